Background: an optimization exercise with open tools, aiming at small area. Do not read the settings as production practice.
In this exercise RTL edits were held to simulation tests only and were not proved equivalent to the original.
The runs stand in the order in which they began. Some may have run side by side, so a run need not build on the results above it, and the first need not be the original design.
Not every run is shown, and edits may drop behaviour that the tests do not exercise.

--- design/flow/design.v ---
module add3 (input logic [3:0] a,
	     output logic [3:0] y);
  assign y = (a<4'd5) ? a : a+4'd3;
endmodule  
`timescale 1ns / 1ps
module avg_4( 
input logic [7:0] count1, count2, count3, count4,
output logic [7:0] pulseavg
    );
    logic [9:0] sum;
    assign sum = count1 + count2 + count3 + count4;
    assign pulseavg = sum >> 2;
endmodule
module binary_to_bcd( input [7:0] b, output [3:0] hundreds, tens, ones );
   logic [3:0] a1, a2, a3, a4, a5, a6, a7;
   logic [3:0] y1, y2, y3, y4, y5, y6, y7;
   add3 U_ADD3_1 (.a(a1), .y(y1));
   add3 U_ADD3_2 (.a(a2), .y(y2));
   add3 U_ADD3_3 (.a(a3), .y(y3));
   add3 U_ADD3_4 (.a(a4), .y(y4));
   add3 U_ADD3_5 (.a(a5), .y(y5));
   add3 U_ADD3_6 (.a(a6), .y(y6));
   add3 U_ADD3_7 (.a(a7), .y(y7));
   assign a1 = {1'b0, b[7:5]};
   assign a2 = {y1[2:0], b[4]};
   assign a3 = {y2[2:0], b[3]};
   assign a4 = {y3[2:0], b[2]};
   assign a5 = {y4[2:0], b[1]};
   assign a6 = {1'b0,y1[3],y2[3],y3[3]};
   assign a7 = {y6[2:0],y4[3]};
   assign ones = {y5[2:0],b[0]};
   assign tens = {y7[2:0],y5[3]};
   assign hundreds = {2'b0,y6[3],y7[3]};
endmodule  
module counter_bcd(input logic clk, rst, enb,
	       output logic [3:0] q,
	       output logic 	  carry);
assign carry = (q == 4'd9) && enb;
  always_ff @( posedge clk )
    begin
       if (rst || carry) q <= 0;
       else if (enb) q <= q + 1;
    end
endmodule  
module debounce(input logic clk, pb, output logic pb_debounced);
   parameter CLKFREQ = 1000;     
   parameter DEBOUNCE_MS = 10;   
   parameter CTRBITS = $clog2(DEBOUNCE_MS*CLKFREQ/1000);
   logic pb_q1, pb_q2, pb_edge, carry;
   logic [CTRBITS:0] count;   
   assign carry = count[CTRBITS];
   always_ff @(posedge clk)
     begin
	pb_q1 <= pb;
	pb_q2 <= pb_q1;
	if (carry) pb_debounced <= pb_q2;
     end
   assign pb_edge = pb_q1 ^ pb_q2;   
   always_ff @(posedge clk)
     if (pb_edge) count <= '0;
     else if (!carry) count <= count + 1;
endmodule  
module pd_counter (input logic clk, rst, enb, clr,
		     output logic [7:0] q);
   always_ff @(posedge clk)
     if (rst || clr) q <= 0;
     else if (enb && (q != 8'b11111111)) q <= q + 1;
endmodule  
module pd_to_bpm(
    input logic [7:0] pd,
    output logic [7:0] bpm
);
    always_comb begin
        int i;
        bpm = 0;   
        for (i=0; i<=255; i++) begin
            if (i == pd) begin
                if (i <= 23) bpm = 255;
                else bpm = int'( 6000.0/i );
            end
        end
    end
endmodule
module pulse_fsm(
    input logic clk,
    input logic rst,
    input logic [11:0] din,
    output logic pulse
    );
    parameter THRESH_HI = 12'd2100;
    parameter THRESH_LO = 12'd2000;
    logic din_gt_hi, din_gt_lo;
    assign din_gt_hi = (din > THRESH_HI);
    assign din_gt_lo = (din > THRESH_LO);
    typedef enum logic { LO, HI } states_t;
    states_t ps, ns;
    always_ff @(posedge clk)
        if (rst) ps <= LO;
        else ps <= ns;
    always_comb begin
       ns = LO;
       pulse = 0;
       case (ps)
            LO: begin
                pulse = 0;
                if (din_gt_hi) ns = HI;
                else ns = LO;
            end
            HI: begin
                pulse = 1;
                if (din_gt_lo) ns = HI;
                else ns = LO;
            end
        endcase
    end
endmodule
module reg_enb #(parameter W=8) (input logic clk, rst, enb,
		 input logic [W-1:0] d,
		 output logic [W-1:0] q);
   always_ff @(posedge clk)
     if (rst) q <= 0;
     else if (enb) q <= d;
endmodule  
module sevenseg_hex (input logic [3:0] a,
		 output logic [6:0] segs_n );
   logic [6:0] 			    segs;   
   always_comb
     unique case (a) 
       4'h0 : segs = 7'b111_1110; 
       4'h1 : segs = 7'b011_0000; 
       4'h2 : segs = 7'b110_1101; 
       4'h3 : segs = 7'b111_1001; 
       4'h4 : segs = 7'b011_0011; 
       4'h5 : segs = 7'b101_1011; 
       4'h6 : segs = 7'b101_1111; 
       4'h7 : segs = 7'b111_0000; 
       4'h8 : segs = 7'b111_1111; 
       4'h9 : segs = 7'b111_0011;
       4'ha : segs = 7'b111_0111;
       4'hb : segs = 7'b001_1111;
       4'hc : segs = 7'b000_1101;
       4'hd : segs = 7'b011_1101;
       4'he : segs = 7'b100_1111;
       4'hf : segs = 7'b100_0111;
   endcase  
   assign segs_n = ~segs;   
endmodule  
module sevenseg_control( input logic clk, rst,
			    input logic [3:0]  d7, d6, d5, d4, d3, d2, d1, d0,
			    input logic [7:0] blank, dpmask,
			    output logic [7:0] anode_n,
			    output logic [6:0] segs_n,
			    output logic dp_n );
   logic [2:0] 			       count;
   logic [3:0] 			       dsel;
   always_ff @(posedge clk)
     if (rst) count <= 0;
     else count <= count + 1;
     assign dp_n = !((dpmask[count]==1'b1) && (blank[count]==1'b0));
   always_comb
      begin
        anode_n = '1;   
	    for (int i=0; i<=7; i=i+1)
	       if ((count == i) && (blank[i] == 1'b0)) anode_n[i] = 1'b0;
	       else anode_n[i] = 1'b1;
       end
   always_comb
     case (count) 
       3'd0: dsel = d0;
       3'd1: dsel = d1;
       3'd2: dsel = d2;
       3'd3: dsel = d3;
       3'd4: dsel = d4;
       3'd5: dsel = d5;
       3'd6: dsel = d6;
       3'd7: dsel = d7;
       default: dsel = '0;
     endcase  
   sevenseg_hex U_SEVENSEG(.a(dsel), .segs_n);
endmodule  
module single_pulser(input logic clk, din, output logic d_pulse);
   logic dq1, dq2;
   always_ff @(posedge clk)
     begin
	   dq1 <= din;
	   dq2 <= dq1;
     end
   assign d_pulse = dq1 & ~dq2;
endmodule  
`timescale 1ns / 1ps
module thermometer_decode(
    input logic [3:0] d,
    output logic [15:0] y
    );
    always_comb
        case (d)
            4'd0: y = 16'b0000000000000001;
            4'd1: y = 16'b0000000000000011;
            4'd2: y = 16'b0000000000000111;
            4'd3: y = 16'b0000000000000111;
            4'd4: y = 16'b0000000000011111;
            4'd5: y = 16'b0000000000111111;
            4'd6: y = 16'b0000000001111111;
            4'd7: y = 16'b0000000011111111;
            4'd8: y = 16'b0000000111111111;
            4'd9: y = 16'b0000001111111111;
            4'd10: y = 16'b0000011111111111;
            4'd11: y = 16'b0000111111111111;
            4'd12: y = 16'b0001111111111111;
            4'd13: y = 16'b0011111111111111;
            4'd14: y = 16'b0111111111111111;
            4'd15: y = 16'b1111111111111111;
        endcase
endmodule
module pulse_monitor (
    input logic clk, rst, pulse_in,
	output logic [3:0] d2, d1, d0,
	output logic pulse_led
);
   logic [7:0] count, count1, count2, count3, count4;
   logic [7:0] bpm;                                                     
   logic [7:0] pulseavg;
   logic pulse_db, pulse_sp, cy;                                         
   assign  pulse_led = pulse_in;                                             
   logic [3:0] q_nc;   
   debounce U_PDB(.clk,.pb(pulse_in), .pb_debounced(pulse_db));
   single_pulser U_PULSE (.clk,.din(pulse_db), .d_pulse(pulse_sp));      
   pd_counter U_COUNT (.clk,.rst,.clr(pulse_sp), .enb(cy), .q(count));    
   reg_enb U_REG1 (.clk, .rst, .enb(pulse_sp), .d(count), .q(count1));
   reg_enb U_REG2 (.clk, .rst, .enb(pulse_sp), .d(count1), .q(count2));
   reg_enb U_REG3 (.clk, .rst, .enb(pulse_sp), .d(count2), .q(count3));
   reg_enb U_REG4 (.clk, .rst, .enb(pulse_sp), .d(count3), .q(count4));
   counter_bcd U_BCDCOUNTER(.clk, .rst, .enb(1'b1), .q(q_nc), .carry(cy));
   avg_4 U_AVERAGE(.count1, .count2, .count3,.count4, .pulseavg);          
   pd_to_bpm U_PD_TO_BPM (.pd(pulseavg), .bpm(bpm));
   binary_to_bcd U_B2B (.b(bpm), .hundreds(d2), .tens(d1), .ones(d0));
endmodule
module health_monitor(
    input  logic        clk,
    input  logic        rst,
    input  logic [11:0] adc_data,    
    output logic [15:0] led,         
    output logic        pulse,       
    output logic [6:0]  segs_n,
    output logic [7:0]  anode_n,
    output logic        dp_n
    );
    logic [3:0] pd2, pd1, pd0;       
    logic       pulse_in;            
    thermometer_decode U_THERM(.d(adc_data[11:8]), .y(led));
    pulse_fsm U_PFSM(.clk, .rst(1'b0), .din(adc_data), .pulse(pulse_in));
    pulse_monitor U_PULSEMONITOR(.pulse_in, .d0(pd0), .d1(pd1), .d2(pd2),
                                 .clk, .rst, .pulse_led(pulse));
    logic [7:0] blank, dpmask;
    assign blank = 8'b11111000;
    assign dpmask = 8'b00000000;
    sevenseg_control U_SSC(
        .clk, .rst, .blank, .dpmask,
        .d7(4'd0), .d6(4'd0), .d5(4'd0), .d4(4'd0), .d3(4'd0),
        .d2(pd2), .d1(pd1), .d0(pd0),
        .anode_n, .segs_n, .dp_n
        );
endmodule
--- design/flow/run.sh ---
#!/bin/bash
# synth_recipe.tcl (not shown) runs the flow's synth.tcl, then flattens the netlist and writes it again
# the make line also repeats each setting of config.mk as NAME=value (left out here)
make -C /OpenROAD-flow-scripts/flow DESIGN_CONFIG=/design/flow/config.mk WORK_HOME=/design/flow/orfs CLKGATE_MAP_FILE= SYNTH_SCRIPT=/design/flow/synth_recipe.tcl finish
--- design/flow/config.mk ---
export PLATFORM = sky130hd
export DESIGN_NAME = health_monitor
export DESIGN_NICKNAME = health_monitor
export VERILOG_FILES = /design/flow/design.v
export SDC_FILE = /design/flow/constraint.sdc
export NUM_CORES = 4
export LEC_CHECK = 0
export CAP_MARGIN = 20
export CORE_MARGIN = 2
export CORE_UTILIZATION = 40
export SLEW_MARGIN = 20
--- design/flow/constraint.sdc ---
create_clock -name core_clock -period 20.0 [get_ports {clk}]
set_input_delay 4.0000 -clock core_clock [delete_from_list [all_inputs] [get_ports {clk}]]
set_output_delay 4.0000 -clock core_clock [all_outputs]
set_load 0.01 [all_outputs]
==> results of run 1 <==
registers in the layout, summed over array words and instances (netlist names):
| register | cells |
|---|---|
| U_PULSEMONITOR.U_REG2.q | 8 |
| U_PULSEMONITOR.U_PDB.pb_q1 | 1 |
| U_PFSM.ps | 1 |
| U_PULSEMONITOR.U_REG1.q | 8 |
| U_PULSEMONITOR.U_PDB.pb_q2 | 1 |
| U_PULSEMONITOR.U_COUNT.q | 8 |
| U_PULSEMONITOR.U_PDB.pb_debounced | 1 |
| U_PULSEMONITOR.U_REG4.q | 8 |
| U_PULSEMONITOR.U_BCDCOUNTER.q | 4 |
| U_PULSEMONITOR.U_REG3.q | 8 |
| U_PULSEMONITOR.U_PULSE.dq1 | 1 |
| U_PULSEMONITOR.U_PULSE.dq2 | 1 |
| U_SSC.count | 3 |
| U_PULSEMONITOR.U_PDB.count | 5 |
synth_stat cells, types with 12 or more instances:
cell	n
o21ai_0	48
or3_1	12
inv_1	55
nand2_1	125
a21oi_1	73
a211oi_1	13
dfxtp_1	57
clkbuf_1	43
nor2_1	83
o211ai_1	15
ha_1	37
xor2_1	12
nand3_1	25
nor3_1	20
a21o_1	14
metrics by stage:
step                hold WS, ns  setup WS, ns
floorplan                 0.323          5.80
finish                    0.346          3.23
global route              0.363          2.43
CTS                       0.352          3.34
detailed placement        0.332          3.72
global placement          0.326          3.89
kinds of logic after synthesis:
logic type | count (synthesis)
other | 1
AO/OA/AOI/OAI | 305
adder cells (fa/ha/maj) | 46
flip-flops | 58
AND/OR/NAND/NOR | 349
buffers and inverters | 121
XOR/XNOR | 24
multiplexers | 16
layout make-up:
cell class	instances	area (um2)	share of cell area (%)
Timing Repair Buffer	51	480	6.51
Sequential cell	58	1170	15.9
Inverter	56	210	2.85
Clock inverter	4	50.0	0.678
Multi-Input combinational cell	747	4940	67.0
Tap cell	216	270	3.66
Clock buffer	12	256	3.48
cell usage in the layout (no fill, tap or decap), types with 12 or more instances in the layout:
cell type / instances
nor2_1: 83
dfxtp_1: 57
ha_1: 37
nand3_1: 25
o21ai_0: 48
a211oi_1: 13
inv_1: 55
a21oi_1: 73
o211ai_1: 15
nand2_1: 125
nor3_1: 20
or3_1: 12
buf_4: 12
a21o_1: 14
clkdlybuf4s50_1: 39
worst min-delay path by stage:
stage,from,depth (start not counted),endpoint
floorplan,U_PULSEMONITOR.U_PDB.pb_debounced,0,U_PULSEMONITOR.U_PULSE.dq1
global placement,U_PULSEMONITOR.U_PDB.pb_debounced,0,U_PULSEMONITOR.U_PULSE.dq1
detailed placement,U_PULSEMONITOR.U_PDB.pb_debounced,0,U_PULSEMONITOR.U_PULSE.dq1
CTS,U_PULSEMONITOR.U_PDB.pb_debounced,0,U_PULSEMONITOR.U_PULSE.dq1
global route,U_PULSEMONITOR.U_PDB.pb_debounced,0,U_PULSEMONITOR.U_PULSE.dq1
finish,U_PULSEMONITOR.U_PDB.pb_debounced,0,U_PULSEMONITOR.U_PULSE.dq1
per-layer routing:
metal / track usage, % / vias up
li1: - / 3368
met2: 33.0 / 343
met4: 9.14 / 0
met3: 2.92 / 68
met1: 29.0 / 3128
met5: 0 / -
worst max-delay path: cells and delay by family, from the launching register on:
| family | cells | cell delay, ns |
|---|---|---|
| muxes | 1 | 0.14 |
| adders and majority gates | 9 | 3.04 |
| and+or+nand+nor | 12 | 2.87 |
| AOI/OAI and AO/OA | 19 | 4.61 |
| buffers and inverters | 6 | 0.94 |
| xor gates and xnor gates | 3 | 0.47 |
| DFF | 1 | 0.35 |
==> metrics.cfg, run 1 <==
[outcome]
outcome=timing/DRC/antenna clean

[clock_tree]
cts_buffer_depth=2
cts_tree=built
postCtsHoldBufs=0
cts-resized-gates=0
cts_made_buffers=9
clk_latency_ns=0.32
path_clk_slew_ns=0.05
cts_max_level=3
root_buffer=clkbuf_16
clkSinkCount=58
cts_setup_buffers=0

[synthesis]
synth_compound_area_share_pct=32.9
synth_top_area_cell=dfxtp_1
synth_ff_type=dfxtp_1
yosys_warnings=242
synth_top_family_by_area=compound AO/OA/AOI/OAI gates
postSynthAreaPerCell_um2=7.16
synth_seq_cells=58
synthAdderAreaFrac_pct=9.76
synthCells=920
synth-seq-area-share_pct=17.8
yosys.area_share.simple_pct=25.7
muxShareOfSynthArea_pct=2.72
synth_xor_area_share_pct=3.31
synth.distinct_cells=93
synth-async-reset-ratio_pct=0
synth_area_um2=6590
synth_top_area_share_pct=17.3
synth-edff-count=1
synth_area_leaders=dfxtp_1, nand2_1, ha_1

[drt]
highest_layer=met4
drc_errors=0
first_pass_iters=5
wl_met3_mm=1.60
postRouteWirelength_mm=19.1
wl_met2_mm=8.30
wl_per_cell_um=16.7
drt_iter0_markers=909
wl_met1_mm=8.44
avgViaCountPerCell=6.04
vias=6907
final_antenna_net_count=0

[floorplan]
rows=46
die-area_um2=17500
initial_utilization_pct=41.2
core_um2=16000
num_io_pins=47
die-height_um=132
die_w_um=132

[timing]
worst_clock_skew_ns=0.00622
min_period_over_period_pct=83.8
rsz0062_at_grt=no
period_needed_ns=16.77
setup_viol=0
fmax_mhz=59.6
slew_viol_final=0
tightest_slew_ns=1.03
relSlewSlack_pct=31.0
fin_tns_setup_ns=0
hold_violations=0

[worst_setup_path]
critical_path_arrival_ns=12.77
cp-end-kind=primary output
crit_path_end=segs_n[3]
r2r_start=U_PULSEMONITOR.U_BCDCOUNTER.q[0]
ff2ff_setup_slack_ns=18.16
worstPathRequired_ns=16.00
r2r_end=U_PULSEMONITOR.U_COUNT.q[7]
cp-startpoint=U_PULSEMONITOR.U_REG2.q[0]
critPathKind=reg -> out
crit_path_top_delay_cell=a211oi_1
startpoint_type=register
path_max_fanout=13
path_common_cell=ha_1
cp_slowest_stage_delay_ns=0.78
reg2reg_depth=7

[placed_design]
place_area_um2=7070
dpl.cell_count=1128
place.gp.congestion=1.00
dp_hpwl_mm=13.5
port_buffers=39

[global_routing]
grt_overflow=0
antenna_found_initial=0
grt_pass1_wl_mm=31.4
grt_max_degree=40
grt_pass1_vias=6336
grtUsageTotal_pct=21.1

[flow_run]
cap_violations=0

[finish]
fin_area_um2=7380
n_antenna_cell=0
drive_gt1_share_pct=8.62
nFillCells=1679
syn2layout_area_growth_pct=12.1
final_util_pct=46.1
final_nets=983
final_cells=1144

[min_path]
worstHoldPathType=reg -> reg

Power of run 1 is not shown: the default activity estimate is doubtful for this run.
==> run 2, diff against run 1 <==
==> design/flow/design.v (replaced) <==
module avg_4(
    input  logic [7:0] count1, count2, count3, count4,
    output logic [7:0] pulseavg
    );
    logic [7:0] x1, k1;              
    logic [8:0] u, v, w, x2, k2;     
    logic [9:0] p, g, cc, sum;
    always_comb begin
        x1 = count1 ^ count2 ^ count3;
        k1 = (count1 & count2) | (count1 & count3) | (count2 & count3);
        u = {1'b0, x1};
        v = {1'b0, count4};
        w = {k1, 1'b0};
        x2 = u ^ v ^ w;
        k2 = (u & v) | (u & w) | (v & w);
        p = {1'b0, x2};
        g = {k2, 1'b0};
        cc[0] = 1'b0;
        for (int i = 0; i < 9; i++)
            cc[i+1] = (p[i] & g[i]) | (p[i] & cc[i]) | (g[i] & cc[i]);
        sum = p ^ g ^ cc;
    end
    assign pulseavg = sum[9:2];
endmodule
module counter_bcd(input logic clk, rst, count0,
                   output logic carry);
   logic [2:0] s;
   always_ff @(posedge clk)
     if (rst) s <= '0;
     else s <= {s[1], s[0], ~(s[2] | s[1])};
   assign carry = count0 & s[2] & ~s[1];
endmodule
module debounce(input logic clk, pb, output logic pb_debounced);
   logic       pb_q1, pb_q2;
   logic [4:0] count;           
   always_ff @(posedge clk) begin
      pb_q1 <= pb;
      pb_q2 <= pb_q1;
      if (count[4]) pb_debounced <= pb_q2;
      if (pb_q1 ^ pb_q2) count <= '0;
      else if (!count[4]) count <= count + 5'd1;
   end
endmodule
module pd_counter (input logic clk, clr, enb,
                   output logic [7:0] q);
   always_ff @(posedge clk)
     if (clr) q <= '0;
     else if (enb && (q != 8'hff)) q <= q + 8'd1;
endmodule
module pd_to_bpm(input logic [7:0] a, output logic [9:0] y);
  logic n19, n20, n21, n22, n23, n24, n25, n26, n27, n28;
  logic n29, n30, n32, n33, n34, n35, n36, n37, n39, n40;
  logic n41, n42, n43, n44, n45, n46, n47, n48, n49, n50;
  logic n51, n52, n53, n54, n55, n56, n58, n59, n61, n62;
  logic n63, n64, n65, n66, n67, n68, n69, n70, n71, n72;
  logic n73, n74, n75, n76, n77, n78, n79, n80, n81, n82;
  logic n83, n84, n85, n86, n87, n88, n89, n90, n91, n92;
  logic n93, n94, n95, n96, n97, n98, n99, n100, n101, n102;
  logic n103, n104, n105, n106, n107, n108, n109, n111, n112, n114;
  logic n115, n116, n117, n118, n119, n120, n121, n122, n123, n124;
  logic n125, n126, n127, n128, n129, n130, n131, n132, n133, n134;
  logic n135, n136, n137, n138, n139, n140, n141, n142, n143, n144;
  logic n145, n146, n147, n148, n149, n150, n151, n152, n153, n154;
  logic n155, n156, n157, n158, n159, n160, n161, n162, n163, n164;
  logic n165, n166, n167, n168, n169, n170, n171, n172, n173, n174;
  logic n175, n176, n177, n178, n179, n180, n181, n182, n183, n184;
  logic n186, n187, n188, n189, n190, n191, n192, n193, n194, n195;
  logic n196, n197, n198, n199, n200, n201, n202, n203, n204, n205;
  logic n206, n207, n208, n209, n210, n211, n212, n213, n214, n215;
  logic n216, n217, n218, n219, n220, n221, n222, n223, n225, n227;
  logic n228, n229, n230, n231, n232, n233, n234, n235, n236, n237;
  logic n238, n239, n240, n241, n242, n243, n244, n245, n246, n247;
  logic n248, n249, n250, n251, n252, n253, n254, n255, n256, n257;
  logic n258, n259, n260, n261, n262, n263, n264, n265, n266, n267;
  logic n268, n269, n270, n271, n272, n273, n274, n275, n276, n277;
  logic n278, n279, n280, n281, n282, n283, n284, n285;
  assign n19 = ~a[3] & ~a[2];
  assign n20 = a[4] & n19;
  assign n21 = a[4] & a[3];
  assign n22 = a[0] & n21;
  assign n23 = ~n20 & ~n22;
  assign n24 = a[3] & ~a[2];
  assign n25 = ~a[1] & ~n24;
  assign n26 = ~n23 & ~n25;
  assign n27 = ~a[5] & ~n26;
  assign n28 = ~a[5] & ~a[2];
  assign n29 = ~n27 & ~n28;
  assign n30 = ~a[7] & ~a[6];
  assign y[9] = ~n29 & n30;
  assign n32 = ~a[1] & ~a[0];
  assign n33 = a[3] & a[2];
  assign n34 = a[4] & n33;
  assign n35 = ~n32 & n34;
  assign n36 = a[5] & n35;
  assign n37 = n30 & ~n36;
  assign y[8] = n29 & n37;
  assign n39 = n29 & n35;
  assign n40 = ~a[4] & ~n33;
  assign n41 = ~n39 & ~n40;
  assign n42 = ~a[2] & ~a[1];
  assign n43 = ~a[4] & ~a[3];
  assign n44 = ~n42 & ~n43;
  assign n45 = ~a[6] & ~a[5];
  assign n46 = ~a[6] & ~n42;
  assign n47 = ~n45 & ~n46;
  assign n48 = ~n44 & ~n47;
  assign n49 = ~a[6] & n40;
  assign n50 = a[3] & n49;
  assign n51 = a[6] & a[5];
  assign n52 = a[6] & ~n40;
  assign n53 = ~n51 & ~n52;
  assign n54 = ~n50 & n53;
  assign n55 = ~n48 & n54;
  assign n56 = ~a[7] & n55;
  assign y[7] = ~n41 & n56;
  assign n58 = ~n21 & n45;
  assign n59 = ~a[7] & ~n55;
  assign y[6] = n58 | n59;
  assign n61 = a[5] & ~a[4];
  assign n62 = a[6] & n19;
  assign n63 = ~a[6] & a[2];
  assign n64 = ~a[3] & a[1];
  assign n65 = n63 & ~n64;
  assign n66 = ~n62 & ~n65;
  assign n67 = a[2] & a[0];
  assign n68 = ~a[3] & ~n67;
  assign n69 = ~a[2] & a[1];
  assign n70 = a[2] & ~a[1];
  assign n71 = ~n69 & ~n70;
  assign n72 = n68 & ~n71;
  assign n73 = n66 & ~n72;
  assign n74 = n61 & ~n73;
  assign n75 = ~a[7] & a[6];
  assign n76 = a[5] & n75;
  assign n77 = n21 & ~n42;
  assign n78 = n76 & ~n77;
  assign n79 = ~n74 & n78;
  assign n80 = a[1] & a[0];
  assign n81 = ~a[5] & a[3];
  assign n82 = n80 & ~n81;
  assign n83 = a[2] & ~n43;
  assign n84 = ~n82 & n83;
  assign n85 = a[6] & ~n19;
  assign n86 = ~a[5] & ~n85;
  assign n87 = ~n84 & ~n86;
  assign n88 = ~a[7] & ~n34;
  assign n89 = ~n22 & n88;
  assign n90 = ~n87 & n89;
  assign n91 = ~n79 & ~n90;
  assign n92 = a[5] & a[4];
  assign n93 = a[3] & ~a[0];
  assign n94 = ~a[1] & ~n93;
  assign n95 = ~n92 & ~n94;
  assign n96 = ~a[2] & n80;
  assign n97 = ~n95 & ~n96;
  assign n98 = a[3] & a[1];
  assign n99 = n30 & ~n98;
  assign n100 = ~n97 & n99;
  assign n101 = n91 & ~n100;
  assign n102 = a[5] & n20;
  assign n103 = n101 & n102;
  assign n104 = n21 & n69;
  assign n105 = ~n52 & ~n104;
  assign n106 = ~a[5] & ~n105;
  assign n107 = a[7] & ~n58;
  assign n108 = ~n74 & ~n107;
  assign n109 = ~n106 & n108;
  assign y[5] = n103 | ~n109;
  assign n111 = ~n39 & ~n107;
  assign n112 = n53 & ~n111;
  assign y[4] = ~n101 | n112;
  assign n114 = ~n19 & n32;
  assign n115 = ~n83 & n114;
  assign n116 = ~a[3] & n32;
  assign n117 = ~a[4] & ~n116;
  assign n118 = a[3] & ~a[1];
  assign n119 = a[2] & ~n118;
  assign n120 = n117 & ~n119;
  assign n121 = ~a[3] & ~n42;
  assign n122 = a[4] & n121;
  assign n123 = n75 & ~n122;
  assign n124 = ~n120 & n123;
  assign n125 = ~n29 & n124;
  assign n126 = n21 & ~n70;
  assign n127 = y[9] & ~n126;
  assign n128 = ~n125 & ~n127;
  assign n129 = ~n115 & ~n128;
  assign n130 = a[3] & ~n46;
  assign n131 = ~a[1] & n34;
  assign n132 = ~n32 & n88;
  assign n133 = ~n131 & ~n132;
  assign n134 = ~n130 & ~n133;
  assign n135 = a[7] & a[6];
  assign n136 = ~n30 & ~n135;
  assign n137 = ~n20 & n136;
  assign n138 = ~n117 & n137;
  assign n139 = ~n134 & ~n138;
  assign n140 = a[7] & ~n69;
  assign n141 = ~n80 & ~n140;
  assign n142 = n77 & ~n141;
  assign n143 = ~a[7] & ~a[0];
  assign n144 = ~a[4] & ~a[2];
  assign n145 = n143 & n144;
  assign n146 = a[5] & ~n145;
  assign n147 = ~n142 & ~n146;
  assign n148 = n139 & ~n147;
  assign n149 = ~a[1] & a[0];
  assign n150 = ~n21 & n149;
  assign n151 = ~n32 & ~n80;
  assign n152 = a[2] & ~n151;
  assign n153 = a[4] & ~n94;
  assign n154 = ~n152 & n153;
  assign n155 = ~n150 & ~n154;
  assign n156 = n51 & n98;
  assign n157 = n155 & n156;
  assign n158 = ~a[5] & ~n98;
  assign n159 = ~n152 & ~n158;
  assign n160 = n49 & ~n159;
  assign n161 = ~n157 & ~n160;
  assign n162 = ~n148 & n161;
  assign n163 = ~n129 & n162;
  assign n164 = a[5] & a[2];
  assign n165 = ~a[0] & ~n28;
  assign n166 = ~n164 & ~n165;
  assign n167 = y[7] & ~n166;
  assign n168 = ~a[5] & ~n21;
  assign n169 = a[7] & ~n92;
  assign n170 = ~n168 & n169;
  assign n171 = a[4] & ~n91;
  assign n172 = ~a[7] & n80;
  assign n173 = ~n21 & n172;
  assign n174 = ~a[6] & ~n173;
  assign n175 = ~n68 & n76;
  assign n176 = ~n34 & ~n40;
  assign n177 = ~n175 & ~n176;
  assign n178 = ~n174 & ~n177;
  assign n179 = a[2] & n61;
  assign n180 = n64 & n179;
  assign n181 = ~n178 & ~n180;
  assign n182 = ~n171 & ~n181;
  assign n183 = ~n170 & ~n182;
  assign n184 = ~n167 & n183;
  assign y[3] = n163 & ~n184;
  assign n186 = ~n42 & n76;
  assign n187 = ~n40 & n51;
  assign n188 = ~n186 & ~n187;
  assign n189 = ~n21 & ~n32;
  assign n190 = a[2] & n189;
  assign n191 = ~a[2] & ~n189;
  assign n192 = ~n190 & ~n191;
  assign n193 = ~y[5] & n192;
  assign n194 = ~n188 & ~n193;
  assign n195 = ~n119 & n142;
  assign n196 = ~a[4] & n70;
  assign n197 = ~n150 & ~n196;
  assign n198 = ~a[7] & ~n197;
  assign n199 = ~a[0] & n126;
  assign n200 = ~a[6] & ~n199;
  assign n201 = ~n19 & ~n33;
  assign n202 = n140 & n201;
  assign n203 = a[1] & n145;
  assign n204 = ~n202 & ~n203;
  assign n205 = n200 & n204;
  assign n206 = ~n198 & n205;
  assign n207 = ~n195 & n206;
  assign n208 = ~n194 & ~n207;
  assign n209 = ~n118 & ~n149;
  assign n210 = y[7] & ~n209;
  assign n211 = n27 & ~n210;
  assign n212 = n184 & n211;
  assign n213 = ~y[3] & ~n212;
  assign n214 = n208 & n213;
  assign n215 = a[3] & n213;
  assign n216 = a[7] & ~n32;
  assign n217 = a[5] & ~n216;
  assign n218 = ~a[7] & ~n149;
  assign n219 = a[4] & n216;
  assign n220 = ~n218 & ~n219;
  assign n221 = ~n217 & n220;
  assign n222 = ~n208 & n221;
  assign n223 = ~n215 & n222;
  assign y[1] = n214 | n223;
  assign n225 = n100 & y[1];
  assign y[2] = ~n163 | n225;
  assign n227 = ~a[3] & n42;
  assign n228 = n208 & ~n227;
  assign n229 = n177 & n221;
  assign n230 = ~n228 & n229;
  assign n231 = a[1] & ~n135;
  assign n232 = ~n143 & ~n231;
  assign n233 = ~n177 & n232;
  assign n234 = ~a[0] & n62;
  assign n235 = n19 & n172;
  assign n236 = ~n234 & ~n235;
  assign n237 = ~n233 & n236;
  assign n238 = ~n230 & n237;
  assign n239 = n61 & ~n238;
  assign n240 = n67 & n134;
  assign n241 = a[7] & a[0];
  assign n242 = ~a[4] & ~n93;
  assign n243 = ~n241 & n242;
  assign n244 = a[6] & ~n243;
  assign n245 = n155 & n244;
  assign n246 = a[7] & ~n64;
  assign n247 = ~n245 & ~n246;
  assign n248 = ~n240 & n247;
  assign n249 = ~a[5] & ~n248;
  assign n250 = ~n58 & ~n249;
  assign n251 = ~a[4] & ~a[1];
  assign n252 = n24 & ~n251;
  assign n253 = ~a[6] & ~n196;
  assign n254 = ~n252 & n253;
  assign n255 = a[6] & n201;
  assign n256 = ~n254 & ~n255;
  assign n257 = a[4] & ~a[0];
  assign n258 = ~n69 & ~n257;
  assign n259 = n68 & n258;
  assign n260 = a[7] & ~n259;
  assign n261 = ~n256 & n260;
  assign n262 = ~n213 & n261;
  assign n263 = ~n250 & ~n262;
  assign n264 = ~n66 & n121;
  assign n265 = ~a[7] & n24;
  assign n266 = ~n79 & ~n265;
  assign n267 = a[1] & ~n266;
  assign n268 = ~n264 & ~n267;
  assign n269 = ~a[0] & ~n268;
  assign n270 = n33 & ~n80;
  assign n271 = ~n139 & n270;
  assign n272 = ~n32 & ~n62;
  assign n273 = ~n136 & ~n272;
  assign n274 = ~a[3] & ~n149;
  assign n275 = n75 & ~n274;
  assign n276 = n118 & ~n241;
  assign n277 = ~n63 & ~n276;
  assign n278 = ~n275 & n277;
  assign n279 = ~n273 & n278;
  assign n280 = a[6] & n118;
  assign n281 = n92 & ~n280;
  assign n282 = ~n279 & n281;
  assign n283 = ~n271 & n282;
  assign n284 = ~n269 & ~n283;
  assign n285 = ~n263 & n284;
  assign y[0] = n239 | ~n285;
endmodule
module pulse_fsm(
    input  logic        clk,
    input  logic [11:0] din,
    output logic        pulse
    );
    logic din_gt_hi, din_gt_lo;
    assign din_gt_hi = (din > 12'd2100);
    assign din_gt_lo = (din > 12'd2000);
    always_ff @(posedge clk)
        if (pulse) pulse <= din_gt_lo;
        else pulse <= din_gt_hi;
endmodule
module reg_enb (input logic clk, enb,
                input  logic [7:0] d,
                output logic [7:0] c1, c2, c3, c4);
   always_ff @(posedge clk)
     if (enb) begin
        c1 <= d;
        c2 <= c1;
        c3 <= c2;
        c4 <= c3;
     end
endmodule
module sevenseg_hex (input logic [3:0] a,
                     output logic [6:0] segs_n );
   logic [6:0] segs;
   always_comb
     case (a)
       4'h0 : segs = 7'b111_1110;
       4'h1 : segs = 7'b011_0000;
       4'h2 : segs = 7'b110_1101;
       4'h3 : segs = 7'b111_1001;
       4'h4 : segs = 7'b011_0011;
       4'h5 : segs = 7'b101_1011;
       4'h6 : segs = 7'b101_1111;
       4'h7 : segs = 7'b111_0000;
       4'h8 : segs = 7'b111_1111;
       4'h9 : segs = 7'b111_0011;
       4'ha : segs = 7'b111_0111;
       4'hb : segs = 7'b001_1111;
       4'hc : segs = 7'b000_1101;
       4'hd : segs = 7'b011_1101;
       4'he : segs = 7'b100_1111;
       default : segs = 7'b100_0111;
     endcase
   assign segs_n = ~segs;
endmodule
module sevenseg_control( input logic clk, rst,
                         input  logic [9:0] bcd,    
                         output logic [2:0] count,
                         output logic [7:0] anode_n,
                         output logic [6:0] segs_n,
                         output logic dp_n );
   logic [3:0] dsel;
   always_ff @(posedge clk)
     if (rst) count <= '0;
     else count <= count + 3'd1;
   assign dp_n = 1'b1;
   assign anode_n = {5'b11111, count != 3'd2, count != 3'd1, count != 3'd0};
   always_comb
     case (count)
       3'd0: dsel = bcd[3:0];
       3'd1: dsel = bcd[7:4];
       3'd2: dsel = {2'b00, bcd[9:8]};
       default: dsel = 4'd0;
     endcase
   sevenseg_hex U_SEVENSEG(.a(dsel), .segs_n);
endmodule
module single_pulser(input logic clk, din, output logic d_pulse);
   logic dq1, dq2;
   always_ff @(posedge clk) begin
      dq1 <= din;
      dq2 <= dq1;
   end
   assign d_pulse = dq1 & ~dq2;
endmodule
module thermometer_decode(
    input  logic [3:0]  d,
    output logic [15:0] y
    );
    always_comb begin
        for (int i = 0; i < 16; i++)
            y[i] = (d >= i);
        y[3] = (d >= 4);
    end
endmodule
module pulse_monitor (
    input  logic       clk, rst, pulse_in, count0,
    output logic [9:0] bcd
);
   logic [7:0] count, count1, count2, count3, count4, pulseavg;
   logic       pulse_db, pulse_sp, cy, clr;
   debounce U_PDB(.clk, .pb(pulse_in), .pb_debounced(pulse_db));
   single_pulser U_PULSE (.clk, .din(pulse_db), .d_pulse(pulse_sp));
   counter_bcd U_PRESCALE(.clk, .rst, .count0, .carry(cy));
   assign clr = rst | pulse_sp;
   pd_counter U_COUNT (.clk, .clr, .enb(cy), .q(count));
   reg_enb U_HIST (.clk, .enb(clr), .d(count), .c1(count1), .c2(count2),
                   .c3(count3), .c4(count4));
   avg_4 U_AVERAGE(.count1, .count2, .count3, .count4, .pulseavg);
   pd_to_bpm U_PD_TO_BPM (.a(pulseavg), .y(bcd));
endmodule
module health_monitor(
    input  logic        clk,
    input  logic        rst,
    input  logic [11:0] adc_data,    
    output logic [15:0] led,         
    output logic        pulse,       
    output logic [6:0]  segs_n,
    output logic [7:0]  anode_n,
    output logic        dp_n
    );
    logic [9:0] bcd;                 
    logic [2:0] count;               
    logic       pre_a, pre_b;        
    thermometer_decode U_THERM(.d(adc_data[11:8]), .y(led));
    pulse_fsm U_PFSM(.clk, .din(adc_data), .pulse);
    pulse_monitor U_PULSEMONITOR(.clk, .rst, .pulse_in(pulse), .count0(count[0]),
                                 .bcd);
    sevenseg_control U_SSC(.clk, .rst, .bcd, .count, .anode_n, .segs_n, .dp_n);
endmodule
--- a/design/flow/config.mk
+++ b/design/flow/config.mk
@@ -5,7 +5,9 @@
 export SDC_FILE = /design/flow/constraint.sdc
 export NUM_CORES = 4
 export LEC_CHECK = 0
+export ABC_AREA = 1
 export CAP_MARGIN = 20
 export CORE_MARGIN = 2
 export CORE_UTILIZATION = 40
+export CTS_BUF_LIST = sky130_fd_sc_hd__clkbuf_4
 export SLEW_MARGIN = 20
==> metrics.cfg, run 2 <==
[clock_tree]
cts_setup_buffers=0  ; unchanged
cts-resized-gates=0  ; unchanged
path_clk_slew_ns=0.09  ; +0.04 ns
cts_buffer_depth=2  ; unchanged
root_buffer=clkbuf_4
postCtsHoldBufs=0  ; unchanged
cts_made_buffers=9  ; unchanged
cts_tree=built
clkSinkCount=57  ; -1.7%
cts_max_level=3  ; unchanged
clk_latency_ns=0.38  ; +0.06 ns

[timing]
fin_tns_setup_ns=0  ; unchanged
period_needed_ns=11.83  ; -4.93 ns
relSlewSlack_pct=55.7  ; +25 points
tightest_slew_ns=0.664  ; -0.362 ns
slew_viol_final=0  ; unchanged
worst_clock_skew_ns=0.00865  ; +0.00243 ns
rsz0062_at_grt=no
setup_viol=0  ; unchanged
min_period_over_period_pct=59.2  ; -25 points
fmax_mhz=84.5  ; +42%
hold_violations=0  ; unchanged

[drt]
drc_errors=0  ; unchanged
wl_per_cell_um=13.1  ; -21%
final_antenna_net_count=0  ; unchanged
postRouteWirelength_mm=9.55  ; -50%
vias=3606  ; -48%
first_pass_iters=7  ; +2
avgViaCountPerCell=4.95  ; -18%
drt_iter0_markers=201  ; -78%

[synthesis]
synth_seq_cells=57  ; -1.7%
synth_top_area_share_pct=22.8  ; +5.4 points
synth_top_area_cell=edfxtp_1
synth.distinct_cells=52  ; -44%
synth_area_um2=4350  ; -34%
synth_most_common_cell=inv_1
synth_common_cells=inv_1, nand2_1, nor2_1, edfxtp_1, nand3_1
synthCells=542  ; -41%
synth_area_leaders=edfxtp_1, dfxtp_1, fa_1
synth-seq-area-share_pct=33.8  ; +16 points
postSynthAreaPerCell_um2=8.03  ; +12%
synth-edff-count=33  ; +32
synth_ff_type=edfxtp_1
yosys_warnings=10  ; -96%
synth-async-reset-ratio_pct=0  ; unchanged

[worst_setup_path]
cpLargestDelayFamily=adder cells
path_max_fanout=13  ; unchanged
startpoint_type=register
critical_path_arrival_ns=7.83  ; -4.94 ns
worstPathRequired_ns=16.00  ; about the same
crit_path_top_delay_cell=fa_1
cp.buffers_inverters=9  ; +3
ff2ff_setup_slack_ns=18.03  ; -0.13 ns
cp_slowest_stage_delay_ns=0.83  ; +0.05 ns
cp.depth=39  ; -22%
cp-startpoint=U_PULSEMONITOR.U_HIST.c1[1]
path_common_cell=nand2_1
r2r_end=U_PULSEMONITOR.U_COUNT.q[4]
r2r_start=U_PULSEMONITOR.U_COUNT.q[0]
reg2reg_depth=8  ; +1
cp-end-kind=primary output
critPathKind=reg -> out
crit_path_end=segs_n[4]

[finish]
final_nets=644  ; -34%
layout_common_cells=inv_1, nand2_1, nor2_1
syn2layout_area_growth_pct=13.5
drive_gt1_share_pct=10.4  ; +1.8 points
final_common_cell=inv_1

[floorplan]
die-area_um2=11700  ; -33%
core_um2=10700  ; -33%
die_w_um=108  ; -18%
num_io_pins=47  ; unchanged
initial_utilization_pct=40.5  ; -0.65 points
die-height_um=108  ; -18%
rows=38  ; -17%

[global_routing]
grt_max_degree=27  ; -33%
grtUsageTotal_pct=17.0  ; -4.1 points
antenna_found_initial=1  ; +1
grt_pass1_wl_mm=15.6  ; -50%
grt_pass1_vias=3490  ; -45%
grt_overflow=0  ; unchanged

[placed_design]
port_buffers=39  ; unchanged
dp_hpwl_mm=7.58  ; -44%
place.gp.congestion=0.987  ; -1.3%

[min_path]
worstHoldPathType=reg -> reg

[outcome]
outcome=timing/DRC/antenna clean

[flow_run]
cap_violations=0  ; unchanged

run 2: kinds of logic (layout without fill, tap and decap cells):
kind of cell / count (synthesis) / in the layout / share of synthesized area [%]
simple gates: 230 / 230 / 24.6
buf+inv: 126 / 166 / 13.0
compound gates: 77 / 77 / 10.4
flops: 57 / 57 / 33.8
fa+ha+maj: 47 / 47 / 17.3
xor+xnor: 4 / 4 / 0.805
other cells: 1 / 8 / 0.0861
run 2: cell type report:
cell class	count	area [um2]
Clock buffer	12	90.1
Sequential cell	57	1470
Clock inverter	4	43.8
Timing Repair Buffer	40	398
Tap cell	140	175
Antenna cell	1	2.50
Multi-Input combinational cell	365	2340
Fill cell	1095	5800
Inverter	110	420
run 2: worst min path at each step:
stage	startpoint	to	slack [ns]	cells after the start
after CTS	U_PULSEMONITOR.U_PULSE.dq1	U_PULSEMONITOR.U_PULSE.dq2	0.36	0
after floorplan	U_PULSEMONITOR.U_PDB.pb_debounced	U_PULSEMONITOR.U_PULSE.dq1	0.32	0
after global placement	U_PULSEMONITOR.U_PULSE.dq1	U_PULSEMONITOR.U_PULSE.dq2	0.34	0
after global routing	U_PULSEMONITOR.U_PULSE.dq1	U_PULSEMONITOR.U_PULSE.dq2	0.36	0
after detailed placement	U_PULSEMONITOR.U_PULSE.dq1	U_PULSEMONITOR.U_PULSE.dq2	0.34	0
final	U_PULSEMONITOR.U_PULSE.dq1	U_PULSEMONITOR.U_PULSE.dq2	0.35	0
run 2: worst register-to-register path, stage by stage, from the launching register on:
cell and delay [ns]:
dfxtp_1 0.34, ha_1 0.21, inv_1 0.10, nor4_1 0.08, a31oi_1 0.35, inv_1 0.16
nor3_1 0.31, nand2_1 0.09, a221oi_1 0.24
run 2: metrics by stage:
stage,utilization [%],cell area [um2],cells,setup WS (ns),hold WS (ns)
final,46.0,4940,729,8.17,0.354
after CTS,46.0,4940,728,8.11,0.356
after global placement,44.7,4800,712,8.79,0.340
after detailed placement,44.7,4800,712,8.58,0.338
after floorplan,-,4380,548,9.96,0.323
after global routing,46.0,4940,729,7.60,0.358
run 2: metal layers:
metal	vias up	track usage (%)	share of wire, %
met2	153	29.8	49
li1	1801	-	-
met5	-	0	0
met4	0	9.89	4.3
met3	32	2.95	6.0
met1	1620	19.5	40
Power of run 2 is not shown: the default activity estimate is doubtful for this run.
==> run 3, diff against run 2 <==
==> design/flow/config.mk (replaced) <==
export PLATFORM = sky130hd
export DESIGN_NAME = health_monitor
export DESIGN_NICKNAME = health_monitor
export VERILOG_FILES = /design/flow/design.v
export SDC_FILE = /design/flow/constraint.sdc
export NUM_CORES = 4
export LEC_CHECK = 0
export CAP_MARGIN = 20
export CORE_MARGIN = 2
export CORE_UTILIZATION = 40
export SLEW_MARGIN = 20
==> metrics.cfg, run 3 <==
[synthesis]
synth_seq_cells=57  ; unchanged
synth-seq-area-share_pct=34.5  ; +0.71 points
synth_area_leaders=edfxtp_1, dfxtp_1, fa_1
synth-edff-count=33  ; unchanged
synth_top_area_cell=edfxtp_1
synth_area_um2=4260  ; -2.1%
synth_most_common_cell=inv_1
synth_ff_type=edfxtp_1
yosys_warnings=10  ; unchanged
synthCells=451  ; -17%
synth_top_area_share_pct=23.2  ; +0.48 points
synth-async-reset-ratio_pct=0  ; unchanged
postSynthAreaPerCell_um2=9.45  ; +18%
synth.distinct_cells=71  ; +37%
synth_common_cells=inv_1, edfxtp_1, nor2_1, o21ai_0, nand2_1

[worst_setup_path]
critPathKind=reg -> out
worstPathRequired_ns=16.00  ; about the same
ff2ff_setup_slack_ns=17.64  ; -0.39 ns
startpoint_type=register
cp-startpoint=U_PULSEMONITOR.U_HIST.c1[1]
cp_slowest_stage_delay_ns=1.02  ; +0.19 ns
r2r_end=U_PULSEMONITOR.U_COUNT.q[5]
critical_path_arrival_ns=8.50  ; +0.67 ns
cp-end-kind=primary output
path_common_cell=fa_1
crit_path_top_delay_cell=fa_1
crit_path_end=segs_n[3]
reg2reg_depth=7  ; -1
r2r_start=U_PULSEMONITOR.U_COUNT.q[0]
path_max_fanout=23  ; +10

[timing]
fin_tns_setup_ns=0  ; unchanged
tightest_slew_ns=0.972  ; +0.308 ns
slew_viol_final=0  ; unchanged
setup_viol=0  ; unchanged
rsz0062_at_grt=no
relSlewSlack_pct=35.2  ; -21 points
fmax_mhz=80.0  ; -5.3%
worst_clock_skew_ns=0.00650  ; -0.00215 ns
period_needed_ns=12.50  ; +0.669 ns
min_period_over_period_pct=62.5  ; +3.3 points
hold_violations=0  ; unchanged

[flow_run]
cap_violations=0  ; unchanged

[drt]
postRouteWirelength_mm=9.51  ; -0.45%
first_pass_iters=5  ; -2
avgViaCountPerCell=5.43  ; +9.7%
drc_errors=0  ; unchanged
final_antenna_net_count=0  ; unchanged
vias=3381  ; -6.2%
drt_iter0_markers=240  ; +19%
wl_per_cell_um=15.3  ; +16%

[finish]
layout_common_cells=inv_1, clkdlybuf4s50_1, edfxtp_1
final_nets=543  ; -16%
nFillCells=982  ; -10%
drive_gt1_share_pct=6.16  ; -4.2 points
syn2layout_area_growth_pct=15.2
final_cells=623  ; -15%
n_antenna_cell=0  ; -1
final_common_cell=inv_1

[global_routing]
grt_pass1_vias=3297  ; -5.5%
antenna_found_initial=0  ; -1
use_met1_pct=21.7  ; +2.2 points
grt.busiest_layer=met2
grtUsageMet2_pct=28.3  ; -1.5 points
grtUsageTotal_pct=17.2  ; +0.16 points
grt_pass1_wl_mm=15.7  ; +0.89%
grt_max_degree=41  ; +52%
grt_overflow=0  ; unchanged
grt.met3_usage_pct=3.04  ; +0.086 points

[min_path]
worstHoldPathType=reg -> reg
hold_path_depth=0  ; unchanged

[clock_tree]
cts_tree=built
postCtsHoldBufs=0  ; unchanged
path_clk_slew_ns=0.07  ; -0.02 ns
cts_made_buffers=9  ; unchanged
clk_latency_ns=0.33  ; -0.05 ns
root_buffer=clkbuf_8
cts_buffer_depth=2  ; unchanged
cts_setup_buffers=0  ; unchanged
cts-resized-gates=0  ; unchanged
cts_max_level=3  ; unchanged
clkSinkCount=57  ; unchanged

[placed_design]
port_buffers=39  ; unchanged
dpl.cell_count=607  ; -15%
dp_hpwl_mm=7.16  ; -5.6%
place.gp.congestion=0.955  ; -3.3%

[outcome]
outcome=timing/DRC/antenna clean

[floorplan]
core_um2=10300  ; -3.9%
rows=37  ; -2.6%
die-area_um2=11500  ; -2.0%
die-height_um=107  ; -1.0%
num_io_pins=47  ; unchanged
initial_utilization_pct=41.3  ; +0.78 points
die_w_um=107  ; -1.0%

==> run 3: cell count changes after synthesis, sizes merged, moves of 7 or more <==
cell    change
nor2b      +18
nand2b     +14
nand3      -31
clkbuf      +7
nor2       -21
nand2      -90
a21oi      -10
inv        -52
==> run 3: per-layer routing <==
metal | part of all wire [%] | up-vias
met5 | 0 | -
li1 | - | 1629
met2 | 48 | 127
met1 | 43 | 1602
met4 | 2.7 | 0
met3 | 6.1 | 23
==> run 3: area by class of cell <==
class | instances | area, um2 | share of cell area, %
Clock buffer | 10 | 128 | 2.60
Clock inverter | 6 | 82.6 | 1.68
Inverter | 56 | 210 | 4.28
Multi-Input combinational cell | 317 | 2440 | 49.8
Sequential cell | 57 | 1470 | 30.0
Tap cell | 136 | 170 | 3.46
Timing Repair Buffer | 41 | 405 | 8.25
==> run 3: cell families after synthesis <==
| kind of cell | synth area share (%) |
|---|---|
| XOR/XNOR | 2.26 |
| multiplexers | 1.67 |
| AND/OR/NAND/NOR | 15.8 |
| flip-flops | 34.5 |
| other | 0.0880 |
| AO/OA/AOI/OAI | 19.1 |
| adder cells (fa/ha/maj) | 17.9 |
| buffers and inverters | 8.66 |
==> run 3: critical path: cells and delay by family, from the launching register on <==
family	cells	cell delay (ns)
fa+ha+maj	11	4.21
compound gates	8	2.00
buf+inv	8	1.18
flops	1	0.43
simple gates	3	0.33
==> run 3: how the worst min path moves through the flow <==
stage,end,startpoint
floorplan,U_PULSEMONITOR.U_PULSE.dq1,U_PULSEMONITOR.U_PDB.pb_debounced
global placement,U_PULSEMONITOR.U_PULSE.dq1,U_PULSEMONITOR.U_PDB.pb_debounced
detailed placement,U_PULSEMONITOR.U_PULSE.dq1,U_PULSEMONITOR.U_PDB.pb_debounced
CTS,U_PULSEMONITOR.U_PULSE.dq1,U_PULSEMONITOR.U_PDB.pb_debounced
global route,U_PULSEMONITOR.U_PULSE.dq2,U_PULSEMONITOR.U_PULSE.dq1
finish,U_PULSEMONITOR.U_PULSE.dq1,U_PULSEMONITOR.U_PDB.pb_debounced
==> run 3: stage by stage <==
stage | setup WS [ns] | util (%) | hold slack (ns) | area (um2)
5_1_grt | 6.85 | 47.6 | 0.360 | 4910
3_3_place_gp | 8.16 | 45.5 | 0.327 | 4700
3_5_place_dp | 7.94 | 45.5 | 0.339 | 4700
6_report | 7.50 | 47.6 | 0.347 | 4910
4_1_cts | 7.54 | 47.6 | 0.355 | 4910
2_1_floorplan | 9.09 | - | 0.323 | 4290
Power of run 3 is not shown: the default activity estimate is doubtful for this run.
==> run 4, diff against run 3 <==
==> design/flow/flow/run.sh (new file) <==
#!/bin/bash
# Own layout flow.
#  1. the standard synthesis (standard.sh synth), unchanged.
#  2. The combinational logic between the standard synthesis's registers is
#     re-mapped for area with ABC (reopt.ys / reopt.abc).  Registers (their
#     instance names and cell types), full adders and tie cells are kept as
#     they are; only the gates between them are rebuilt.
#  3. The standard ORFS layout from floorplan to finish on that netlist, with
#     every port still buffered (by buf_1) and a clock tree built without
#     dummy loads.
# Each tool's output goes to a log_*.log file in the work folder.
set -euo pipefail
W=$(pwd)
R=$W/orfs/results/$FLOW_PLATFORM/health_monitor/base
YOSYS=${YOSYS_EXE:-$FLOW_HOME/../tools/install/yosys/bin/yosys}
[[ -x $YOSYS ]] || YOSYS=$(command -v yosys)
LIB=$FLOW_HOME/platforms/$FLOW_PLATFORM/lib/sky130_fd_sc_hd__tt_025C_1v80.lib

bash standard.sh synth > $W/log_1_standard_synth.log 2>&1
cp $R/1_2_yosys.v $W/synth_standard.v

# cells kept as they are: registers, full adders and tie cells
KEEP=$(grep -oE 'sky130_fd_sc_hd__(df|edf|sdf|dl|conb|fa_)[a-z0-9_]*' $W/synth_standard.v | sort -u | tr '\n' ' ')
sed -e "s#@LIB@#$LIB#g" -e "s#@KEEP@#$KEEP#g" -e "s#@IN@#$W/synth_standard.v#g" \
    -e "s#@OUT@#$W/synth_reopt.v#g" -e "s#@ABC@#$W/flow/reopt.abc#g" \
    -e "s#@TOP@#$FLOW_TOP#g" $W/flow/reopt.ys > $W/reopt_run.ys
$YOSYS -s $W/reopt_run.ys > $W/log_2_reopt.log 2>&1
cp $W/synth_reopt.v $R/1_2_yosys.v

bash standard.sh \
  "BUFFER_PORTS_ARGS=-buffer_cell sky130_fd_sc_hd__buf_1" \
  "CTS_ARGS=-sink_clustering_enable -repair_clock_nets -dont_use_dummy_load" \
  finish > $W/log_3_layout.log 2>&1
==> design/flow/flow/reopt.abc (new file) <==
strash
&get -n
&deepsyn -T 120
&put
dch
map -a
topo
==> design/flow/flow/reopt.ys (new file) <==
read_liberty -ignore_miss_func @LIB@
setattr -mod -set blackbox 1 @KEEP@
read_verilog @IN@
hierarchy -top @TOP@
flatten
opt_clean -purge
abc -liberty @LIB@ -dont_use sky130_fd_sc_hd__clkinv_1 -dont_use sky130_fd_sc_hd__clkbuf_1 -script @ABC@
opt_clean -purge
splitnets
opt_clean -purge
stat -liberty @LIB@
write_verilog -noattr -noexpr -nohex -nodec @OUT@
==> design/flow/standard.sh (new file) <==
#!/bin/bash
# synth_recipe.tcl (not shown) runs the flow's synth.tcl, then flattens the netlist and writes it again
# the make line also repeats each setting of config.mk as NAME=value (left out here)
make -C /OpenROAD-flow-scripts/flow DESIGN_CONFIG=/design/flow/config.mk WORK_HOME=/design/flow/orfs CLKGATE_MAP_FILE= SYNTH_SCRIPT=/design/flow/synth_recipe.tcl "${@:-finish}"
removed: design/flow/run.sh
==> metrics.cfg, run 4 <==
[placed_design]
place.gp.congestion=0.978  ; +2.5%
port_buffers=39  ; unchanged
dp_hpwl_mm=6.57  ; -8.2%
place_ws_ns=8.40  ; +0.461 ns
place_area_um2=3800  ; -19%

[drt]
vias=3183  ; -5.9%
drt_iter0_markers=194  ; -19%
final_antenna_net_count=0  ; unchanged
postRouteWirelength_mm=8.54  ; -10%
drc_errors=0  ; unchanged
wl_per_cell_um=14.6  ; -4.0%
avgViaCountPerCell=5.46  ; +0.60%
first_pass_iters=6  ; +1

[timing]
hold_violations=0  ; unchanged
tightest_slew_ns=1.13  ; +0.154 ns
slew_viol_final=0  ; unchanged
relSlewSlack_pct=23.0  ; -12 points
setup_viol=0  ; unchanged
worst_clock_skew_ns=0.0219  ; +0.0154 ns
min_period_over_period_pct=61.3  ; -1.2 points
worst_slack_ns=7.74  ; +0.239 ns
period_needed_ns=12.26  ; -0.239 ns
fmax_mhz=81.5  ; +1.9%
fin_tns_setup_ns=0  ; unchanged
rsz0062_at_grt=no

[global_routing]
grtUsageTotal_pct=18.5  ; +1.3 points
grt_overflow=0  ; unchanged
grt_max_degree=41  ; unchanged
antenna_found_initial=0  ; unchanged
grt_pass1_wl_mm=13.8  ; -12%
grt_pass1_vias=2985  ; -9.5%

[worst_setup_path]
worstPathRequired_ns=16.00  ; about the same
crit_path_top_delay_cell=a2111oi_0
critPathKind=reg -> out
critical_path_arrival_ns=8.26  ; -0.24 ns
path_max_fanout=12  ; -48%
cp-end-kind=primary output
cp_slowest_stage_delay_ns=0.98  ; -0.04 ns
startpoint_type=register

[outcome]
outcome=timing/DRC/antenna clean

[finish]
drive_gt1_share_pct=2.95  ; -3.2 points
final_common_cell=inv_1
fin_area_um2=3950  ; -20%
nFillCells=843  ; -14%
layout_common_cells=inv_1, nor2_1, nand2_1
syn2layout_area_growth_pct=13.4
final_nets=513  ; -5.5%
n_antenna_cell=0  ; unchanged

[synthesis]
yosys_warnings=10  ; unchanged
synth_area_um2=3480  ; -18%
postSynthAreaPerCell_um2=8.30  ; -12%
synthCells=419  ; -7.1%

[floorplan]
num_io_pins=47  ; unchanged
die_w_um=97.3  ; -9.3%
core_um2=8590  ; -17%
rows=34  ; -8.1%
initial_utilization_pct=40.5  ; -0.80 points
die-area_um2=9460  ; -18%
die-height_um=97.3  ; -9.3%

[clock_tree]
root_buffer=clkbuf_8
cts_made_buffers=9  ; unchanged
postCtsHoldBufs=0  ; unchanged
clk_latency_ns=0.33  ; about the same
cts_buffer_depth=2  ; unchanged
cts_tree=built
clkSinkCount=57  ; unchanged
path_clk_slew_ns=0.07  ; about the same
cts-resized-gates=0  ; unchanged
cts_max_level=3  ; unchanged
cts_setup_buffers=0  ; unchanged

[flow_run]
cap_violations=0  ; unchanged

[min_path]
worstHoldPathType=reg -> reg

-- run 4: routing by layer --
metal | part of all wire [%] | vias up | GRT usage, % | wire length, um
met5 | 0 | - | 0 | 0
met4 | 5.9 | 0 | 13.4 | 501
met3 | 7.8 | 59 | 4.17 | 667
met2 | 46 | 178 | 29.5 | 3970
met1 | 40 | 1439 | 21.9 | 3400
li1 | - | 1507 | - | -
-- run 4: worst max-delay path: cells and delay by family, from the launching register on --
family / cells / cell delay (ns)
AO/OA/AOI/OAI: 4 / 1.68
adder cells (fa/ha/maj): 7 / 3.04
buffers and inverters: 8 / 0.87
flip-flops: 1 / 0.43
AND/OR/NAND/NOR: 15 / 1.91
-- run 4: area by class of cell --
type	instances	area, um2	area share (%)
clock buffers	9	124	3.14
inverters	88	330	8.37
multi-input cells	280	1710	43.4
flip-flops and latches	57	1470	37.3
well taps	108	135	3.42
repair buffers	41	174	4.41
-- run 4: final timing paths --
kind	from	endpoint	cells past startpoint	slack [ns]
worst max-delay path	U_PULSEMONITOR.U_HIST.c1[2]	segs_n[0]	34	7.74
worst min-delay path	U_PULSEMONITOR.U_PULSE.dq1	U_PULSEMONITOR.U_PULSE.dq2	0	0.34
worst max register to register	U_SSC.count[0]	U_PULSEMONITOR.U_COUNT.q[6]	12	18.07
worst min register to register	U_PULSEMONITOR.U_PULSE.dq1	U_PULSEMONITOR.U_PULSE.dq2	0	0.34
-- run 4: stage by stage --
stage / instances / hold WS [ns] / util, %
after detailed placement: 573 / 0.332 / 44.2
after floorplan: 425 / 0.323 / -
after CTS: 582 / 0.346 / 45.7
after global routing: 583 / 0.358 / 45.9
final: 583 / 0.343 / 45.9
after global placement: 573 / 0.326 / 44.2
Power of run 4 is not shown: the default activity estimate is doubtful for this run.
==> run 5, diff against run 4 <==
--- a/design/flow/flow/run.sh
+++ b/design/flow/flow/run.sh
@@ -29,5 +29,5 @@
 
 bash standard.sh \
   "BUFFER_PORTS_ARGS=-buffer_cell sky130_fd_sc_hd__buf_1" \
-  "CTS_ARGS=-sink_clustering_enable -repair_clock_nets -dont_use_dummy_load" \
+  "CTS_ARGS=-sink_clustering_enable -repair_clock_nets -dont_use_dummy_load -buf_list sky130_fd_sc_hd__clkbuf_4 -sink_clustering_size 30 -sink_clustering_max_diameter 100" \
   finish > $W/log_3_layout.log 2>&1
--- a/design/flow/flow/reopt.ys
+++ b/design/flow/flow/reopt.ys
@@ -8,5 +8,7 @@
 opt_clean -purge
 splitnets
 opt_clean -purge
+# nets named after the flattened cells' pins get plain names
+rename -hide w:_*.*
 stat -liberty @LIB@
 write_verilog -noattr -noexpr -nohex -nodec @OUT@
==> metrics.cfg, run 5 <==
[timing]
hold_violations=0  ; unchanged
worst_clock_skew_ns=0.0340  ; +0.0121 ns
relSlewSlack_pct=46.2  ; +23 points
worst_slack_ns=8.56  ; +0.823 ns
fmax_mhz=87.4  ; +7.2%
tightest_slew_ns=0.787  ; -0.340 ns
slew_viol_final=0  ; unchanged
setup_viol=0  ; unchanged
rsz0062_at_grt=no
min_period_over_period_pct=57.2  ; -4.1 points
fin_tns_setup_ns=0  ; unchanged
period_needed_ns=11.44  ; -0.823 ns

[finish]
layout_common_cells=inv_1, nor2_1, nand2_1, buf_1, edfxtp_1
n_antenna_cell=0  ; unchanged
nFillCells=833  ; -1.2%
regArea_um2=1470  ; unchanged
final_common_cell=inv_1
syn2layout_area_growth_pct=10.9
multi_input_area_um2=1700  ; -0.80%
drive_gt1_share_pct=2.56  ; -0.38 points
final_nets=506  ; -1.4%

[drt]
wl_per_cell_um=13.6  ; -7.1%
avgViaCountPerCell=5.36  ; -1.9%
drt_iter0_markers=200  ; +3.1%
final_antenna_net_count=0  ; unchanged
drc_errors=0  ; unchanged
postRouteWirelength_mm=7.80  ; -8.7%
first_pass_iters=5  ; -1
vias=3070  ; -3.6%

[clock_tree]
cts_setup_buffers=0  ; unchanged
cts_max_level=3  ; unchanged
clk_latency_ns=0.38  ; +0.05 ns
cts_buffer_depth=2  ; unchanged
cts_made_buffers=9  ; unchanged
cts-resized-gates=0  ; unchanged
path_clk_slew_ns=0.10  ; +0.03 ns
postCtsHoldBufs=0  ; unchanged
root_buffer=clkbuf_4
cts_tree=built
clkSinkCount=57  ; unchanged

[synthesis]
yosys_warnings=10  ; unchanged
synth_area_um2=3450  ; -0.83%
postSynthAreaPerCell_um2=8.36  ; +0.61%
synthCells=413  ; -1.4%

[global_routing]
antenna_found_initial=0  ; unchanged
grt_pass1_wl_mm=13.5  ; -2.6%
grtUsageTotal_pct=17.4  ; -1.1 points
grt_overflow=0  ; unchanged
grt_max_degree=32  ; -22%
grt_pass1_vias=2999  ; +0.47%

[floorplan]
initial_utilization_pct=41.6  ; +1.1 points
num_io_pins=47  ; unchanged
die-height_um=96.9  ; -0.40%
die_w_um=96.9  ; -0.40%
core_um2=8300  ; -3.4%
rows=33  ; -2.9%
die-area_um2=9390  ; -0.80%

[worst_setup_path]
path_max_fanout=14  ; +2
critical_path_arrival_ns=7.44  ; -0.82 ns
r2r_start=U_SSC.count[0]
r2r_end=U_PULSEMONITOR.U_COUNT.q[7]
worstPathRequired_ns=16.00  ; about the same
cp-end-kind=primary output
cp_slowest_stage_delay_ns=0.56  ; -0.42 ns
crit_path_top_delay_cell=fa_1
reg2reg_depth=10  ; -2
ff2ff_setup_slack_ns=18.09  ; +0.02 ns
critPathKind=reg -> out
startpoint_type=register

[placed_design]
place.gp.congestion=0.936  ; -4.3%
dp_hpwl_mm=5.99  ; -8.9%
port_buffers=39  ; unchanged
place_ws_ns=9.02  ; +0.619 ns

[min_path]
worstHoldPathType=reg -> reg
hold_path_depth=0  ; unchanged
hold_path.startpoint=U_PULSEMONITOR.U_PULSE.dq1
min_to=U_PULSEMONITOR.U_PULSE.dq2

[flow_run]
cap_violations=0  ; unchanged

[outcome]
outcome=timing/DRC/antenna clean

run 5: final cells by class:
type                            instances  share of cell area (%)
Clock buffer                            9                    1.77
Multi-Input combinational cell        281                    44.4
Tap cell                              105                    3.43
Inverter                               81                    7.95
Sequential cell                        57                    38.5
Timing Repair Buffer                   40                    4.02
run 5: worst max path at each step:
stage | start | to | slack (ns) | depth (start not counted)
after floorplan | U_PULSEMONITOR.U_HIST.c1[2] | segs_n[0] | 9.82 | 34
after global placement | U_PULSEMONITOR.U_HIST.c1[1] | segs_n[0] | 8.89 | 36
after detailed placement | U_PULSEMONITOR.U_HIST.c1[1] | segs_n[0] | 9.02 | 35
after CTS | U_PULSEMONITOR.U_HIST.c2[1] | segs_n[0] | 8.58 | 35
after global routing | U_PULSEMONITOR.U_HIST.c1[1] | segs_n[0] | 7.87 | 36
final | U_PULSEMONITOR.U_HIST.c1[2] | segs_n[0] | 8.56 | 36
run 5: layer usage:
metal,up-vias,routed length [um],global-route usage [%]
li1,1496,-,-
met1,1394,3240,21.4
met3,26,557,4.26
met2,154,3710,27.5
met4,0,286,10.6
met5,-,0,0
run 5: per-stage QoR:
stage	hold slack (ns)	area (um2)	utilization [%]	cells
after detailed placement	0.329	3760	45.3	564
after floorplan	0.323	3470	-	419
after global placement	0.328	3760	45.3	564
after global routing	0.351	3830	46.1	573
final	0.337	3830	46.1	573
after CTS	0.347	3830	46.1	573
run 5: worst max-delay path, delay by kind of cell, from the launching register on:
kind | cells | cell delay (ns)
AOI/OAI and AO/OA | 9 | 1.49
and+or+nand+nor | 8 | 0.88
adders and majority gates | 9 | 3.23
buffers and inverters | 10 | 1.03
DFF | 1 | 0.43
Power of run 5 is not shown: the default activity estimate is doubtful for this run.
==> run 6, diff against run 5 <==
==> design/flow/flow/run.sh (replaced) <==
#!/bin/bash
# Own layout flow.
#  1. the standard synthesis (standard.sh synth), unchanged.
#  2. The combinational logic between the standard synthesis's registers is
#     re-mapped for area: faflip.py feeds full adders whose inputs are mostly
#     inverted the uninverted signals (inverting their outputs instead), then
#     ABC (reopt.ys / reopt.abc) rebuilds the gates between registers, full
#     adders and tie cells, which are kept as they are (instance names and
#     cell types).  A combinational equivalence check (cutregs.py, ceq.ys)
#     must pass, else the standard netlist is used unchanged.
#  3. The standard ORFS layout from floorplan to finish on that netlist, with
#     every port still buffered (by buf_1) and a clock tree of clkbuf_4
#     without dummy loads.
# Each tool's output goes to a log_*.log file in the work folder.
set -euo pipefail
W=$(pwd)
R=$W/orfs/results/$FLOW_PLATFORM/health_monitor/base
YOSYS=${YOSYS_EXE:-$FLOW_HOME/../tools/install/yosys/bin/yosys}
[[ -x $YOSYS ]] || YOSYS=$(command -v yosys)
LIB=$FLOW_HOME/platforms/$FLOW_PLATFORM/lib/sky130_fd_sc_hd__tt_025C_1v80.lib

bash standard.sh synth > $W/log_1_standard_synth.log 2>&1
cp $R/1_2_yosys.v $W/synth_standard.v

python3 $W/flow/faflip.py $W/synth_standard.v $W/synth_faflip.v > $W/log_2a_faflip.log 2>&1
# cells kept as they are: registers, full adders and tie cells
# cells the platform marks don't-use (probe and lpflow cells) stay out of the mapping
DONTUSE=$(grep -oE 'cell *\("?sky130_fd_sc_hd__(probe|lpflow)[a-z0-9_]*' $LIB | grep -oE 'sky130_fd_sc_hd__[a-z0-9_]*' | sort -u | sed 's/^/-dont_use /' | tr '\n' ' ')
KEEP=$(grep -oE 'sky130_fd_sc_hd__(df|edf|sdf|dl|conb|fa_)[a-z0-9_]*' $W/synth_faflip.v | sort -u | tr '\n' ' ')
sed -e "s#@LIB@#$LIB#g" -e "s#@KEEP@#$KEEP#g" -e "s#@DONTUSE@#$DONTUSE#g" -e "s#@IN@#$W/synth_faflip.v#g" \
    -e "s#@OUT@#$W/synth_reopt.v#g" -e "s#@ABC@#$W/flow/reopt.abc#g" \
    -e "s#@TOP@#$FLOW_TOP#g" $W/flow/reopt.ys > $W/reopt_run.ys
USE=$W/synth_standard.v
if $YOSYS -s $W/reopt_run.ys > $W/log_2b_reopt.log 2>&1; then
  python3 $W/flow/cutregs.py $W/synth_standard.v $W/ceq_gold.v $FLOW_TOP
  python3 $W/flow/cutregs.py $W/synth_reopt.v $W/ceq_gate.v $FLOW_TOP
  sed -e "s#@LIB@#$LIB#g" -e "s#@GOLD@#$W/ceq_gold.v#g" -e "s#@GATE@#$W/ceq_gate.v#g" \
      -e "s#@TOP@#$FLOW_TOP#g" $W/flow/ceq.ys > $W/ceq_run.ys
  if $YOSYS -s $W/ceq_run.ys > $W/log_2c_ceq.log 2>&1; then
    USE=$W/synth_reopt.v
  fi
fi
echo "netlist used: $USE" > $W/log_2d_netlist.log
cp $USE $R/1_2_yosys.v

bash standard.sh \
  "BUFFER_PORTS_ARGS=-buffer_cell sky130_fd_sc_hd__buf_1" \
  "CTS_ARGS=-sink_clustering_enable -repair_clock_nets -dont_use_dummy_load -buf_list sky130_fd_sc_hd__clkbuf_4 -sink_clustering_size 30 -sink_clustering_max_diameter 100" \
  finish > $W/log_3_layout.log 2>&1
==> design/flow/flow/ceq.ys (new file) <==
# combinational equivalence of the standard and re-mapped netlists, with the
# registers cut out (cutregs.py) and paired by instance name
read_liberty -ignore_miss_func @LIB@
read_verilog @GOLD@
rename @TOP@ gold
read_verilog @GATE@
rename @TOP@ gate
flatten gold gate
opt_clean
miter -equiv -flatten -make_outputs gold gate miter
hierarchy -top miter
sat -prove trigger 0 -verify miter
==> design/flow/flow/cutregs.py (new file) <==
import re, sys
# cutregs.py IN OUT TOP: registers become ports (Q an input, D/DE outputs) named after them
TOP = sys.argv[3]
src = open(sys.argv[1]).read()
CELL = re.compile(r'^(\s*)(sky130_fd_sc_hd__\w+)\s+(\\\S+|\S+)\s*\((.*?)\);\n', re.S | re.M)
PIN = re.compile(r'\.(\w+)\(([^()]*)\)')
ports = []; assigns = []
def repl(m):
    t = m.group(2)
    if not re.match(r'sky130_fd_sc_hd__(dfxtp|edfxtp|dfrtp|dfstp|dfxbp|sdf)', t):
        return m.group(0)
    name = re.sub(r'[^A-Za-z0-9_]', '_', m.group(3).lstrip('\\'))
    pins = {k: v.strip() for k, v in PIN.findall(m.group(4))}
    for k, v in pins.items():
        if k == 'CLK': continue
        pn = f'ff_{name}_{k}'
        if k in ('Q', 'Q_N'):
            ports.append(f'  input {pn};\n'); assigns.append(f'  assign {v} = {pn};\n' if k=='Q' else f'  assign {v} = ~{pn};\n')
        else:
            ports.append(f'  output {pn};\n'); assigns.append(f'  assign {pn} = {v} ;\n')
    return ''
body = CELL.sub(repl, src)
# add ports to header
m = re.search(r'module\s+' + TOP + r'\s*\((.*?)\);', body, re.S)
names = [re.search(r'(input|output) (\w+);', p).group(2) for p in ports]
hdr = 'module ' + TOP + '(' + m.group(1) + ', ' + ', '.join(names) + ');'
body = body[:m.start()] + hdr + ''.join(ports) + body[m.end():]
i = body.rfind('endmodule')
body = body[:i] + ''.join(assigns) + body[i:]
open(sys.argv[2], 'w').write(body)
==> design/flow/flow/faflip.py (new file) <==
#!/usr/bin/env python3
# faflip.py IN OUT: rewrites full adders whose inputs mostly come from inverters.
# fa(~a,~b,~c) = ~fa(a,b,c) for both SUM and COUT, so such an adder is fed the
# uninverted signals and its outputs are inverted instead.  Later logic
# optimisation (ABC) absorbs or cancels the inverters.  Function is unchanged.
import re, sys
src = open(sys.argv[1]).read()
CELL = re.compile(r'^(\s*)(sky130_fd_sc_hd__\w+)\s+(\\\S+|\S+)\s*\((.*?)\);\n', re.S | re.M)
PIN = re.compile(r'\.(\w+)\(([^()]*)\)')
cells = []
for m in CELL.finditer(src):
    pins = {k: v.strip() for k, v in PIN.findall(m.group(4))}
    cells.append([m.group(2), m.group(3), pins, m.span()])
def inv_src():
    d = {}
    for t, n, p, _ in cells:
        if re.match(r'sky130_fd_sc_hd__(inv|clkinv)_\d+$', t):
            d[p['Y']] = p['A']
    return d
new_cells = []
new_wires = []
k = 0
changed = True
passes = 0
while changed and passes < 10:
    changed = False; passes += 1
    inv = inv_src()
    for c in cells:
        t, n, p, _ = c
        if not t.startswith('sky130_fd_sc_hd__fa_'):
            continue
        ninv = sum(1 for x in ('A', 'B', 'CIN') if p[x] in inv)
        if ninv < 2:
            continue
        for x in ('A', 'B', 'CIN'):
            if p[x] in inv:
                p[x] = inv[p[x]]
            else:
                k += 1; w = f'_faflip_{k}_'; new_wires.append(w)
                cells.append(['sky130_fd_sc_hd__inv_1', f'_faflipi_{k}_', {'A': p[x], 'Y': w}, None])
                p[x] = w
        for o in ('SUM', 'COUT'):
            if p.get(o):
                k += 1; w = f'_faflip_{k}_'; new_wires.append(w)
                cells.append(['sky130_fd_sc_hd__inv_1', f'_faflipi_{k}_', {'A': w, 'Y': p[o]}, None])
                p[o] = w
        changed = True
        inv = inv_src()
# rebuild: drop old cell text, append all cells before endmodule
out = []
last = 0
for t, n, p, span in cells:
    if span:
        out.append(src[last:span[0]]); last = span[1]
body = ''.join(out) + src[last:]
decl = ''.join(f'  wire {w};\n' for w in new_wires)
cells_txt = ''.join(f'  {t} {n} (' + ', '.join(f'.{a}({b} )' for a, b in p.items()) + ');\n' for t, n, p, _ in cells)
i = body.rfind('endmodule')
body = body[:i] + decl + cells_txt + body[i:]
open(sys.argv[2], 'w').write(body)
print(f'faflip: {passes} passes, {k} inverters added')
--- a/design/flow/flow/reopt.ys
+++ b/design/flow/flow/reopt.ys
@@ -4,7 +4,7 @@
 hierarchy -top @TOP@
 flatten
 opt_clean -purge
-abc -liberty @LIB@ -dont_use sky130_fd_sc_hd__clkinv_1 -dont_use sky130_fd_sc_hd__clkbuf_1 -script @ABC@
+abc -liberty @LIB@ -dont_use sky130_fd_sc_hd__clkinv_1 -dont_use sky130_fd_sc_hd__clkbuf_1 @DONTUSE@ -script @ABC@
 opt_clean -purge
 splitnets
 opt_clean -purge
==> metrics.cfg, run 6 <==
[drt]
final_antenna_net_count=0  ; unchanged
wl_per_cell_um=15.0  ; +10%
avgViaCountPerCell=5.55  ; +3.6%
drc_errors=0  ; unchanged
drt_iter0_markers=238  ; +19%
first_pass_iters=5  ; unchanged
vias=3048  ; -0.72%
postRouteWirelength_mm=8.23  ; +5.5%

[clock_tree]
postCtsHoldBufs=0  ; unchanged
clk_latency_ns=0.38  ; about the same
root_buffer=clkbuf_4
cts_max_level=3  ; unchanged
clkSinkCount=57  ; unchanged
cts_made_buffers=9  ; unchanged
path_clk_slew_ns=0.08  ; -0.02 ns
cts_buffer_depth=2  ; unchanged
cts_setup_buffers=0  ; unchanged
cts_tree=built
cts-resized-gates=0  ; unchanged

[finish]
drive_gt1_share_pct=3.60  ; +1.0 points
n_antenna_cell=0  ; unchanged
syn2layout_area_growth_pct=11.8
nFillCells=800  ; -4.0%
layout_common_cells=nor2_1, inv_1, nand2_1
final_common_cell=nor2_1
final_nets=482  ; -4.7%

[timing]
worst_clock_skew_ns=0.0396  ; +0.00558 ns
rsz0062_at_grt=no
tightest_slew_ns=0.673  ; -0.113 ns
fmax_mhz=78.2  ; -10%
hold_violations=0  ; unchanged
min_period_over_period_pct=63.9  ; +6.7 points
setup_viol=0  ; unchanged
relSlewSlack_pct=55.1  ; +8.9 points
fin_tns_setup_ns=0  ; unchanged
period_needed_ns=12.78  ; +1.34 ns
slew_viol_final=0  ; unchanged

[floorplan]
die_w_um=95.8  ; -1.1%
initial_utilization_pct=41.3  ; -0.32 points
die-area_um2=9180  ; -2.2%
num_io_pins=47  ; unchanged
core_um2=8180  ; -1.5%
die-height_um=95.8  ; -1.1%
rows=33  ; unchanged

[min_path]
worstHoldPathType=reg -> reg

[worst_setup_path]
cp-end-kind=primary output
startpoint_type=register
cp_slowest_stage_delay_ns=0.84  ; +0.28 ns
path_max_fanout=14  ; unchanged
worstPathRequired_ns=16.00  ; about the same
path_common_cell=fa_1
crit_path_top_delay_cell=fa_1
critPathKind=reg -> out
critical_path_arrival_ns=8.78  ; +1.34 ns

[synthesis]
postSynthAreaPerCell_um2=8.61  ; +3.0%
synthCells=392  ; -5.1%
synth_area_um2=3370  ; -2.2%
yosys_warnings=10  ; unchanged

[global_routing]
grt_overflow=0  ; unchanged
antenna_found_initial=0  ; unchanged
grt_pass1_vias=2856  ; -4.8%
grt_max_degree=41  ; +28%
grtUsageTotal_pct=19.7  ; +2.3 points
grt_pass1_wl_mm=13.4  ; -0.25%

[outcome]
outcome=timing/DRC/antenna clean

[placed_design]
dp_hpwl_mm=6.14  ; +2.5%
port_buffers=39  ; unchanged
place.gp.congestion=0.993  ; +6.1%

[flow_run]
cap_violations=0  ; unchanged

run 6: area by class of cell:
class | instances | area, um2 | area share (%)
Multi-Input combinational cell | 284 | 1720 | 45.6
Sequential cell | 57 | 1470 | 39.0
Inverter | 53 | 199 | 5.27
Timing Repair Buffer | 41 | 181 | 4.81
Tap cell | 105 | 131 | 3.48
Clock buffer | 9 | 67.6 | 1.79
run 6: worst paths after layout:
kind                                                        start                          end  slack [ns]  cells past startpoint
worst max register to register                     U_SSC.count[0]  U_PULSEMONITOR.U_COUNT.q[6]       17.92                     16
worst max-delay path                  U_PULSEMONITOR.U_HIST.c1[1]                    segs_n[0]        7.22                     32
worst min register to register  U_PULSEMONITOR.U_PDB.pb_debounced   U_PULSEMONITOR.U_PULSE.dq1        0.35                      0
worst min-delay path            U_PULSEMONITOR.U_PDB.pb_debounced   U_PULSEMONITOR.U_PULSE.dq1        0.35                      0
run 6: critical path: cells and delay by family (launching register included):
family,cells,cell delay (ns)
compound gates,6,1.58
fa+ha+maj,9,4.19
buf+inv,3,0.54
flops,1,0.42
simple gates,14,1.68
run 6: metrics by stage:
step,worst slack (ns),util (%),cell area [um2],hold WS [ns],cells
floorplan,8.19,-,3400,0.323,398
global placement,7.91,45.0,3680,0.325,539
detailed placement,7.74,45.0,3680,0.330,539
CTS,7.30,45.8,3740,0.349,548
global route,6.66,46.1,3770,0.358,549
finish,7.22,46.1,3770,0.345,549
run 6: metal layers:
metal / global-route usage (%) / wire, um
met3: 6.19 / 785
met1: 24.1 / 3240
met2: 30.0 / 3890
met4: 12.5 / 310
met5: 0 / 0
Power of run 6 is not shown: the default activity estimate is doubtful for this run.
==> run 7, diff against run 6 <==
==> design/flow/flow/run.sh (replaced) <==
#!/bin/bash
# Own layout flow.
#  1. the standard synthesis (standard.sh synth), unchanged.
#  2. The combinational logic between the standard synthesis's registers is
#     re-mapped for area: faflip.py feeds full adders whose inputs are mostly
#     inverted the uninverted signals (inverting their outputs instead), then
#     ABC (reopt.ys with each flow/reopt_*.abc script) rebuilds the gates between registers, full
#     adders and tie cells, which are kept as they are (instance names and
#     cell types).  Each candidate must pass a combinational equivalence check
#     (cutregs.py, ceq.ys); the smallest is used, else the standard netlist.
#  3. The standard ORFS layout from floorplan to finish on that netlist, with
#     every port still buffered (by buf_1) and a clock tree of clkbuf_4
#     without dummy loads.
# Each tool's output goes to a log_*.log file in the work folder.
set -euo pipefail
W=$(pwd)
R=$W/orfs/results/$FLOW_PLATFORM/health_monitor/base
YOSYS=${YOSYS_EXE:-$FLOW_HOME/../tools/install/yosys/bin/yosys}
[[ -x $YOSYS ]] || YOSYS=$(command -v yosys)
LIB=$FLOW_HOME/platforms/$FLOW_PLATFORM/lib/sky130_fd_sc_hd__tt_025C_1v80.lib

bash standard.sh synth > $W/log_1_standard_synth.log 2>&1
cp $R/1_2_yosys.v $W/synth_standard.v

python3 $W/flow/faflip.py $W/synth_standard.v $W/synth_faflip.v > $W/log_2a_faflip.log 2>&1
# cells kept as they are: registers, full adders and tie cells
# cells the platform marks don't-use (probe and lpflow cells) stay out of the mapping
DONTUSE=$(grep -oE 'cell *\("?sky130_fd_sc_hd__(probe|lpflow)[a-z0-9_]*' $LIB | grep -oE 'sky130_fd_sc_hd__[a-z0-9_]*' | sort -u | sed 's/^/-dont_use /' | tr '\n' ' ')
KEEP=$(grep -oE 'sky130_fd_sc_hd__(df|edf|sdf|dl|conb|fa_)[a-z0-9_]*' $W/synth_faflip.v | sort -u | tr '\n' ' ')
# each ABC script in flow/reopt_*.abc gives a candidate netlist; the smallest
# one that passes the equivalence check is used
python3 $W/flow/cutregs.py $W/synth_standard.v $W/ceq_gold.v $FLOW_TOP
reopt() {
  local v=$1
  sed -e "s#@LIB@#$LIB#g" -e "s#@KEEP@#$KEEP#g" -e "s#@DONTUSE@#$DONTUSE#g" -e "s#@IN@#$W/synth_faflip.v#g" \
      -e "s#@OUT@#$W/synth_reopt_$v.v#g" -e "s#@ABC@#$W/flow/reopt_$v.abc#g" \
      -e "s#@TOP@#$FLOW_TOP#g" $W/flow/reopt.ys > $W/reopt_$v.ys
  $YOSYS -s $W/reopt_$v.ys > $W/log_2b_reopt_$v.log 2>&1 || return 0
  python3 $W/flow/cutregs.py $W/synth_reopt_$v.v $W/ceq_gate_$v.v $FLOW_TOP
  sed -e "s#@LIB@#$LIB#g" -e "s#@GOLD@#$W/ceq_gold.v#g" -e "s#@GATE@#$W/ceq_gate_$v.v#g" \
      -e "s#@TOP@#$FLOW_TOP#g" $W/flow/ceq.ys > $W/ceq_$v.ys
  if $YOSYS -s $W/ceq_$v.ys > $W/log_2c_ceq_$v.log 2>&1; then
    grep -i 'chip area' $W/log_2b_reopt_$v.log | tail -1 | awk -v f=$W/synth_reopt_$v.v '{print $NF, f}' > $W/cand_$v.txt
  fi
}
VARIANTS=$(cd $W/flow && ls reopt_*.abc | sed 's/^reopt_//; s/\.abc$//')
for v in $VARIANTS; do reopt $v & done
wait
USE=$W/synth_standard.v
if ls $W/cand_*.txt > /dev/null 2>&1; then
  USE=$(cat $W/cand_*.txt | sort -g | head -1 | awk '{print $2}')
fi
echo "netlist used: $USE" > $W/log_2d_netlist.log
cp $USE $R/1_2_yosys.v

bash standard.sh \
  "BUFFER_PORTS_ARGS=-buffer_cell sky130_fd_sc_hd__buf_1" \
  "CTS_ARGS=-sink_clustering_enable -repair_clock_nets -dont_use_dummy_load -buf_list sky130_fd_sc_hd__clkbuf_4 -sink_clustering_size 30 -sink_clustering_max_diameter 100" \
  finish > $W/log_3_layout.log 2>&1
==> design/flow/flow/reopt_amap.abc (new file) <==
strash
&get -n
&deepsyn -T 120
&put
dch -f
amap
topo
==> design/flow/flow/reopt_amap2.abc (new file) <==
strash
&get -n
&deepsyn -S 2 -T 120
&put
dch -f
amap
topo
==> design/flow/flow/reopt_map.abc (new file) <==
strash
&get -n
&deepsyn -T 120
&put
dch
map -a
topo
--- a/design/flow/config.mk
+++ b/design/flow/config.mk
@@ -5,7 +5,7 @@
 export SDC_FILE = /design/flow/constraint.sdc
 export NUM_CORES = 4
 export LEC_CHECK = 0
-export CAP_MARGIN = 20
+export CAP_MARGIN = 0
 export CORE_MARGIN = 2
 export CORE_UTILIZATION = 40
-export SLEW_MARGIN = 20
+export SLEW_MARGIN = 0
removed: design/flow/flow/reopt.abc
==> metrics.cfg, run 7 <==
[timing]
setup_viol=0  ; unchanged
worst_clock_skew_ns=0.0408  ; +0.00126 ns
hold_violations=0  ; unchanged
fin_tns_setup_ns=0  ; unchanged
rsz0062_at_grt=no
min_period_over_period_pct=65.1  ; +1.2 points
slew_viol_final=0  ; unchanged
period_needed_ns=13.02  ; +0.234 ns
fmax_mhz=76.8  ; -1.8%
relSlewSlack_pct=52.3  ; -2.7 points
whs_ns=0.360  ; +0.0145 ns
tightest_slew_ns=0.697  ; +0.0235 ns

[drt]
postRouteWirelength_mm=8.04  ; -2.2%
drt_iter0_markers=225  ; -5.5%
avgViaCountPerCell=5.71  ; +2.8%
wl_per_cell_um=15.5  ; +3.7%
vias=2956  ; -3.0%
drc_errors=0  ; unchanged
final_antenna_net_count=0  ; unchanged
first_pass_iters=20  ; +15

[worst_setup_path]
critical_path_arrival_ns=9.02  ; +0.24 ns
path_common_cell=fa_1
cp-end-kind=primary output
startpoint_type=register
cp.buffers_inverters=4  ; +1
crit_path_top_delay_cell=fa_1
cpLargestDelayFamily=adder cells
path_max_fanout=13  ; -1
cp_slowest_stage_delay_ns=0.76  ; -0.08 ns
critPathKind=reg -> out
worstPathRequired_ns=16.00  ; about the same

[global_routing]
grt_pass1_wl_mm=13.7  ; +1.8%
antenna_found_initial=0  ; unchanged
grt_max_degree=21  ; -49%
grt_pass1_vias=2879  ; +0.81%
grt_overflow=0  ; unchanged
grtUsageTotal_pct=19.7  ; +0.035 points

[finish]
drive_gt1_share_pct=2.66  ; -0.94 points
layout_common_cells=nor2_1, inv_1, buf_1
final_nets=451  ; -6.4%
fin_area_um2=3670  ; -2.7%
nFillCells=806  ; +0.75%
final_common_cell=nor2_1
n_antenna_cell=0  ; unchanged
syn2layout_area_growth_pct=11.1

[floorplan]
die_w_um=94.9  ; -0.98%
initial_utilization_pct=40.8  ; -0.43 points
rows=33  ; unchanged
core_um2=8090  ; -1.0%
die-area_um2=9000  ; -2.0%
die-height_um=94.9  ; -0.98%
num_io_pins=47  ; unchanged

[clock_tree]
cts_buffer_depth=2  ; unchanged
clkSinkCount=57  ; unchanged
clk_latency_ns=0.37  ; about the same
cts_tree=built
cts_setup_buffers=0  ; unchanged
postCtsHoldBufs=0  ; unchanged
cts-resized-gates=0  ; unchanged
cts_max_level=3  ; unchanged
root_buffer=clkbuf_4
path_clk_slew_ns=0.10  ; +0.02 ns
cts_made_buffers=9  ; unchanged

[synthesis]
synthCells=361  ; -7.9%
synth_area_um2=3300  ; -2.0%
yosys_warnings=10  ; unchanged
postSynthAreaPerCell_um2=9.15  ; +6.4%

[placed_design]
place_area_um2=3600  ; -2.0%
dp_hpwl_mm=6.27  ; +2.2%
place.gp.congestion=0.972  ; -2.1%
port_buffers=39  ; unchanged

[min_path]
worstHoldPathType=reg -> reg

[outcome]
outcome=timing/DRC/antenna clean

[flow_run]
cap_violations=0  ; unchanged

run 7: worst reg2reg max path, delay by kind of cell (launching register included):
family | cells | cell delay [ns]
and+or+nand+nor | 10 | 1.53
DFF | 1 | 0.39
AOI/OAI and AO/OA | 1 | 0.15
run 7: worst paths after layout:
path	start	slack [ns]	to	cells after the start
worst max register to register	U_SSC.count[0]	17.86	U_PULSEMONITOR.U_COUNT.q[7]	11
worst min-delay path	U_PFSM.pulse	0.36	U_PULSEMONITOR.U_PDB.pb_q1	0
worst min register to register	U_PFSM.pulse	0.36	U_PULSEMONITOR.U_PDB.pb_q1	0
worst max-delay path	U_PULSEMONITOR.U_HIST.c1[1]	6.98	segs_n[0]	32
run 7: per-layer routing:
metal,wire length (um),GRT usage (%),vias to the layer above
met5,0,0,-
met4,381,12.0,0
met3,628,4.55,41
met2,3840,31.6,181
met1,3190,24.1,1361
li1,-,-,1373
run 7: stage by stage:
stage	worst slack [ns]	cells	utilization [%]
after floorplan	8.26	367	-
after global placement	7.44	509	44.5
after detailed placement	7.51	509	44.5
after CTS	7.05	518	45.4
after global routing	6.16	518	45.4
final	6.98	518	45.4
run 7: cell type report:
cell class | instances | area (um2) | area share (%)
Clock buffer | 9 | 67.6 | 1.84
Timing Repair Buffer | 41 | 161 | 4.40
Tap cell | 105 | 131 | 3.58
Sequential cell | 57 | 1470 | 40.1
Inverter | 45 | 169 | 4.60
Multi-Input combinational cell | 261 | 1670 | 45.5
Power of run 7 is not shown: the default activity estimate is doubtful for this run.
==> run 8, diff against run 7 <==
==> design/flow/flow/reopt_amap3.abc (new file) <==
strash
&get -n
&deepsyn -S 3 -T 120
&put
dch -f
amap
topo
==> design/flow/flow/reopt_amap5.abc (new file) <==
strash
&get -n
&deepsyn -S 5 -T 120
&put
dch -f
amap
topo
--- a/design/flow/config.mk
+++ b/design/flow/config.mk
@@ -8,4 +8,5 @@
 export CAP_MARGIN = 0
 export CORE_MARGIN = 2
 export CORE_UTILIZATION = 40
+export GPL_TIMING_DRIVEN = 0
 export SLEW_MARGIN = 0
==> metrics.cfg, run 8 <==
[clock_tree]
postCtsHoldBufs=0  ; unchanged
clk_latency_ns=0.37  ; about the same
root_buffer=clkbuf_4
cts_made_buffers=9  ; unchanged
path_clk_slew_ns=0.07  ; -0.03 ns
cts_setup_buffers=0  ; unchanged
cts_max_level=3  ; unchanged
clkSinkCount=57  ; unchanged
cts_buffer_depth=2  ; unchanged
cts_tree=built
cts-resized-gates=0  ; unchanged

[drt]
avgViaCountPerCell=5.54  ; -2.8%
final_antenna_net_count=0  ; unchanged
vias=2883  ; -2.5%
first_pass_iters=8  ; -60%
drc_errors=0  ; unchanged
postRouteWirelength_mm=7.36  ; -8.5%
drt_iter0_markers=230  ; +2.2%
wl_per_cell_um=14.2  ; -8.9%

[finish]
syn2layout_area_growth_pct=12.0
drive_gt1_share_pct=2.41  ; -0.25 points
final_nets=453  ; +0.44%
nFillCells=799  ; -0.87%
final_common_cell=nor2_1
layout_common_cells=nor2_1, buf_1, inv_1
n_antenna_cell=0  ; unchanged

[floorplan]
rows=33  ; unchanged
initial_utilization_pct=40.6  ; -0.20 points
die-area_um2=8960  ; -0.47%
num_io_pins=47  ; unchanged
die_w_um=94.7  ; -0.24%
die-height_um=94.7  ; -0.24%
core_um2=8090  ; unchanged

[synthesis]
postSynthAreaPerCell_um2=9.13  ; -0.22%
synth_area_um2=3290  ; -0.49%
synthCells=360  ; -0.28%
yosys_warnings=10  ; unchanged

[global_routing]
grt.busiest_layer=met2
use_met1_pct=22.0  ; -2.1 points
grt_overflow=0  ; unchanged
grt_pass1_vias=2652  ; -7.9%
grt.met3_usage_pct=3.99  ; -0.56 points
antenna_found_initial=0  ; unchanged
grtUsageMet2_pct=27.8  ; -3.8 points
grt_pass1_wl_mm=12.1  ; -11%
grtUsageTotal_pct=17.3  ; -2.3 points
grt_max_degree=39  ; +86%

[worst_setup_path]
crit_path_top_delay_cell=fa_1
cpLargestDelayFamily=adder cells
cp-startpoint=U_PULSEMONITOR.U_HIST.c1[1]
startpoint_type=register
critPathKind=reg -> out
worstPathRequired_ns=16.00  ; about the same
path_max_fanout=12  ; -1
cp_slowest_stage_delay_ns=0.77  ; about the same
path_common_cell=fa_1
cp-end-kind=primary output
cp.buffers_inverters=5  ; +1
r2r_start=U_SSC.count[0]
critical_path_arrival_ns=9.29  ; +0.27 ns

[timing]
period_needed_ns=13.29  ; +0.273 ns
rsz0062_at_grt=no
setup_viol=0  ; unchanged
hold_violations=0  ; unchanged
fin_tns_setup_ns=0  ; unchanged
min_period_over_period_pct=66.4  ; +1.4 points
worst_clock_skew_ns=0.0353  ; -0.00556 ns
slew_viol_final=0  ; unchanged
fmax_mhz=75.3  ; -2.1%
tightest_slew_ns=0.614  ; -0.0829 ns
relSlewSlack_pct=58.0  ; +5.7 points

[placed_design]
port_buffers=39  ; unchanged
dp_hpwl_mm=5.63  ; -10%
place.gp.congestion=0.985  ; +1.4%

[min_path]
worstHoldPathType=reg -> reg
hold_path.startpoint=U_PULSEMONITOR.U_PDB.pb_debounced

[flow_run]
cap_violations=0  ; unchanged

[outcome]
outcome=timing/DRC/antenna clean

-- run 8: changes by cell type in the layout (fill, tap and decap cells not counted), sizes merged, moves of 3 or more --
cell,before,now
o21a,1,4
nor2,78,91
nor3,11,17
o21ai,25,19
inv,45,34
o211ai,5,2
or3,1,4
a31o,0,3
nor2b,5,2
nor4,0,3
or2,4,1
o32ai,5,2
buf,41,44
-- run 8: routing by layer --
layer  wire length (um)  part of all wire (%)
met5                  0                     0
met1               3050                    41
met3                588                   8.0
met4                272                   3.7
met2               3450                    47
-- run 8: final timing paths --
path                            depth (start not counted)  slack [ns]                           to
worst max-delay path                                   34        6.71                    segs_n[6]
worst min-delay path                                    0        0.35   U_PULSEMONITOR.U_PULSE.dq1
worst max register to register                         11       17.91  U_PULSEMONITOR.U_COUNT.q[7]
worst min register to register                          0        0.35   U_PULSEMONITOR.U_PULSE.dq1
-- run 8: through the flow --
| step | instances | utilization [%] | hold slack (ns) | setup WS, ns | area, um2 |
|---|---|---|---|---|---|
| 2_1_floorplan | 366 | - | 0.323 | 7.98 | 3310 |
| 3_3_place_gp | 510 | 44.3 | 0.328 | 7.16 | 3590 |
| 3_5_place_dp | 510 | 44.3 | 0.327 | 7.17 | 3590 |
| 4_1_cts | 519 | 45.2 | 0.349 | 6.73 | 3660 |
| 5_1_grt | 520 | 45.5 | 0.363 | 5.99 | 3680 |
| 6_report | 520 | 45.5 | 0.347 | 6.71 | 3680 |
-- run 8: area by class of cell --
type                    instances  area [um2]  share of cell area [%]
plain buffers                   4        15.0                   0.408
clock buffers                   9        67.6                    1.83
inverters                      35         131                    3.57
multi-input cells             270        1690                    46.0
flip-flops and latches         57        1470                    39.9
well taps                     105         131                    3.57
repair buffers                 40         174                    4.72
-- run 8: worst register-to-register path, cell delays in order, from the launching register on --
cell     delay (ns)
dfxtp_1        0.38
and3_1         0.24
nand2_1        0.11
a21oi_1        0.16
nor2b_1        0.27
nand2_1        0.11
nor2_1         0.20
nand2_1        0.11
nor2_1         0.16
and2_0         0.18
nor2_1         0.05
nor2_1         0.07
Power of run 8 is not shown: the default activity estimate is doubtful for this run.
==> run 9, diff against run 8 <==
--- a/design/flow/config.mk
+++ b/design/flow/config.mk
@@ -7,6 +7,6 @@
 export LEC_CHECK = 0
 export CAP_MARGIN = 0
 export CORE_MARGIN = 2
-export CORE_UTILIZATION = 40
+export CORE_UTILIZATION = 65
 export GPL_TIMING_DRIVEN = 0
 export SLEW_MARGIN = 0
==> metrics.cfg, run 9 <==
[outcome]
outcome=timing/DRC/antenna clean

[placed_design]
place_ws_ns=7.26  ; +0.0922 ns
dp_hpwl_mm=5.82  ; +3.3%
port_buffers=39  ; unchanged
place.gp.congestion=1.03  ; +4.6%
dpl.cell_count=472  ; -7.5%

[drt]
wl_met2_mm=3.95  ; +15%
vias=2941  ; +2.0%
wl_per_cell_um=16.3  ; +15%
postRouteWirelength_mm=7.84  ; +6.6%
drc_errors=0  ; unchanged
avgViaCountPerCell=6.10  ; +10%
highest_layer=met4
first_pass_iters=6  ; -2
final_antenna_net_count=0  ; unchanged
wl_met3_um=746  ; +27%
wl_met1_mm=2.97  ; -2.8%
drt_iter0_markers=547  ; +140%

[finish]
n_antenna_cell=0  ; unchanged
final_util_pct=75.8  ; +30 points
final_nets=453  ; unchanged
drive_gt1_share_pct=2.41  ; unchanged
final_cells=482  ; -7.3%
syn2layout_area_growth_pct=10.4
layout_common_cells=nor2_1, buf_1, inv_1
final_common_cell=nor2_1

[flow_run]
cap_violations=0  ; unchanged

[synthesis]
synth_area_um2=3290  ; unchanged
yosys_warnings=10  ; unchanged
synthCells=360  ; unchanged
postSynthAreaPerCell_um2=9.13  ; unchanged

[worst_setup_path]
r2r_end=U_PULSEMONITOR.U_COUNT.q[7]
startpoint_type=register
cp-end-kind=primary output
critical_path_arrival_ns=9.41  ; +0.12 ns
worstPathRequired_ns=16.00  ; about the same
path_common_cell=fa_1
ff2ff_setup_slack_ns=17.82  ; -0.09 ns
cp_slowest_stage_delay_ns=0.66  ; -0.11 ns
reg2reg_depth=11  ; unchanged
path_max_fanout=12  ; unchanged
critPathKind=reg -> out
crit_path_top_delay_cell=fa_1
r2r_start=U_SSC.count[0]

[timing]
min_period_over_period_pct=67.0  ; +0.60 points
worst_slack_ns=6.59  ; -0.121 ns
slew_viol_final=0  ; unchanged
fmax_mhz=74.6  ; -0.90%
hold_violations=0  ; unchanged
setup_viol=0  ; unchanged
tightest_slew_ns=0.652  ; +0.0384 ns
fin_tns_setup_ns=0  ; unchanged
period_needed_ns=13.41  ; +0.121 ns
relSlewSlack_pct=55.4  ; -2.6 points
rsz0062_at_grt=no
worst_clock_skew_ns=0.0273  ; -0.00801 ns

[global_routing]
grt_max_degree=39  ; unchanged
grtUsageTotal_pct=29.7  ; +12 points
antenna_found_initial=0  ; unchanged
grt_overflow=0  ; unchanged
grt_pass1_wl_mm=12.2  ; +0.40%
grt_pass1_vias=2674  ; +0.83%

[floorplan]
core_um2=4790  ; -41%
rows=25  ; -24%
initial_utilization_pct=68.7  ; +28 points
die_w_um=75.1  ; -21%
die-height_um=75.1  ; -21%
die-area_um2=5640  ; -37%
num_io_pins=47  ; unchanged

[clock_tree]
cts_tree=built
clkSinkCount=57  ; unchanged
cts-resized-gates=0  ; unchanged
postCtsHoldBufs=0  ; unchanged
root_buffer=clkbuf_4
path_clk_slew_ns=0.10  ; +0.03 ns
clk_latency_ns=0.40  ; +0.03 ns
cts_max_level=3  ; unchanged
cts_setup_buffers=0  ; unchanged
cts_made_buffers=9  ; unchanged
cts_buffer_depth=2  ; unchanged

[min_path]
min_to=U_PULSEMONITOR.U_PULSE.dq1
hold_path_depth=0  ; unchanged
worstHoldPathType=reg -> reg
hold_path.startpoint=U_PULSEMONITOR.U_PDB.pb_debounced

## run 9: layer usage
| metal | vias up | track usage, % |
|---|---|---|
| met4 | 0 | 9.72 |
| met1 | 1340 | 35.9 |
| li1 | 1379 | - |
| met5 | - | 0 |
| met2 | 192 | 50.5 |
| met3 | 30 | 9.64 |
## run 9: final cells by class
cell class	instances	area (um2)
Inverter	35	131
Clock buffer	9	67.6
Multi-Input combinational cell	270	1690
Buffer	4	15.0
Timing Repair Buffer	40	166
Fill cell	340	1160
Sequential cell	57	1470
Tap cell	67	83.8
## run 9: worst max path at each step
stage | slack (ns) | from | end | cells past startpoint
after floorplan | 7.98 | U_PULSEMONITOR.U_HIST.c1[1] | segs_n[6] | 32
after global placement | 7.35 | U_PULSEMONITOR.U_HIST.c1[1] | segs_n[6] | 33
after detailed placement | 7.26 | U_PULSEMONITOR.U_HIST.c1[2] | segs_n[6] | 33
after CTS | 6.79 | U_PULSEMONITOR.U_HIST.c1[2] | segs_n[6] | 33
after global routing | 6.13 | U_PULSEMONITOR.U_HIST.c1[1] | segs_n[6] | 33
final | 6.59 | U_PULSEMONITOR.U_HIST.c1[2] | segs_n[6] | 33
## run 9: metrics by stage
stage / hold WS [ns] / cell area [um2]
6_report: 0.335 / 3630
2_1_floorplan: 0.323 / 3310
3_5_place_dp: 0.337 / 3540
4_1_cts: 0.342 / 3610
5_1_grt: 0.359 / 3630
3_3_place_gp: 0.325 / 3540
## run 9: worst max-delay path, delay by kind of cell, from the launching register on
family                   cells  cell delay, ns
buffers and inverters        6            1.08
flip-flops                   1            0.44
AND/OR/NAND/NOR              7            1.16
AO/OA/AOI/OAI               11            2.25
adder cells (fa/ha/maj)      9            4.07
Power of run 9 is not shown: the default activity estimate is doubtful for this run.
==> run 10, diff against run 9 <==
--- a/design/flow/config.mk
+++ b/design/flow/config.mk
@@ -7,6 +7,5 @@
 export LEC_CHECK = 0
 export CAP_MARGIN = 0
 export CORE_MARGIN = 2
-export CORE_UTILIZATION = 65
-export GPL_TIMING_DRIVEN = 0
+export CORE_UTILIZATION = 40
 export SLEW_MARGIN = 0
==> metrics.cfg, run 10 <==
[drt]
avgViaCountPerCell=5.54  ; -9.3%
vias=2857  ; -2.9%
postRouteWirelength_mm=7.70  ; -1.9%
wl_per_cell_um=14.9  ; -8.4%
drt_iter0_markers=169  ; -69%
drc_errors=0  ; unchanged
final_antenna_net_count=0  ; unchanged
first_pass_iters=5  ; -1

[finish]
nFillCells=809  ; +140%
layout_common_cells=nor2_1, buf_1, inv_1
n_antenna_cell=0  ; unchanged
final_common_cell=nor2_1
syn2layout_area_growth_pct=11.0
drive_gt1_share_pct=2.43  ; +0.023 points
final_nets=449  ; -0.88%

[timing]
period_needed_ns=13.00  ; -0.412 ns
fmax_mhz=76.9  ; +3.2%
min_period_over_period_pct=65.0  ; -2.1 points
worst_clock_skew_ns=0.0344  ; +0.00718 ns
fin_tns_setup_ns=0  ; unchanged
rsz0062_at_grt=no
slew_viol_final=0  ; unchanged
hold_violations=0  ; unchanged
setup_viol=0  ; unchanged
tightest_slew_ns=0.615  ; -0.0375 ns
relSlewSlack_pct=58.0  ; +2.6 points

[outcome]
outcome=timing/DRC/antenna clean

[floorplan]
die_w_um=94.7  ; +26%
core_um2=8090  ; +69%
initial_utilization_pct=40.6  ; -28 points
die-height_um=94.7  ; +26%
die-area_um2=8960  ; +59%
num_io_pins=47  ; unchanged
rows=33  ; +32%

[clock_tree]
postCtsHoldBufs=0  ; unchanged
clkSinkCount=57  ; unchanged
clk_latency_ns=0.39  ; about the same
cts_setup_buffers=0  ; unchanged
cts-resized-gates=0  ; unchanged
cts_max_level=3  ; unchanged
root_buffer=clkbuf_4
path_clk_slew_ns=0.11  ; about the same
cts_buffer_depth=2  ; unchanged
cts_made_buffers=9  ; unchanged
cts_tree=built

[worst_setup_path]
crit_path_top_delay_cell=fa_1
worstPathRequired_ns=16.00  ; about the same
cp_slowest_stage_delay_ns=0.77  ; +0.11 ns
cp-end-kind=primary output
startpoint_type=register
path_max_fanout=12  ; unchanged
critical_path_arrival_ns=9.00  ; -0.41 ns
path_common_cell=fa_1
ff2ff_setup_slack_ns=17.89  ; +0.07 ns
critPathKind=reg -> out

[global_routing]
grt_pass1_wl_mm=12.5  ; +2.8%
grt_max_degree=29  ; -26%
grt_pass1_vias=2681  ; +0.26%
grtUsageTotal_pct=18.1  ; -12 points
antenna_found_initial=0  ; unchanged
grt_overflow=0  ; unchanged

[flow_run]
cap_violations=0  ; unchanged

[synthesis]
yosys_warnings=10  ; unchanged
synthCells=360  ; unchanged
postSynthAreaPerCell_um2=9.13  ; unchanged
synth_area_um2=3290  ; unchanged

[placed_design]
place.gp.congestion=1.02  ; -1.3%
port_buffers=39  ; unchanged
dp_hpwl_mm=5.90  ; +1.4%

[min_path]
worstHoldPathType=reg -> reg

-- run 10: changes by cell type in the layout (fill, tap and decap cells not counted) --
cell      previous run  this run
buf_1               43        39
buf_4                0         1
buf_12               1         0
clkinv_1             1         0
inv_1               34        35
-- run 10: final cells by class --
class	instances	area, um2	area share (%)
Tap cell	105	131	3.60
Multi-Input combinational cell	270	1690	46.4
Clock buffer	9	67.6	1.85
Sequential cell	57	1470	40.3
Timing Repair Buffer	40	154	4.22
Inverter	35	131	3.60
-- run 10: path summary, 6_finish.rpt --
path / from / end / cells past startpoint
min reg2reg: U_PULSEMONITOR.U_PDB.pb_debounced / U_PULSEMONITOR.U_PULSE.dq1 / 0
max: U_PULSEMONITOR.U_HIST.c1[1] / segs_n[6] / 31
min: U_PULSEMONITOR.U_PDB.pb_debounced / U_PULSEMONITOR.U_PULSE.dq1 / 0
max reg2reg: U_SSC.count[0] / U_PULSEMONITOR.U_COUNT.q[7] / 11
-- run 10: worst max-delay path, delay by kind of cell, from the launching register on --
family	cells	cell delay [ns]
AO/OA/AOI/OAI	11	2.26
flip-flops	1	0.44
AND/OR/NAND/NOR	8	1.13
adder cells (fa/ha/maj)	9	4.16
buffers and inverters	3	0.62
-- run 10: metal layers --
metal	global-route usage [%]	vias up	routed length [um]
met3	3.91	26	513
met5	0	-	0
met1	23.1	1319	3290
li1	-	1371	-
met2	29.1	141	3630
met4	9.18	0	260
-- run 10: per-stage QoR --
| stage | hold WS, ns | worst slack [ns] | instances | utilization [%] | cell area, um2 |
|---|---|---|---|---|---|
| 2_1_floorplan | 0.323 | 7.98 | 366 | - | 3310 |
| 3_3_place_gp | 0.332 | 7.63 | 507 | 44.2 | 3580 |
| 4_1_cts | 0.357 | 7.08 | 516 | 45.1 | 3650 |
| 5_1_grt | 0.358 | 6.34 | 516 | 45.1 | 3650 |
| 3_5_place_dp | 0.330 | 7.54 | 507 | 44.2 | 3580 |
| 6_report | 0.354 | 7.00 | 516 | 45.1 | 3650 |
Power of run 10 is not shown: the default activity estimate is doubtful for this run.
==> run 11, diff against run 10 <==
--- a/design/flow/config.mk
+++ b/design/flow/config.mk
@@ -7,5 +7,5 @@
 export LEC_CHECK = 0
 export CAP_MARGIN = 0
 export CORE_MARGIN = 2
-export CORE_UTILIZATION = 40
+export CORE_UTILIZATION = 65
 export SLEW_MARGIN = 0
==> metrics.cfg, run 11 <==
[outcome]
outcome=timing/DRC/antenna clean

[clock_tree]
cts_buffer_depth=2  ; unchanged
cts_tree=built
cts_setup_buffers=0  ; unchanged
clk_latency_ns=0.41  ; +0.02 ns
cts_made_buffers=9  ; unchanged
postCtsHoldBufs=0  ; unchanged
path_clk_slew_ns=0.09  ; -0.02 ns
cts_max_level=3  ; unchanged
cts-resized-gates=0  ; unchanged
clkSinkCount=57  ; unchanged
root_buffer=clkbuf_4

[timing]
tightest_slew_ns=0.606  ; -0.00852 ns
hold_violations=0  ; unchanged
rsz0062_at_grt=no
slew_viol_final=0  ; unchanged
worst_clock_skew_ns=0.0249  ; -0.00950 ns
fmax_mhz=75.7  ; -1.7%
period_needed_ns=13.22  ; +0.219 ns
worst_slack_ns=6.78  ; -0.219 ns
whs_ns=0.361  ; +0.00692 ns
fin_tns_setup_ns=0  ; unchanged
relSlewSlack_pct=58.5  ; +0.58 points
setup_viol=0  ; unchanged
min_period_over_period_pct=66.1  ; +1.1 points

[finish]
final_common_cell=nor2_1
fin_area_um2=3600  ; -1.3%
drive_gt1_share_pct=2.43  ; unchanged
syn2layout_area_growth_pct=9.51
layout_common_cells=nor2_1, buf_1, inv_1
multi_input_area_um2=1690  ; unchanged
nFillCells=330  ; -59%
final_nets=449  ; unchanged
regArea_um2=1470  ; unchanged
n_antenna_cell=0  ; unchanged

[worst_setup_path]
worstPathRequired_ns=16.00  ; about the same
cp-end-kind=primary output
cp_slowest_stage_delay_ns=0.63  ; -0.14 ns
path_max_fanout=12  ; unchanged
critical_path_arrival_ns=9.22  ; +0.22 ns
critPathKind=reg -> out
path_common_cell=fa_1
startpoint_type=register
crit_path_top_delay_cell=fa_1

[drt]
drc_errors=0  ; unchanged
final_antenna_net_count=0  ; unchanged
first_pass_iters=7  ; +2
vias=2993  ; +4.8%
postRouteWirelength_mm=7.98  ; +3.6%
drt_iter0_markers=725  ; +330%
wl_per_cell_um=16.7  ; +12%
avgViaCountPerCell=6.26  ; +13%

[floorplan]
die-height_um=75.1  ; -21%
rows=25  ; -24%
core_um2=4790  ; -41%
die_w_um=75.1  ; -21%
initial_utilization_pct=68.7  ; +28 points
num_io_pins=47  ; unchanged
die-area_um2=5640  ; -37%

[global_routing]
grt_pass1_vias=2858  ; +6.6%
antenna_found_initial=0  ; unchanged
grt_overflow=0  ; unchanged
grt_pass1_wl_mm=12.9  ; +3.1%
grtUsageTotal_pct=30.9  ; +13 points
grt_max_degree=32  ; +10%

[min_path]
worstHoldPathType=reg -> reg

[synthesis]
yosys_warnings=10  ; unchanged
postSynthAreaPerCell_um2=9.13  ; unchanged
synth_area_um2=3290  ; unchanged
synthCells=360  ; unchanged

[flow_run]
cap_violations=0  ; unchanged

[placed_design]
place_ws_ns=7.37  ; -0.170 ns
place.gp.congestion=1.01  ; -1.1%
port_buffers=39  ; unchanged
place_area_um2=3530  ; -1.3%
dp_hpwl_mm=5.84  ; -1.1%

[run 11: critical path: cells and delay by family (launching register included)]
kind,cells,cell delay (ns)
adder cells (fa/ha/maj),9,4.05
AO/OA/AOI/OAI,11,2.21
AND/OR/NAND/NOR,8,1.43
buffers and inverters,3,0.72
flip-flops,1,0.42
[run 11: path summary, 6_finish.rpt]
kind,to,startpoint,cells after the start,slack [ns]
setup / recovery,segs_n[6],U_PULSEMONITOR.U_HIST.c1[1],31,6.78
hold / removal,U_PULSEMONITOR.U_PULSE.dq2,U_PULSEMONITOR.U_PULSE.dq1,0,0.36
setup reg to reg,U_PULSEMONITOR.U_COUNT.q[7],U_SSC.count[0],11,17.81
hold reg to reg,U_PULSEMONITOR.U_PULSE.dq2,U_PULSEMONITOR.U_PULSE.dq1,0,0.36
[run 11: final cells by class]
type,count,area share (%)
Clock buffer,9,1.88
Inverter,35,3.65
Multi-Input combinational cell,270,47.0
Sequential cell,57,40.9
Tap cell,67,2.33
Timing Repair Buffer,40,4.27
[run 11: stage by stage]
stage	util [%]	cells
floorplan	-	366
global placement	73.8	469
detailed placement	73.8	469
CTS	75.2	478
global route	75.2	478
finish	75.2	478
[run 11: routing by layer]
metal | up-vias | GRT usage, % | part of all wire (%)
met1 | 1325 | 35.7 | 37
li1 | 1374 | - | -
met4 | 0 | 19.8 | 6.2
met2 | 219 | 49.8 | 47
met3 | 75 | 9.77 | 10
met5 | - | 0 | 0
Power of run 11 is not shown: the default activity estimate is doubtful for this run.
==> run 12, diff against run 11 <==
--- a/design/flow/flow/run.sh
+++ b/design/flow/flow/run.sh
@@ -9,8 +9,9 @@
 #     cell types).  Each candidate must pass a combinational equivalence check
 #     (cutregs.py, ceq.ys); the smallest is used, else the standard netlist.
 #  3. The standard ORFS layout from floorplan to finish on that netlist, with
-#     every port still buffered (by buf_1) and a clock tree of clkbuf_4
-#     without dummy loads.
+#     every port still buffered (by buf_1), the constant outputs sharing the
+#     synthesis's one tie cell, and a clock tree of clkbuf_4 without dummy
+#     loads.
 # Each tool's output goes to a log_*.log file in the work folder.
 set -euo pipefail
 W=$(pwd)
@@ -55,5 +56,6 @@
 
 bash standard.sh \
   "BUFFER_PORTS_ARGS=-buffer_cell sky130_fd_sc_hd__buf_1" \
+  "SKIP_REPAIR_TIE_FANOUT=1" \
   "CTS_ARGS=-sink_clustering_enable -repair_clock_nets -dont_use_dummy_load -buf_list sky130_fd_sc_hd__clkbuf_4 -sink_clustering_size 30 -sink_clustering_max_diameter 100" \
   finish > $W/log_3_layout.log 2>&1
==> metrics.cfg, run 12 <==
[synthesis]
postSynthAreaPerCell_um2=9.13  ; unchanged
synth_area_um2=3290  ; unchanged
synthCells=360  ; unchanged
yosys_warnings=10  ; unchanged

[timing]
rsz0062_at_grt=no
min_period_over_period_pct=65.6  ; -0.47 points
worst_clock_skew_ns=0.0340  ; +0.00908 ns
slew_viol_final=0  ; unchanged
tightest_slew_ns=0.600  ; -0.00645 ns
fmax_mhz=76.2  ; +0.71%
period_needed_ns=13.12  ; -0.0931 ns
relSlewSlack_pct=59.9  ; +1.4 points
hold_violations=0  ; unchanged
setup_viol=0  ; unchanged
fin_tns_setup_ns=0  ; unchanged

[floorplan]
core_um2=4790  ; unchanged
die-height_um=75.1  ; unchanged
num_io_pins=47  ; unchanged
die_w_um=75.1  ; unchanged
die-area_um2=5640  ; unchanged
initial_utilization_pct=68.7  ; unchanged
rows=25  ; unchanged

[global_routing]
grtUsageTotal_pct=31.0  ; +0.042 points
grt_max_degree=30  ; -6.3%
grt_pass1_vias=2794  ; -2.2%
grt_pass1_wl_mm=12.8  ; -1.0%
antenna_found_initial=0  ; unchanged
grt_overflow=0  ; unchanged

[worst_setup_path]
critPathKind=reg -> out
path_common_cell=fa_1
path_max_fanout=12  ; unchanged
startpoint_type=register
cp_slowest_stage_delay_ns=0.76  ; +0.13 ns
worstPathRequired_ns=16.00  ; about the same
ff2ff_setup_slack_ns=17.81  ; about the same
reg2reg_depth=11  ; unchanged
crit_path_top_delay_cell=fa_1
cp-end-kind=primary output
critical_path_arrival_ns=9.12  ; -0.10 ns

[flow_run]
cap_violations=0  ; unchanged

[placed_design]
dp_hpwl_mm=5.96  ; +2.0%
place.gp.congestion=1.03  ; +2.1%
port_buffers=39  ; unchanged

[drt]
wl_per_cell_um=16.9  ; +1.4%
postRouteWirelength_mm=7.98  ; +0.11%
drt_iter0_markers=653  ; -9.9%
vias=2995  ; +0.067%
avgViaCountPerCell=6.35  ; +1.3%
first_pass_iters=7  ; unchanged
final_antenna_net_count=0  ; unchanged
drc_errors=0  ; unchanged

[finish]
final_common_cell=nor2_1
regArea_um2=1470  ; unchanged
layout_common_cells=nor2_1, buf_1, inv_1
nFillCells=359  ; +8.8%
multi_input_area_um2=1670  ; -1.3%
drive_gt1_share_pct=2.47  ; +0.036 points
syn2layout_area_growth_pct=8.83
n_antenna_cell=0  ; unchanged
final_nets=443  ; -1.3%

[clock_tree]
cts_setup_buffers=0  ; unchanged
cts_max_level=3  ; unchanged
root_buffer=clkbuf_4
cts_buffer_depth=2  ; unchanged
cts_made_buffers=9  ; unchanged
postCtsHoldBufs=0  ; unchanged
clkSinkCount=57  ; unchanged
path_clk_slew_ns=0.09  ; about the same
cts-resized-gates=0  ; unchanged
cts_tree=built
clk_latency_ns=0.39  ; -0.02 ns

[min_path]
worstHoldPathType=reg -> reg
hold_path_depth=0  ; unchanged

[outcome]
outcome=timing/DRC/antenna clean

==> run 12: per-layer routing <==
layer  part of all wire [%]  track usage, %  vias to the layer above
met1                     36            37.5                     1347
met2                     49            50.4                      233
li1                       -               -                     1365
met4                    3.9            12.1                        0
met3                     11            11.8                       50
met5                      0               0                        -
==> run 12: worst max-delay path: cells and delay by family, from the launching register on <==
kind            cells  cell delay [ns]
simple gates       13             2.23
compound gates      7             1.28
fa+ha+maj           9             4.17
flops               1             0.42
buf+inv             3             0.64
==> run 12: path summary, 6_finish.rpt <==
| kind | startpoint | end |
|---|---|---|
| setup / recovery | U_PULSEMONITOR.U_HIST.c1[1] | segs_n[6] |
| hold / removal | U_PULSEMONITOR.U_PDB.pb_debounced | U_PULSEMONITOR.U_PULSE.dq1 |
| setup reg to reg | U_SSC.count[0] | U_PULSEMONITOR.U_COUNT.q[7] |
| hold reg to reg | U_PULSEMONITOR.U_PDB.pb_debounced | U_PULSEMONITOR.U_PULSE.dq1 |
==> run 12: area by class of cell <==
cell class	count	share of cell area [%]
inverters	35	3.67
clock buffers	9	1.89
flip-flops and latches	57	41.1
repair buffers	40	4.30
multi-input cells	264	46.7
well taps	67	2.34
==> run 12: metrics by stage <==
stage	std cells	utilization [%]	instance area (um2)	hold slack, ns	worst slack (ns)
after global routing	472	74.8	3580	0.372	6.25
final	472	74.8	3580	0.352	6.88
after detailed placement	463	73.4	3510	0.358	7.47
after floorplan	360	-	3290	0.323	7.98
after global placement	463	73.4	3510	0.325	7.79
after CTS	472	74.8	3580	0.362	7.04
Power of run 12 is not shown: the default activity estimate is doubtful for this run.

port drivers added, routing unchanged:
How much do the figures lean on ideal ports? The routed layouts below were timed once more, with nothing changed but the port constraints.
Step 1 (the two cells are an assumption about what drives the block):
set clk [get_ports {clk}]
set_driving_cell -lib_cell sky130_fd_sc_hd__clkbuf_16 $clk
set_driving_cell -lib_cell sky130_fd_sc_hd__buf_2 [delete_from_list [all_inputs] $clk]
Step 2, shift: input delay + t, output delay - t, t = (earliest + latest rising clock arrival at the registers) / 2. This alone moves slack from input paths to output paths.
a / b / c = ideal / step 1 / step 2; a / b = the first two.
run	shift t [ns]	slack for setup (ns)	slew at the worst register clock pin (ns)
run 1	0.348	3.232 / 3.199 / 3.547	0.05 / 0.05
run 2	0.408	8.167 / 8.139 / 8.547	0.09 / 0.09
run 3	0.351	7.498 / 7.471 / 7.822	0.07 / 0.07
run 4	0.349	7.737 / 7.708 / 8.057	0.07 / 0.07
run 5	0.388	8.560 / 8.534 / 8.922	0.10 / 0.10
run 6	0.390	7.219 / 7.191 / 7.581	0.11 / 0.11
run 7	0.380	6.985 / 6.959 / 7.338	0.10 / 0.10
run 8	0.378	6.712 / 6.691 / 7.069	0.10 / 0.10
run 9	0.410	6.591 / 6.565 / 6.976	0.10 / 0.10
run 10	0.389	7.003 / 6.982 / 7.371	0.11 / 0.11
run 11	0.420	6.783 / 6.759 / 7.179	0.10 / 0.10
run 12	0.402	6.877 / 6.851 / 7.253	0.09 / 0.09
After both steps setup and hold are still met in every run listed.
